Background: an optimization exercise with open tools, aiming at small area. Do not read the settings as production practice. Function was checked by simulation only, so behaviour that the tests miss may differ from the original. The runs stand in the order in which they began. Some may have run side by side, so a run need not build on the results above it, and the first need not be the original design. Some runs may be left out. An edit can pass the tests and still lose a function that they never use. No driver is modelled on the clock port, so clocking that relies on it looks cheaper here than on a real chip. No activity file was given, so power comes from the tool's default toggle rates.

$ cat design/flow/run.sh
#!/bin/bash
# synth_recipe.tcl (not shown) runs the flow's synth.tcl, then flattens the netlist and writes it again
# the make line also repeats each setting of config.mk as NAME=value (left out here)
make -C /OpenROAD-flow-scripts/flow DESIGN_CONFIG=/design/flow/config.mk WORK_HOME=/design/flow/orfs CLKGATE_MAP_FILE= SYNTH_SCRIPT=/design/flow/synth_recipe.tcl finish
$ cat design/flow/config.mk
export PLATFORM = sky130hd
export DESIGN_NAME = N64_Driver
export DESIGN_NICKNAME = N64_Driver
export VERILOG_FILES = /design/flow/design.v
export SDC_FILE = /design/flow/constraint.sdc
export NUM_CORES = 4
export LEC_CHECK = 0
export CAP_MARGIN = 20
export CORE_MARGIN = 2
export CORE_UTILIZATION = 40
export SLEW_MARGIN = 20
$ cat design/flow/constraint.sdc
create_clock -name core_clock -period 10.0 [get_ports {PCLK}]
set_input_delay 2.0000 -clock core_clock [delete_from_list [all_inputs] [get_ports {PCLK}]]
set_output_delay 2.0000 -clock core_clock [all_outputs]
set_load 0.01 [all_outputs]
$ cat design/flow/design.v
module N64_Driver(
input PCLK,  
input PRESERN,  
input PSEL,  
input PENABLE,  
output wire PREADY,  
output wire PSLVERR,  
input PWRITE,  
input [31:0] PADDR,  
input wire [31:0] PWDATA,  
output reg [31:0] PRDATA,  
input wire N64_data,  
output wire N64_drive_low,  
output reg FABINT
);
assign PREADY = 1'b1;
assign PSLVERR = 1'b0;
reg [31:0] dataReg;
reg [8:0] commandReg;
reg N64_enable;
reg N64_reg;
reg [31:0] N64_reg_out;
reg [31:0] bits_recieved;
reg [31:0] bits_sent;
reg sending_data;
reg recieving_data;
reg recieve_counter_reset;
reg [31:0] recieve_counter;
wire WRITE_EN;
assign WRITE_EN = (PENABLE && PWRITE && PSEL);
reg [31:0] interupt_period;
reg [31:0] interupt_timer;
reg interupt_timer_reset;
always@(posedge PCLK) begin
if (~PRESERN)
	N64_enable <= 0;
else if (WRITE_EN && (PADDR[3:2] == 2'b01))
	N64_enable <= PWDATA[0];
end
reg FABINT_reg;
always@(posedge PCLK) begin
if (~PRESERN) begin
	FABINT <= 1'b0;
	interupt_timer_reset <= 1'b0;
	interupt_timer <= 1'b0;
	interupt_period <= 10000000;
end
else if (interupt_timer_reset) begin
	interupt_timer <= 0;
	interupt_timer_reset <= 0;
end
else if (N64_enable) begin
	if (interupt_timer == interupt_period) begin 
		interupt_timer_reset <= 1;
		FABINT <= 1'b1;
	end
	else begin
		FABINT <= 1'b0;
		interupt_timer <= interupt_timer + 1;
	end
end
end
always@(posedge PCLK) begin
if(~PRESERN)
	recieve_counter <= 0;
else if(recieve_counter_reset)
	recieve_counter <= 0;
else if (recieving_data)
	recieve_counter <= recieve_counter + 1;
end
reg send_counter_reset;
reg [31:0] send_counter;
always@(posedge PCLK) begin
if(~PRESERN)
	send_counter <= 0;
else if(send_counter_reset)
	send_counter <= 0;
else if (sending_data)
	send_counter <= send_counter + 1;
end
reg [2:0] syncer;
always@(posedge PCLK) begin
if(~PRESERN)
    syncer <= 3'b111;
else if(N64_data) begin
    syncer[0] <= 1'b1;
    syncer[1] <= 1'b1;
    syncer[2] <= 1'b1;
end
else begin
    syncer[0] <= 1'b0;
    syncer[1] <= syncer[0];
    syncer[2] <= syncer[1];
end
end
always@(posedge PCLK) begin
if (~PRESERN) begin
	recieving_data <= 0;
	bits_recieved <= 0;
end
else begin
	if (syncer[1] == 1'b0 && syncer[2] == 1'b1 && ~sending_data) begin
		recieve_counter_reset <= 1;
		if (~recieving_data) begin
			recieving_data <= 1;
			bits_recieved <= 0;
		end
	end
	else
		recieve_counter_reset <= 0;
	if (bits_recieved >= 32 && recieving_data) begin
		PRDATA <= N64_reg_out;
		recieving_data <= 0;
		bits_recieved <= 0;
	end
end
if (recieving_data) begin
	if (recieve_counter == 200)
		N64_reg_out <= (N64_reg_out << 1);
	else if (recieve_counter == 201) begin
		if (bits_recieved != 33)
			N64_reg_out[0] <= N64_data;
		bits_recieved <= bits_recieved + 1;
	end
end
if (~PRESERN)
	sending_data <= 0;
else begin
	if (WRITE_EN && PADDR[3:2] == 2'b00)
		commandReg <= PWDATA[8:0];
	if (WRITE_EN && ~sending_data) begin
		sending_data <= 1;
		recieving_data <= 0;
		bits_recieved <= 0;
		send_counter_reset <= 1;
		bits_sent <= 0;
		PRDATA <= N64_reg_out;
	end
	if (sending_data) begin
		if (send_counter < 100)
			N64_reg <= 0;
		else if (send_counter >= 100 && send_counter < 300) begin
			if (commandReg[8-bits_sent])
				N64_reg <= 1;
			else
				N64_reg <= 0;
		end
		else 
			N64_reg <= 1;
		if (send_counter == 300) begin
			if (bits_sent == 8) begin
				sending_data <= 0;
				recieving_data <= 1;
			end
			bits_sent <= bits_sent + 1;
		end
		if (send_counter == 400)
			send_counter_reset <= 1;
		else
			send_counter_reset <= 0;
	end
end
if (~PRESERN) begin
	commandReg <= 0;
	N64_reg <= 0;
	N64_reg_out <= 0;
	bits_recieved <= 0;
	bits_sent <= 0;
	sending_data <= 0;
	recieving_data <= 0;
	recieve_counter_reset <= 0;
	send_counter_reset <= 0;
	PRDATA <= 0;
end
end
assign N64_drive_low = ~N64_reg;
endmodule
==> notes.md, run 1 <==
status=complete, no violations; RSZ-0062 raised after global routing=no; DRC Markers=0; number of setup buffers added after CTS=0; GRT Total Usage=0.168; CTS resizes=0; fin crit share=0.370; CP most frequent cell=buf_4; Yosys warnings=1; Initial Util=0.405; simple-gate area share of the yosys netlist=0.301; dpl cells=roughly 1.8k; R2R Path End=bits_sent[21]$_SDFF_PN0_; number of global-route vias before repair=approximately 9.1k; Vias=about 9.9k; worst slew pin tran=roughly 1 ns; compound-cell area share of the yosys netlist=0.0890; Seq cells post-synth=244; Reg clk slew, reported paths=0.06 ns; Worst Hold End=syncer[1]$_SDFF_PP1_; asr flop ratio synth=0; Post-DP HPWL=around 18000 um; slowest stage delay, CP=between 0.7 and 0.8 ns; reg2reg setup slack=between 7 and 8 ns; Finished Core Util=0.461; root buffer cell=clkbuf_16; # setup viols final=0; Worst path slowest cell=buf_4; clock period minus final worst setup slack=between 3 and 4 ns; die width=177 um; Required @ worst endpoint=10.46 ns; Die Footprint=between 0.03 and 0.04 mm^2; P&R area growth vs syn=13.8%; Rows=63; CP Class=input port to flip-flop; 1st-pass router iterations=5; CTS Hold Bufs=0; Port Buf Inserts=50; clk sinks=244; commonest non-fill, non-tap cell in the layout=dfxtp_1; maximum vdd drop=approximately 0.11 mV; Power Density=about 150 mW/mm^2; crit-path cells=buf_4 > buf_4 > o21ai_4 > buf_4 > nor3_1 > nand3_1 > o21ai_0; Seq/Total Area, Yosys=0.407; reg2reg start=sending_data$_SDFF_PN0_; core area=0.0296 mm^2; HP Class=flip-flop to flip-flop; Final Non-Filler Cells=between 1.5k and 2k; later-pin clock latency in the skew report=~0.54 ns; crit-path max FO=a little over 100; vias per cell=approximately 5.5; Die Span Y=177 um; num ports=between 100 and 150; leakage power=between 4 and 5 nW; post-synthesis mux area share=0.0829; Netlist cell types=60; Antenna Cells=0; Total Wirelength=approximately 27000 um; EDFF count, synth=0; DRT iter0 DRCs=600; ANT nets after route=0; Register Area=just under 0.005 mm^2; multi-input logic area=roughly 0.0066 mm^2; Max Slew Vio Count=0; XOR/XNOR share of the synthesized area=0.0605; HP Start=syncer[0]$_SDFF_PN1_; most frequent cells in the layout=dfxtp_1 (244), nand2_1 (146), nor2_1 (105); average size of a mapped cell=around 8.5 um^2; CTS tree=yes; fill count=roughly 2.9k; synthesized cell area=approximately 0.012 mm^2; initial antenna violation count=0; slew margin rel.=0.325; Reg2Reg Depth=5; clk_skew=between 0.006 and 0.007 ns; Synth Area in Adders=0.0125; Overflow after GRT=0; max cap viols=0; crit end category=flip-flop; routability congestion estimate=between 0.7 and 0.8; hold path cells=1; largest net degree at the start of global routing=between 100 and 150; syn nets=1491; Fin. Hold Viols=0; critical path arrival=4.15 ns; Achievable Freq=~0.27 GHz; critical path launch point type=input port; prevailing post-synth register cell=dfxtp_1; first-pass GRT wire length=about 45000 um; Max clock buf depth=3; largest family of logic cells by synthesized area=simple AND/OR/NAND/NOR gates; share of cells above drive strength 1=0.0531; setup tns final=0 ns; H-tree levels=1; CTS Buf Count=29; Post-Synthesis Cells=1409; final layout net count=1493; WL/cell=between 10 and 15 um
-- per-layer routing --
metal,vias to the layer above,track usage,share of wire
li1,5063,-,-
met1,4696,0.242,0.50
met2,154,0.268,0.45
met3,35,0.0212,0.033
met4,0,0.0393,0.018
met5,-,0,0
-- synthesized netlist by cell type (20+ instances only) --
master,number,area share
nand2_1,146,0.046
nand4_1,50,0.026
nand3_1,65,0.027
clkbuf_1,56,0.017
nor4_1,66,0.034
and3_1,20,0.010
a21oi_1,57,0.024
o21ai_0,48,0.020
nor3_1,43,0.018
dfxtp_1,244,0.41
mux2i_1,95,0.079
and4_1,24,0.017
nor2b_1,44,0.023
nor2_1,105,0.033
xnor2_1,65,0.047
inv_1,40,0.012
or3_1,33,0.017
-- worst max path at each step --
stage            start                           end  slack, ns  cells past startpoint
6_report       PRESERN  bits_recieved[14]$_SDFF_PP0_       6.30                      7
5_1_grt        PRESERN  bits_recieved[14]$_SDFF_PP0_       6.07                      7
2_1_floorplan  PRESERN  bits_recieved[10]$_SDFF_PP0_       6.91                      5
3_5_place_dp      PSEL  bits_recieved[14]$_SDFF_PP0_       5.79                      7
3_3_place_gp      PSEL  bits_recieved[14]$_SDFF_PP0_       5.77                      7
4_1_cts           PSEL  bits_recieved[14]$_SDFF_PP0_       6.33                      7
-- area by class of cell --
type,instances,area share
Clock inverter,8,0.00915
Sequential cell,244,0.357
Clock buffer,42,0.0618
Inverter,40,0.0110
Timing Repair Buffer,61,0.0424
Multi-Input combinational cell,1035,0.483
Tap cell,390,0.0357
-- critical path: cells and delay by family --
kind,cells,cell delay [ns]
compound gates,2,0.40
simple gates,2,0.31
buf+inv,3,1.34
-- cells by family (layout without fill, tap and decap cells) --
family                   Yosys count  count (layout)
buffers and inverters            130             151
XOR/XNOR                          83              83
adder cells (fa/ha/maj)           12              12
AO/OA/AOI/OAI                    173             173
AND/OR/NAND/NOR                  668             668
multiplexers                      97              97
flip-flops                       244             244
other                              2               2
-- stage by stage --
stage          power, mW  hold WS (ns)  setup WS (ns)  area (um^2)
6_report            2.10         0.413           6.30        13700
5_1_grt             2.17         0.419           6.07        13700
4_1_cts             2.13         0.418           6.33        13700
3_5_place_dp        1.05         0.409           5.79        12700
3_3_place_gp        1.05         0.399           5.77        12700
2_1_floorplan       1.04         0.393           6.91        12000
-- power by group --
part	internal (mW)	switching (mW)	leakage, nW
Clock	0.658	0.405	0.473
Combinational	0.0198	0.0344	1.93
Sequential	0.975	0.00342	1.97
==> inputs of run 2 (changes only) <==
==> design/flow/design.v (replaced) <==
module N64_Driver(
input PCLK,
input PRESERN,
input PSEL,
input PENABLE,
output wire PREADY,
output wire PSLVERR,
input PWRITE,
input [31:0] PADDR,
input wire [31:0] PWDATA,
output reg [31:0] PRDATA,
input wire N64_data,
output wire N64_drive_low,
output reg FABINT
);
assign PREADY = 1'b1;
assign PSLVERR = 1'b0;
wire we    = PSEL & PENABLE & PWRITE;
wire wr0   = we & ~PADDR[3] & ~PADDR[2];
wire wr1   = we & ~PADDR[3] &  PADDR[2];
reg        en;
reg  [8:0] cmd;
reg        sending, receiving;
reg  [8:0] scnt;       
reg  [5:0] bcnt;       
reg        nreg;
reg  [1:0] lows;       
reg        rcr;
reg  [7:0] rcnt;       
reg [31:0] sr;
wire start = we & ~sending;
wire fe    = (lows == 2'd2);
wire s301  = (scnt == 9'd301);
wire endsend = sending & s301 & bcnt[3];
wire rdone = receiving & bcnt[5];
wire ev200 = receiving & (rcnt == 8'd200);
wire ev201 = receiving & (rcnt == 8'd201);
wire rsat  = (rcnt == 8'd202);
reg [23:0] lf;
reg        itr;
wire       lterm = (lf == 24'hc9adf3);
wire       lfb   = ~(lf[23] ^ lf[22] ^ lf[21] ^ lf[16]);
wire l_go = PRESERN & ~itr & en & ~lterm;
wire l_hd = PRESERN & ~itr & ~(en & ~lterm);
always @(posedge PCLK) lf <= ({24{l_go}} & {lf[22:0], lfb}) | ({24{l_hd}} & lf);
always @(posedge PCLK) begin
	if (~PRESERN) begin
		itr <= 1'b0;
		FABINT <= 1'b0;
	end else if (itr)
		itr <= 1'b0;
	else if (en) begin
		itr <= lterm;
		FABINT <= lterm;
	end
end
wire c_ld = PRESERN & wr0;
wire c_hd = PRESERN & ~wr0;
wire e_ld = PRESERN & wr1;
wire e_hd = PRESERN & ~wr1;
always @(posedge PCLK) begin
	cmd <= ({9{c_ld}} & PWDATA[8:0]) | ({9{c_hd}} & cmd);
	en <= (e_ld & PWDATA[0]) | (e_hd & en);
end
always @(posedge PCLK) begin
	if (~sending | (scnt == 9'd401))
		scnt <= 9'd0;
	else
		scnt <= scnt + 9'd1;
end
always @(posedge PCLK) begin
	if (~PRESERN)
		lows <= 2'd0;
	else if (N64_data)
		lows <= 2'd0;
	else if (lows != 2'd3)
		lows <= lows + 2'd1;
end
always @(posedge PCLK) rcr <= fe & ~sending;
always @(posedge PCLK) begin
	if (~PRESERN | rcr)
		rcnt <= 8'd0;
	else if (receiving & ~rsat)
		rcnt <= rcnt + 8'd1;
end
wire [8:0] cmdr = {cmd[0], cmd[1], cmd[2], cmd[3], cmd[4], cmd[5], cmd[6], cmd[7], cmd[8]};
always @(posedge PCLK) begin
	if (~PRESERN) begin
		sending <= 1'b0;
		receiving <= 1'b0;
		bcnt <= 6'd0;
		nreg <= 1'b0;
	end else begin
		if (start) begin
			sending <= 1'b1;
			receiving <= 1'b0;
		end else if (endsend) begin
			sending <= 1'b0;
			receiving <= 1'b1;
		end else if (fe & ~sending & ~receiving)
			receiving <= 1'b1;
		else if (rdone)
			receiving <= 1'b0;
		if (start | endsend | (rdone & ~ev201))
			bcnt <= 6'd0;
		else if ((sending & s301) | ev201)
			bcnt <= bcnt + 6'd1;
		if (sending & (scnt != 9'd0)) begin
			if (scnt <= 9'd100)
				nreg <= 1'b0;
			else if (scnt <= 9'd300)
				nreg <= cmdr[bcnt[3:0]];
			else
				nreg <= 1'b1;
		end
	end
end
wire pload = start | rdone;
wire p_ld  = PRESERN & pload;
wire p_hd  = PRESERN & ~pload;
always @(posedge PCLK) PRDATA <= ({32{p_ld}} & sr) | ({32{p_hd}} & PRDATA);
wire s_sh  = PRESERN & ev200;
wire s_hd  = PRESERN & ~ev200;
wire s_h0  = PRESERN & ~ev200 & ~ev201;
wire s_in  = PRESERN & ev201;
always @(posedge PCLK) begin
	sr[31:1] <= ({31{s_sh}} & sr[30:0]) | ({31{s_hd}} & sr[31:1]);
	sr[0] <= (s_in & N64_data) | (s_h0 & sr[0]);
end
assign N64_drive_low = ~nreg;
endmodule
==> run 2 against run 1 <==
  * Die area decreased by 57%
  * Synthesized cell count decreased by 62%
  * Hold slack improved by 0.041 ns
  * Worst setup slack improved by 0.16 ns
  * Non-clock buffer count decreased by 8
  * Clock skew increased by 0.0031 ns
  * Largest cell class is now registers
  * Highest routed layer unchanged
==> notes.md, run 2 <==
Seq/Total Area, Yosys=0.513 (+0.106); final layout net count=658 (-56%); worst slew pin tran=1.05 ns (+0.0475 ns); number of global-route vias before repair=3633 (-60%); clk sinks=129 (-47%); asr flop ratio synth=0 (unchanged); P&R area growth vs syn=22.8%; Post-DP HPWL=6260 um (-65%); fin crit share=0.354 (-0.0158); Internal=0.874 mW (-47%); 1st-pass router iterations=4 (-1); post-route cell area=0.00618 mm^2 (-55%); switching power=0.238 mW (-46%); crit-path max FO=45 (-56%); Worst Hold End=sr[31]$_DFF_P_; HP Start=sr[31]$_DFF_P_; Gate power share=0.023 (-0.003); reg2reg setup slack=7.39 ns (+0.26 ns); post-synth top area share=0.513 (+0.106); slew margin rel.=0.297 (-0.0280); Max clock buf depth=2 (-1); max cap viols=0 (unchanged); DRT iter0 DRCs=161 (-73%); EDFF count, synth=0 (unchanged); GRT Total Usage=0.152 (-0.0159); RSZ-0062 raised after global routing=no; average size of a mapped cell=9.34 um^2 (+9.6%); maximum vdd drop=0.115 mV (+2.0%); CTS Buf Count=17 (-41%); number of setup buffers added after CTS=0 (unchanged); Hold Slack=0.454 ns (+0.0410 ns); Max Slew Vio Count=0 (unchanged); post-synth top area cell=dfxtp_1; Antenna Cells=0 (unchanged); H-tree levels=4 (+3); initial antenna violation count=0 (unchanged); Die Footprint=0.0135 mm^2 (-57%); top post-synthesis cells by count=dfxtp_1 (129), nand2_1 (80), nor2_1 (67), a21oi_1 (42), mux2i_1 (35); critical path launch point type=input port; ANT nets after route=0 (unchanged); first-pass GRT wire length=16200 um (-64%); Overflow after GRT=0 (unchanged); Port Buf Inserts=50 (unchanged); num ports=106 (unchanged); Yosys warnings=1 (unchanged); largest net degree at the start of global routing=46 (-55%); Register Area=0.00258 mm^2 (-47%); commonest non-fill, non-tap cell in the layout=dfxtp_1; sw frac=0.214 (+0.00252); Placed Instance Area=0.00563 mm^2 (-56%); clk_skew=0.00951 ns (+0.00314 ns); reg2reg start=lf[17]$_DFF_P_; fill count=1148 (-61%); CP Class=input port to flip-flop; Initial Util=0.414 (+0.00874); WL/cell=12.6 um (-15%); later-pin clock latency in the skew report=0.41 ns (-0.13 ns); leakage power=2.30 nW (-47%); setup tns final=0 ns (unchanged); clock period minus final worst setup slack=3.54 ns (-0.158 ns); cell types occupying the most area after synthesis=dfxtp_1 (51%), mux2i_1 (7.0%), nand2_1 (6.0%), a22o_1 (5.6%), nor2_1 (5.0%); Clk pwr share=0.510 (+0.003); Reg power frac=0.466 (about the same); HP Class=flip-flop to flip-flop; Seq cells post-synth=129 (-47%); die width=116 um (-34%); CTS tree=yes; most frequent cells in the layout=dfxtp_1 (129), nand2_1 (80), nor2_1 (66); Reg clk slew, reported paths=0.06 ns (about the same); top flop regs=PRDATA: 32 flops, sr: 32 flops, lf: 24 flops; Total Power Consumption=1.11 mW (-47%); Rows=40 (-37%); prevailing post-synth register cell=dfxtp_1; syn nets=620 (-58%); Die Span Y=116 um (-34%); Post-Synthesis Cells=539 (-62%); count leader, synth=dfxtp_1; DRC Markers=0 (unchanged); Vias=3782 (-62%); Fin. Hold Viols=0 (unchanged); Required @ worst endpoint=10.29 ns (-0.17 ns); Reg2Reg Depth=5 (unchanged); Power Density=180 mW/mm^2 (+17%); Netlist cell types=49 (-18%); root buffer cell=clkbuf_16; critical path arrival=3.83 ns (-0.32 ns); hold path cells=2 (+1); synthesized cell area=0.00504 mm^2 (-58%); vias per cell=5.00 (-8.6%); R2R Path End=lf[0]$_DFF_P_; CTS Hold Bufs=0 (unchanged); routability congestion estimate=0.796 (+1.7%); share of cells above drive strength 1=0.0747 (+0.0216); CTS resizes=0 (unchanged); multi-input logic area=0.00227 mm^2 (-66%); core area=0.0122 mm^2 (-59%); status=complete, no violations; Achievable Freq=0.282 GHz (+4.5%); # setup viols final=0 (unchanged); Total Wirelength=9530 um (-65%); crit end category=flip-flop
## run 2: changes by cell type in the layout (fill, tap and decap cells not counted), moves of 32 or more
cell | previous run | this run
nor3_1 | 42 | 4
o21ai_0 | 47 | 11
nand4_1 | 50 | 6
nand3_1 | 65 | 8
xnor2_1 | 65 | 5
nor2_1 | 105 | 66
dfxtp_1 | 244 | 129
mux2i_1 | 95 | 35
nand2_1 | 146 | 80
nor2b_1 | 44 | 3
a22o_1 | 0 | 32
nor4_1 | 66 | 3
## run 2: kinds of logic (layout without fill, tap and decap cells)
kind of cell               Yosys count  count (layout)  share of synthesized area
xor gates and xnor gates            17              17                     0.0296
adders and majority gates           11              11                     0.0273
other                                2               2                    0.00149
AOI/OAI and AO/OA                  101             101                      0.137
and+or+nand+nor                    198             198                      0.181
muxes                               37              37                     0.0740
buffers and inverters               44              94                     0.0373
DFF                                129             129                      0.513
## run 2: how the worst max path moves through the flow
| stage | slack (ns) | startpoint | to |
|---|---|---|---|
| 6_report | 6.46 | PRESERN | PRDATA[25]$_DFF_P_ |
| 5_1_grt | 6.35 | PRESERN | PRDATA[27]$_DFF_P_ |
| 4_1_cts | 6.45 | PRESERN | PRDATA[25]$_DFF_P_ |
| 3_5_place_dp | 6.02 | PRESERN | PRDATA[25]$_DFF_P_ |
| 3_3_place_gp | 6.04 | PRESERN | PRDATA[27]$_DFF_P_ |
| 2_1_floorplan | 6.83 | PWRITE | PRDATA[10]$_DFF_P_ |
## run 2: area by class of cell
class | count | share of cell area
multi-input combinational | 366 | 0.367
inverter | 10 | 0.00607
sequential | 129 | 0.418
clock buffer | 20 | 0.0722
timing repair buffer | 53 | 0.0846
tap | 168 | 0.0340
clock inverter | 11 | 0.0180
## run 2: power groups by stage
| stage | clock network [mW] | registers (mW) | logic (mW) |
|---|---|---|---|
| 2_1_floorplan | 0 | 0.529 | 0.0165 |
| 3_3_place_gp | 0 | 0.529 | 0.0258 |
| 6_report | 0.568 | 0.518 | 0.0261 |
| 3_5_place_dp | 0 | 0.529 | 0.0264 |
| 4_1_cts | 0.585 | 0.518 | 0.0266 |
| 5_1_grt | 0.607 | 0.518 | 0.0291 |
## run 2: layer usage
layer | wire [um] | up-vias | global-route usage
met5 | 0 | - | 0
met3 | 273 | 8 | 0.0379
met2 | 4620 | 73 | 0.254
met1 | 4550 | 1766 | 0.180
li1 | - | 1935 | -
met4 | 82 | 0 | 0.0841
## run 2: per-stage QoR
stage,instances,worst slack (ns),utilization
floorplan,539,6.83,-
global placement,726,6.04,0.463
detailed placement,726,6.02,0.463
CTS,757,6.45,0.508
global route,757,6.35,0.508
finish,757,6.46,0.508
## run 2: worst max-delay path: stages
cell and delay [ns]:
clkdlybuf4s50_1 0.58, inv_2 0.67, nor2_2 0.07, buf_4 0.26, a22o_1 0.23
==> inputs of run 3 (changes only) <==
--- a/design/flow/design.v
+++ b/design/flow/design.v
@@ -37,22 +37,17 @@
 wire ev201 = receiving & (rcnt == 8'd201);
 wire rsat  = (rcnt == 8'd202);
 reg [23:0] lf;
-reg        itr;
 wire       lterm = (lf == 24'hc9adf3);
+wire       itr   = FABINT & lterm;
 wire       lfb   = ~(lf[23] ^ lf[22] ^ lf[21] ^ lf[16]);
 wire l_go = PRESERN & ~itr & en & ~lterm;
 wire l_hd = PRESERN & ~itr & ~(en & ~lterm);
 always @(posedge PCLK) lf <= ({24{l_go}} & {lf[22:0], lfb}) | ({24{l_hd}} & lf);
 always @(posedge PCLK) begin
-	if (~PRESERN) begin
-		itr <= 1'b0;
+	if (~PRESERN)
 		FABINT <= 1'b0;
-	end else if (itr)
-		itr <= 1'b0;
-	else if (en) begin
-		itr <= lterm;
+	else if (en & ~itr)
 		FABINT <= lterm;
-	end
 end
 wire c_ld = PRESERN & wr0;
 wire c_hd = PRESERN & ~wr0;
==> design/flow/flow/run.sh (new file) <==
#!/bin/bash
# Standard ORFS layout, with one netlist rewrite between synthesis and floorplan:
# flop next-state logic of the form D = (L1 & a) | (L2 & Q) is re-mapped onto one
# a22o per flop with shared select gates (see surgery2.py). Registers are untouched.
set -euo pipefail
HERE=$(pwd)
R=$HERE/orfs/results/${FLOW_PLATFORM}/N64_Driver/base
LIB=$FLOW_HOME/platforms/${FLOW_PLATFORM}/lib/sky130_fd_sc_hd__tt_025C_1v80.lib
bash standard.sh synth > $HERE/log_synth.txt 2>&1
cp $R/1_2_yosys.v $HERE/netlist_std.v
python3 $HERE/flow/surgery2.py $LIB $HERE/netlist_std.v $HERE/netlist_rw.v > $HERE/log_surgery.txt 2>&1
cp $HERE/netlist_rw.v $R/1_2_yosys.v
rm -f $R/1_synth.odb
bash standard.sh synth > $HERE/log_synth_odb.txt 2>&1
bash standard.sh > $HERE/log_layout.txt 2>&1
==> design/flow/flow/libparse.py (new file) <==
import re
def parse_liberty(path):
    """cell -> dict(area, inputs[list], outputs{pin:func}, ff(bool))"""
    txt = open(path).read()
    cells = {}
    i = 0
    for m in re.finditer(r'\n\s*cell\s*\(\s*"?([\w]+)"?\s*\)\s*\{', txt):
        pass
    # simple brace walker
    pos = 0
    n = len(txt)
    cell_re = re.compile(r'cell\s*\(\s*"?(\w+)"?\s*\)\s*\{')
    for m in cell_re.finditer(txt):
        name = m.group(1)
        start = m.end()
        depth = 1; j = start
        while depth and j < n:
            c = txt[j]
            if c == '{': depth += 1
            elif c == '}': depth -= 1
            j += 1
        body = txt[start:j]
        am = re.search(r'\barea\s*:\s*([\d.]+)', body)
        info = {'area': float(am.group(1)) if am else 0.0, 'inputs': [], 'outputs': {}, 'ff': ('ff (' in body or 'ff(' in body or 'latch' in body)}
        for pm in re.finditer(r'\bpin\s*\(\s*"?(\w+)"?\s*\)\s*\{', body):
            pn = pm.group(1); s = pm.end(); d = 1; k = s
            while d and k < len(body):
                if body[k] == '{': d += 1
                elif body[k] == '}': d -= 1
                k += 1
            pb = body[s:k]
            dm = re.search(r'direction\s*:\s*"?(\w+)"?', pb)
            if not dm: continue
            if dm.group(1) == 'input': info['inputs'].append(pn)
            elif dm.group(1) == 'output':
                fm = re.search(r'\bfunction\s*:\s*"([^"]*)"', pb)
                info['outputs'][pn] = fm.group(1) if fm else None
        cells[name] = info
    return cells

class Expr:
    def __init__(self, s):
        self.toks = re.findall(r'\w+|[!&|^()\']', s); self.i = 0
    def peek(self): return self.toks[self.i] if self.i < len(self.toks) else None
    def take(self): t = self.toks[self.i]; self.i += 1; return t
    def parse(self):
        e = self.p_or(); return e
    def p_or(self):
        l = self.p_xor()
        while self.peek() in ('|', '+'):
            self.take(); r = self.p_xor(); l = ('|', l, r)
        return l
    def p_xor(self):
        l = self.p_and()
        while self.peek() == '^':
            self.take(); r = self.p_and(); l = ('^', l, r)
        return l
    def p_and(self):
        l = self.p_un()
        while True:
            p = self.peek()
            if p in ('&', '*'):
                self.take(); r = self.p_un(); l = ('&', l, r)
            elif p is not None and (p == '(' or p == '!' or re.match(r'\w', p)):
                r = self.p_un(); l = ('&', l, r)
            else: break
        return l
    def p_un(self):
        t = self.take()
        if t == '!': e = ('!', self.p_un())
        elif t == '(':
            e = self.p_or(); assert self.take() == ')'
        else: e = ('v', t)
        while self.peek() == "'":
            self.take(); e = ('!', e)
        return e

def ev(e, env, mask):
    op = e[0]
    if op == 'v':
        if e[1] in ('1',): return mask
        if e[1] in ('0',): return 0
        return env[e[1]]
    if op == '!': return mask & ~ev(e[1], env, mask)
    a = ev(e[1], env, mask); b = ev(e[2], env, mask)
    if op == '&': return a & b
    if op == '|': return a | b
    if op == '^': return a ^ b
    raise Exception(op)
==> design/flow/flow/surgery2.py (new file) <==
#!/usr/bin/env python3
"""Netlist rewrite for area: for every flop whose next state is, as a function of
nearby nets, D = (L1 & a) | (L2 & Q) with L1, L2 independent of a and Q, drive D
with one a22o (A1=L1, A2=a, B1=L2, B2=Q) and build L1, L2 once for all flops that
share them.  Cells that only fed the old D logic are removed.  Every kept net
keeps its function, flops are untouched.
usage: surgery2.py LIB IN.v OUT.v [-v]"""
import re, sys, itertools
from libparse import parse_liberty, Expr, ev

LIB, INV, OUTV = sys.argv[1:4]
VERB = '-v' in sys.argv
lib = parse_liberty(LIB)
text = open(INV).read()

inst_re = re.compile(r'^(\s*)(sky130_fd_sc_hd__\w+)\s+(\S+)\s*\((.*?)\);\n', re.S | re.M)
pin_re = re.compile(r'\.(\w+)\(([^()]*)\)')
insts = []
for m in inst_re.finditer(text):
    pins = {p: v.strip() for p, v in pin_re.findall(m.group(4))}
    insts.append(dict(type=m.group(2), name=m.group(3), pins=pins, span=(m.start(), m.end())))
if re.search(r'^\s*assign\s', text, re.M):
    print('netlist has assign statements; left as is'); open(OUTV, 'w').write(text); sys.exit(0)

hdr = re.search(r'module\s+\w+\s*\((.*?)\);', text, re.S)
ports = set(p.strip() for p in hdr.group(1).split(','))
def is_port(net): return net.split('[')[0].strip() in ports

driver = {}; fanout = {}
for i, c in enumerate(insts):
    info = lib[c['type']]
    for p, n in c['pins'].items():
        if p in info['outputs']: driver[n] = (i, p)
        else: fanout.setdefault(n, []).append((i, p))

exprs = {}
def func(t, p):
    k = (t, p)
    if k not in exprs: exprs[k] = Expr(lib[t]['outputs'][p]).parse()
    return exprs[k]
def is_comb(i):
    info = lib[insts[i]['type']]
    return (not info['ff']) and len(info['outputs']) == 1 and len(info['inputs']) > 0
def out_net(i):
    c = insts[i]; return [n for p, n in c['pins'].items() if p in lib[c['type']]['outputs']][0]
def is_buf(i): return re.match(r'sky130_fd_sc_hd__(clk)?buf_\d+$', insts[i]['type']) is not None
def root(net):
    while net in driver and is_buf(driver[net][0]): net = insts[driver[net][0]]['pins']['A']
    return net

MAXLEAVES = 11
def eval_cone(d, stops, depth_lim):
    """expand from d through comb cells (shared or not) breadth-first; returns leaves, cells"""
    cells = []; leaves = []
    frontier = [(d, 0)]; seen = set()
    while frontier:
        net, dep = frontier.pop(0)
        if net in seen: continue
        seen.add(net)
        if net not in stops and net in driver and is_comb(driver[net][0]) and dep < depth_lim:
            i = driver[net][0]; cells.append(i)
            for p in lib[insts[i]['type']]['inputs']: frontier.append((insts[i]['pins'][p], dep + 1))
        else:
            leaves.append(net)
    return leaves, cells

def removable(d, keep_nets):
    """fanout-free cone of d (cells only feeding d), not crossing keep_nets"""
    cells = set()
    def rec(net, top):
        if net in keep_nets and not top: return
        if net in driver and is_comb(driver[net][0]) and (top or (len(fanout.get(net, [])) == 1 and not is_port(net))):
            i = driver[net][0]
            if i in cells: return
            cells.add(i)
            for p in lib[insts[i]['type']]['inputs']: rec(insts[i]['pins'][p], False)
    rec(d, True)
    return cells

def tables(leaves, cells, nets):
    k = len(leaves); rows = 1 << k; mask = (1 << rows) - 1
    val = {}
    for j, l in enumerate(leaves):
        v = 0
        blk = 1 << j
        # bit r set iff (r>>j)&1
        pat = ((1 << blk) - 1) << blk
        per = pat
        span = blk * 2
        while span < rows:
            per |= per << span; span *= 2
        val[l] = per & mask
    def get(net):
        if net in val: return val[net]
        i, p = driver[net]; c = insts[i]
        env = {q: get(c['pins'][q]) for q in lib[c['type']]['inputs']}
        v = ev(func(c['type'], p), env, mask); val[net] = v; return v
    for n in nets: get(n)
    return val, mask, rows

def cof(f, rows, ja, av, jq, qv):
    r_ = 0
    for r in range(rows):
        rr = (r & ~(1 << ja) & ~(1 << jq)) | (av << ja) | (qv << jq)
        if (f >> rr) & 1: r_ |= 1 << r
    return r_

def reduce_fn(tt, leaves, rows):
    """drop leaves tt doesn't depend on; merge leaves with the same root; return (tuple roots, tt over them)"""
    k = len(leaves)
    dep = []
    for j in range(k):
        f0 = cof1(tt, rows, j, 0); f1 = cof1(tt, rows, j, 1)
        if f0 != f1: dep.append(j)
    roots = sorted(set(root(leaves[j]) for j in dep))
    n = len(roots); nrows = 1 << n; ntt = 0
    for r in range(nrows):
        # build a full row consistent with these root values (others 0)
        full = 0
        for j in dep:
            if (r >> roots.index(root(leaves[j]))) & 1: full |= 1 << j
        if (tt >> full) & 1: ntt |= 1 << r
    # verify consistency for leaves sharing a root: skip if inconsistent
    return tuple(roots), ntt

def cof1(tt, rows, j, v):
    r_ = 0
    for r in range(rows):
        rr = (r & ~(1 << j)) | (v << j)
        if (tt >> rr) & 1: r_ |= 1 << r
    return r_

# ---------- two-level synthesis of small select functions
def primes(tt, n):
    terms = set()
    for r in range(1 << n):
        if (tt >> r) & 1: terms.add((r, 0))   # (value, dontcare mask)
    allp = set()
    cur = terms
    while cur:
        nxt = set(); used = set()
        lst = list(cur)
        for a in lst:
            for b in lst:
                if a[1] == b[1]:
                    diff = a[0] ^ b[0]
                    if diff and (diff & (diff - 1)) == 0 and a[0] < b[0]:
                        nxt.add((a[0] & ~diff, a[1] | diff)); used.add(a); used.add(b)
        allp |= (cur - used)
        cur = nxt
    return list(allp)
def cover(tt, n):
    ps = primes(tt, n)
    def covers(p, r): return (r & ~p[1]) == p[0]
    left = set(r for r in range(1 << n) if (tt >> r) & 1)
    chosen = []
    while left:
        best = max(ps, key=lambda p: (sum(1 for r in left if covers(p, r)), -bin(~p[1] & ((1 << n) - 1)).count('1')))
        chosen.append(best); left -= set(r for r in left if covers(best, r))
    return chosen

A22O = lib['sky130_fd_sc_hd__a22o_1']['area']
new_cells = []; new_wires = []
uid = [0]
def nm(prefix):
    uid[0] += 1; return f'_surg_{prefix}{uid[0]}_'
def conj_cell(lits, out):
    pos = [n for n, p in lits if p]; neg = [n for n, p in lits if not p]; k = len(lits)
    if k == 1:
        return ('sky130_fd_sc_hd__inv_1', {'A': neg[0], 'Y': out}) if neg else ('sky130_fd_sc_hd__buf_1', {'A': pos[0], 'X': out})
    if k == 2:
        if len(pos) == 2: return ('sky130_fd_sc_hd__and2_1', {'A': pos[0], 'B': pos[1], 'X': out})
        if len(pos) == 1: return ('sky130_fd_sc_hd__nor2b_1', {'A': neg[0], 'B_N': pos[0], 'Y': out})
        return ('sky130_fd_sc_hd__nor2_1', {'A': neg[0], 'B': neg[1], 'Y': out})
    if k == 3:
        if len(pos) == 3: return ('sky130_fd_sc_hd__and3_1', {'A': pos[0], 'B': pos[1], 'C': pos[2], 'X': out})
        if len(pos) == 2: return ('sky130_fd_sc_hd__and3b_1', {'A_N': neg[0], 'B': pos[0], 'C': pos[1], 'X': out})
        if len(pos) == 1: return ('sky130_fd_sc_hd__nor3b_1', {'A': neg[0], 'B': neg[1], 'C_N': pos[0], 'Y': out})
        return ('sky130_fd_sc_hd__nor3_1', {'A': neg[0], 'B': neg[1], 'C': neg[2], 'Y': out})
    if k == 4:
        if len(pos) == 4: return ('sky130_fd_sc_hd__and4_1', {'A': pos[0], 'B': pos[1], 'C': pos[2], 'D': pos[3], 'X': out})
        if len(pos) == 3: return ('sky130_fd_sc_hd__and4b_1', {'A_N': neg[0], 'B': pos[0], 'C': pos[1], 'D': pos[2], 'X': out})
        if len(pos) == 2: return ('sky130_fd_sc_hd__and4bb_1', {'A_N': neg[0], 'B_N': neg[1], 'C': pos[0], 'D': pos[1], 'X': out})
        if len(pos) == 1: return ('sky130_fd_sc_hd__nor4b_1', {'A': neg[0], 'B': neg[1], 'C': neg[2], 'D_N': pos[0], 'Y': out})
        return ('sky130_fd_sc_hd__nor4_1', {'A': neg[0], 'B': neg[1], 'C': neg[2], 'D': neg[3], 'Y': out})
    return None
def synth_fn(roots, tt):
    """cells computing tt over roots; returns (cells, out) or None"""
    n = len(roots); full = (1 << (1 << n)) - 1
    if tt == 0 or tt == full or n > 6: return None
    cov = cover(tt, n)
    if len(cov) > 4: return None
    cells = []; terms = []
    for (v, dc) in cov:
        lits = tuple((roots[j], (v >> j) & 1) for j in range(n) if not (dc >> j) & 1)
        if len(lits) > 4: return None
        if len(lits) == 1 and lits[0][1] == 1 and len(cov) > 1:
            terms.append(lits[0][0]); continue
        o = nm('t'); c = conj_cell(lits, o)
        if c is None: return None
        cells.append((c[0], nm('c'), c[1])); terms.append(o)
    if len(terms) == 1:
        if not cells: return None
        return cells, terms[0]
    o = nm('o')
    orc = {2: 'sky130_fd_sc_hd__or2_1', 3: 'sky130_fd_sc_hd__or3_1', 4: 'sky130_fd_sc_hd__or4_1'}[len(terms)]
    cells.append((orc, nm('c'), dict(zip('ABCD', terms), X=o)))
    return cells, o

sel_cache = {}
def sel_net(roots, tt, leaves_val=None):
    key = (roots, tt)
    if key in sel_cache: return sel_cache[key]
    n = len(roots)
    # identity: a single root, positive
    if n == 1 and tt == 0b10:
        sel_cache[key] = (roots[0], 0.0, []); return sel_cache[key]
    r = synth_fn(roots, tt)
    if r is None: sel_cache[key] = None; return None
    cells, o = r
    cost = sum(lib[t]['area'] for t, _, _ in cells)
    sel_cache[key] = (o, cost, cells); return sel_cache[key]

flops = [i for i, c in enumerate(insts) if c['type'].startswith('sky130_fd_sc_hd__dfxtp')]
plans = []
for i in flops:
    c = insts[i]; d = c['pins']['D']; q = c['pins']['Q']
    if d not in driver or not is_comb(driver[d][0]): continue
    best = None
    for depth in (2, 3, 4, 5):
        base_leaves, _ = eval_cone(d, set(), depth)
        if len(base_leaves) > MAXLEAVES: break
        # candidate data nets: leaves and internal nets of the cone
        _, cells = eval_cone(d, set(), depth)
        cand_stops = [None] + [out_net(j) for j in cells if out_net(j) != d]
        for st in cand_stops:
            stops = set() if st is None else {st}
            leaves, cells2 = eval_cone(d, stops, depth)
            if q not in leaves or len(leaves) > MAXLEAVES: continue
            val, mask, rows = tables(leaves, cells2, [d])
            f = val[d]; jq = leaves.index(q)
            for ja, a in enumerate(leaves):
                if a == q: continue
                if st is not None and a != st: continue
                f00 = cof(f, rows, ja, 0, jq, 0)
                if f00: continue
                f10 = cof(f, rows, ja, 1, jq, 0); f01 = cof(f, rows, ja, 0, jq, 1); f11 = cof(f, rows, ja, 1, jq, 1)
                if f11 != (f10 | f01): continue
                k1 = reduce_fn(f10, leaves, rows); k2 = reduce_fn(f01, leaves, rows)
                if q in k1[0] or q in k2[0] or root(a) in k1[0] or root(a) in k2[0]: continue
                s1 = sel_net(*k1); s2 = sel_net(*k2)
                if s1 is None or s2 is None: continue
                keep = {a, s1[0], s2[0]} | set(k1[0]) | set(k2[0])
                rem = removable(d, keep)
                gain = sum(lib[insts[j]['type']]['area'] for j in rem) - A22O
                if best is None or gain > best[0]:
                    best = (gain, k1, k2, a, rem)
    if best: plans.append((i,) + best)

groups = {}
for p in plans:
    if p[1] > 0.01: groups.setdefault((p[2], p[3]), []).append(p)
accepted = []
total_rem = set(); claimed_d = set()
for key, ps in sorted(groups.items(), key=lambda kv: -sum(p[1] for p in kv[1])):
    s1 = sel_net(*key[0]); s2 = sel_net(*key[1])
    cost = (s1[1] if s1[0] not in claimed_d else 0) + (s2[1] if s2[0] not in claimed_d else 0)
    ps = [p for p in ps if not (p[5] & total_rem) and insts[p[0]]['pins']['D'] not in claimed_d]
    # removal sets must not include cells that compute nets we keep for other rewrites
    g = sum(p[1] for p in ps) - cost
    if g <= 1.0:
        if VERB: print('group not worth it', key, round(g, 1), len(ps))
        continue
    for p in ps:
        accepted.append(p); total_rem |= p[5]; claimed_d.add(insts[p[0]]['pins']['D'])
    claimed_d.add(s1[0]); claimed_d.add(s2[0])

# make sure no removed cell drives a net that we use as a, select leaf, or that survives elsewhere
used = set()
for p in accepted:
    used.add(p[4]); used |= set(p[2][0]) | set(p[3][0])
bad = [j for j in total_rem if out_net(j) in used]
if bad:
    print('conflict: removed cells drive used nets; dropping affected rewrites')
    bset = set(bad)
    accepted = [p for p in accepted if not (p[5] & bset)]
    total_rem = set().union(*[p[5] for p in accepted]) if accepted else set()
# every fanout of every removed cell must be a removed cell or the rewritten D pin's flop
for j in total_rem:
    o = out_net(j)
    for (k, pin) in fanout.get(o, []):
        if k not in total_rem and not (insts[k]['type'].startswith('sky130_fd_sc_hd__dfxtp') and pin == 'D'):
            raise SystemExit(f'internal error: removed {insts[j]["name"]} feeds {insts[k]["name"]}')

emitted_sel = set()
for p in accepted:
    i, gain, k1, k2, a, rem = p
    nets = []
    for k in (k1, k2):
        s = sel_net(*k)
        if s[0] not in emitted_sel and s[2]:
            emitted_sel.add(s[0])
            for t, n, pins in s[2]:
                new_cells.append((t, n, pins))
                for pn, v in pins.items():
                    if v.startswith('_surg_') and v not in new_wires: new_wires.append(v)
        nets.append(s[0])
    fl = insts[i]
    new_cells.append(('sky130_fd_sc_hd__a22o_1', nm('m'), {'A1': nets[0], 'A2': a, 'B1': nets[1], 'B2': fl['pins']['Q'], 'X': fl['pins']['D']}))
    if VERB: print('rewrite', fl['name'], round(gain, 1))

removed_area = sum(lib[insts[j]['type']]['area'] for j in total_rem)
added = sum(lib[t]['area'] for t, _, _ in new_cells)
print(f'{len(accepted)} flops rewritten; removed {len(total_rem)} cells {removed_area:.1f} um2, added {len(new_cells)} cells {added:.1f} um2, net {removed_area - added:.1f} um2')

out = []; last = 0
for j in sorted(total_rem, key=lambda j: insts[j]['span'][0]):
    s0, e0 = insts[j]['span']; out.append(text[last:s0]); last = e0
out.append(text[last:])
res = ''.join(out)
body = ''.join(f'  {t} {n} (\n' + ',\n'.join(f'    .{p}({v}' + (' ' if v.startswith('\\') else '') + ')' for p, v in pins.items()) + '\n  );\n' for t, n, pins in new_cells)
k = res.rindex('endmodule'); res = res[:k] + body + res[k:]
m = re.search(r'module\s+\w+\s*\(.*?\);\n', res, re.S)
res = res[:m.end()] + ''.join(f'  wire {w};\n' for w in new_wires) + res[m.end():]
open(OUTV, 'w').write(res)
==> design/flow/standard.sh (new file) <==
#!/bin/bash
# synth_recipe.tcl (not shown) runs the flow's synth.tcl, then flattens the netlist and writes it again
# the make line also repeats each setting of config.mk as NAME=value (left out here)
make -C /OpenROAD-flow-scripts/flow DESIGN_CONFIG=/design/flow/config.mk WORK_HOME=/design/flow/orfs CLKGATE_MAP_FILE= SYNTH_SCRIPT=/design/flow/synth_recipe.tcl "${@:-finish}"
removed: design/flow/run.sh
==> run 3 against run 2 <==
  * Global-route usage rose by 0.088 points
  * Final cell count fell by 13%
  * Worst setup slack got worse by 0.22 ns
  * First-iteration DRC count fell by 1.2%
  * Power rose by 7.1%
  * Non-clock buffer count did not move
  * Core utilization rose by 0.13 points
  * Highest routed layer unchanged
==> notes.md, run 3 <==
status=complete, no violations; core area=0.0119 mm^2 (-2.1%); synthesized cell area=0.00483 mm^2 (-4.1%); number of global-route vias before repair=3313 (-8.8%); Power Density=196 mW/mm^2 (+9.1%); RSZ-0062 raised after global routing=no; Achievable Freq=0.266 GHz (-5.9%); crit end category=flip-flop; most frequent cells in the layout=dfxtp_1 (128), a22o_1 (90), clkdlybuf4s50_1 (50); Reg clk slew, reported paths=0.06 ns (about the same); Finished Core Util=0.510 (+0.00133); slew margin rel.=0.497 (+0.200); WL/cell=14.2 um (+13%); later-pin clock latency in the skew report=0.41 ns (about the same); critical path arrival=4.11 ns (+0.28 ns); Vias=3482 (-7.9%); Max clock buf depth=2 (unchanged); CTS Hold Bufs=0 (unchanged); Worst path slowest cell=clkdlybuf4s50_1; Critical path buffers and inverters=2 (-1); die width=114 um (-2.0%); Die Span Y=114 um (-2.0%); Port Buf Inserts=50 (unchanged); Overflow after GRT=0 (unchanged); average size of a mapped cell=10.7 um^2 (+14%); Required @ worst endpoint=10.35 ns (+0.06 ns); vias per cell=5.28 (+5.8%); clk sinks=128 (-0.78%); Total Power Consumption=1.19 mW (+7.1%); crit-path cells=clkdlybuf4s50_1 > o21ai_0 > a21oi_2 > buf_4 > a22o_1; Post-Synthesis Cells=452 (-16%); first-pass GRT wire length=15800 um (-2.5%); max cap viols=0 (unchanged); Fin. Hold Viols=0 (unchanged); HP Class=flip-flop to flip-flop; fill count=1062 (-7.5%); crit-path max FO=32 (-29%); Initial Util=0.405 (-0.00863); Antenna Cells=0 (unchanged); setup tns final=0 ns (unchanged); leakage power=2.26 nW (-2.0%); largest net degree at the start of global routing=33 (-28%); Yosys warnings=1 (unchanged); CTS tree=yes; number of setup buffers added after CTS=0 (unchanged); clk_skew=0.00542 ns (-0.00409 ns); ANT nets after route=0 (unchanged); num ports=106 (unchanged); Rows=40 (unchanged); DRT iter0 DRCs=159 (-1.2%); share of cells above drive strength 1=0.0879 (+0.0132); Final Non-Filler Cells=659 (-13%); P&R area growth vs syn=25.7%; critical path's top delay family=buffers and inverters; routability congestion estimate=0.754 (-5.3%); worst slew pin tran=0.746 ns (-0.309 ns); CTS Buf Count=17 (unchanged); Register Area=0.00256 mm^2 (-0.78%); syn nets=533 (-14%); Max Slew Vio Count=0 (unchanged); Post-DP HPWL=5930 um (-5.2%); root buffer cell=clkbuf_16; slowest stage delay, CP=0.94 ns (+0.27 ns); Total Wirelength=9350 um (-1.9%); Die Footprint=0.0130 mm^2 (-4.0%); DRC Markers=0 (unchanged); 1st-pass router iterations=4 (unchanged); final layout net count=580 (-12%); H-tree levels=4 (unchanged); initial antenna violation count=0 (unchanged); critical path launch point type=input port; # setup viols final=0 (unchanged); commonest non-fill, non-tap cell in the layout=dfxtp_1; top flop regs=PRDATA: 32 flops, sr: 32 flops, lf: 24 flops; CP Class=input port to flip-flop; maximum vdd drop=0.142 mV (+24%); fin crit share=0.376 (+0.0222); dpl cells=626 (-14%); GRT Total Usage=0.153 (+0.000882); reg2reg setup slack=7.20 ns (-0.19 ns); multi-input logic area=0.00212 mm^2 (-6.5%); clock period minus final worst setup slack=3.76 ns (+0.222 ns); CTS resizes=0 (unchanged)
[run 3: cell type report]
type	count	area share
Sequential cell	128	0.422
Multi-Input combinational cell	288	0.350
Timing Repair Buffer	53	0.0874
Clock buffer	20	0.0736
Tap cell	147	0.0303
Clock inverter	12	0.0301
Inverter	11	0.00680
[run 3: worst paths after layout]
check / start / end / cells past startpoint
setup / recovery: PRESERN / PRDATA[5]$_DFF_P_ / 5
setup reg to reg: lf[17]$_DFF_P_ / lf[16]$_DFF_P_ / 6
hold reg to reg: sr[31]$_DFF_P_ / PRDATA[31]$_DFF_P_ / 1
hold / removal: sr[31]$_DFF_P_ / PRDATA[31]$_DFF_P_ / 1
[run 3: where the power goes]
| part | internal, mW | total [mW] | switching [mW] |
|---|---|---|---|
| clock | 0.425 | 0.651 | 0.225 |
| combinational | 0.0109 | 0.0266 | 0.0158 |
| sequential | 0.512 | 0.514 | 0.00247 |
[run 3: worst reg2reg max path: stages (launching register included)]
cell,delay [ns]
dfxtp_1,0.32
or4b_1,0.53
nor4_1,0.35
nand3_1,0.50
o21ai_2,0.51
nor2_1,0.22
a22o_1,0.25
[run 3: metal layers]
metal,vias up,track usage,share of wire
li1,1779,-,-
met1,1649,0.195,0.50
met2,44,0.240,0.46
met3,10,0.0494,0.028
met4,0,0.0642,0.010
met5,-,0,0
[run 3: through the flow]
step	setup WS, ns	instance area [um^2]	hold slack [ns]
CTS	6.16	6060	0.469
detailed placement	5.74	5430	0.457
finish	6.24	6070	0.466
global route	6.09	6070	0.487
floorplan	6.87	4830	0.437
global placement	5.76	5430	0.457
==> inputs of run 4 (changes only) <==
==> design/flow/flow/run.sh (replaced) <==
#!/bin/bash
# Standard ORFS layout with three changes:
#  1. between synthesis and floorplan, flop next-state logic of the form
#     D = (L1 & a) | (L2 & Q) is re-mapped onto one a22o per flop with shared
#     select gates, and dead or half-used cells are trimmed (flow/surgery2.py);
#     registers are untouched;
#  2. every input and output port still gets its own buffer, but a buf_1;
#  3. CTS builds the tree from small clock buffers and inserts no dummy loads.
set -euo pipefail
HERE=$(pwd)
R=$HERE/orfs/results/${FLOW_PLATFORM}/N64_Driver/base
LIB=$FLOW_HOME/platforms/${FLOW_PLATFORM}/lib/sky130_fd_sc_hd__tt_025C_1v80.lib
CTSBUF="sky130_fd_sc_hd__clkbuf_2 sky130_fd_sc_hd__clkbuf_4"
bash standard.sh synth > $HERE/log_synth.txt 2>&1
cp $R/1_2_yosys.v $HERE/netlist_std.v
python3 $HERE/flow/surgery2.py $LIB $HERE/netlist_std.v $HERE/netlist_rw.v > $HERE/log_surgery.txt 2>&1
cp $HERE/netlist_rw.v $R/1_2_yosys.v
rm -f $R/1_synth.odb
bash standard.sh synth > $HERE/log_synth_odb.txt 2>&1
bash standard.sh BUFFER_PORTS_ARGS="-buffer_cell sky130_fd_sc_hd__buf_1" \
  CTS_ARGS="-sink_clustering_enable -repair_clock_nets -dont_use_dummy_load -buf_list $CTSBUF" \
  finish > $HERE/log_layout.txt 2>&1
--- a/design/flow/flow/surgery2.py
+++ b/design/flow/flow/surgery2.py
@@ -292,6 +292,27 @@
         if k not in total_rem and not (insts[k]['type'].startswith('sky130_fd_sc_hd__dfxtp') and pin == 'D'):
             raise SystemExit(f'internal error: removed {insts[j]["name"]} feeds {insts[k]["name"]}')
 
+# cells left without any load once the rewritten logic is gone
+def loads_left(net, gone):
+    return [k for (k, pin) in fanout.get(net, []) if k not in gone and not (k in rewritten_flops and pin == 'D')]
+rewritten_flops = set(p[0] for p in accepted)
+new_inputs = set()
+for p in accepted:
+    new_inputs.add(p[4]); new_inputs |= set(p[2][0]) | set(p[3][0])
+changed = True
+dead = set()
+while changed:
+    changed = False
+    for j, c in enumerate(insts):
+        if j in total_rem or j in dead or not is_comb(j): continue
+        o = out_net(j)
+        if is_port(o) or o in new_inputs: continue
+        if not loads_left(o, total_rem | dead):
+            dead.add(j); changed = True
+# a flop D net that is rewritten is driven by the new a22o; its old driver is in total_rem
+total_rem |= dead
+print(f'{len(dead)} cells left without loads removed')
+
 emitted_sel = set()
 for p in accepted:
     i, gain, k1, k2, a, rem = p
@@ -309,6 +330,19 @@
     new_cells.append(('sky130_fd_sc_hd__a22o_1', nm('m'), {'A1': nets[0], 'A2': a, 'B1': nets[1], 'B2': fl['pins']['Q'], 'X': fl['pins']['D']}))
     if VERB: print('rewrite', fl['name'], round(gain, 1))
 
+# half adders with one output unused: keep only the gate that is needed
+for j, c in enumerate(insts):
+    if j in total_rem or not re.match(r'sky130_fd_sc_hd__ha_\d+$', c['type']): continue
+    s_, co = c['pins'].get('SUM'), c['pins'].get('COUT')
+    s_used = s_ is not None and (is_port(s_) or loads_left(s_, total_rem))
+    c_used = co is not None and (is_port(co) or loads_left(co, total_rem))
+    if s_used and c_used: continue
+    total_rem.add(j)
+    if s_used:
+        new_cells.append(('sky130_fd_sc_hd__xor2_1', nm('h'), {'A': c['pins']['A'], 'B': c['pins']['B'], 'X': s_}))
+    elif c_used:
+        new_cells.append(('sky130_fd_sc_hd__and2_1', nm('h'), {'A': c['pins']['A'], 'B': c['pins']['B'], 'X': co}))
+
 removed_area = sum(lib[insts[j]['type']]['area'] for j in total_rem)
 added = sum(lib[t]['area'] for t, _, _ in new_cells)
 print(f'{len(accepted)} flops rewritten; removed {len(total_rem)} cells {removed_area:.1f} um2, added {len(new_cells)} cells {added:.1f} um2, net {removed_area - added:.1f} um2')
==> run 4 against run 3 <==
  * The flow now stops in 4_1_cts
  * Synthesized area fell by 0.78%
  * Synthesized cell count stayed put
==> notes.md, run 4 <==
num ports=106 (unchanged); Rows=39 (-2.5%); syn nets=527 (-1.1%); stage reached=4_1_cts; status=did not finish; Die Span Y=113 um (-0.37%); Port Buf Inserts=50 (unchanged); synthesized cell area=0.00479 mm^2 (-0.78%); Yosys warnings=1 (unchanged); dpl cells=623 (-0.48%); routability congestion estimate=0.858 (+14%); average size of a mapped cell=10.6 um^2 (-0.78%); Post-DP HPWL=6090 um (+2.6%); Post-Synthesis Cells=452 (unchanged); die width=113 um (-0.37%); Initial Util=0.414 (+0.00891); Err=[ERROR STA-0564] clock_tree_synthesis positional arguments not supported.
-- run 4: how the worst min path moves through the flow --
stage | depth (start not counted) | endpoint
3_5_place_dp | 1 | cmd[7]$_DFF_P_
3_3_place_gp | 1 | cmd[7]$_DFF_P_
2_1_floorplan | 1 | cmd[1]$_DFF_P_
-- run 4: stage by stage --
stage          setup WS, ns  power [mW]  area [um^2]  hold slack, ns  utilization
3_3_place_gp           6.22       0.548         5070           0.459        0.438
3_5_place_dp           6.39       0.549         5090           0.460        0.440
2_1_floorplan          6.87       0.541         4790           0.437            -
-- run 4: power by group through the flow --
stage	sequential (mW)	clock [mW]	combinational, mW
after detailed placement	0.525	0	0.0233
after global placement	0.525	0	0.0222
after floorplan	0.524	0	0.0165
==> inputs of run 5 (changes only) <==
--- a/design/flow/flow/run.sh
+++ b/design/flow/flow/run.sh
@@ -10,7 +10,7 @@
 HERE=$(pwd)
 R=$HERE/orfs/results/${FLOW_PLATFORM}/N64_Driver/base
 LIB=$FLOW_HOME/platforms/${FLOW_PLATFORM}/lib/sky130_fd_sc_hd__tt_025C_1v80.lib
-CTSBUF="sky130_fd_sc_hd__clkbuf_2 sky130_fd_sc_hd__clkbuf_4"
+CTSBUF="{sky130_fd_sc_hd__clkbuf_8}"
 bash standard.sh synth > $HERE/log_synth.txt 2>&1
 cp $R/1_2_yosys.v $HERE/netlist_std.v
 python3 $HERE/flow/surgery2.py $LIB $HERE/netlist_std.v $HERE/netlist_rw.v > $HERE/log_surgery.txt 2>&1
--- a/design/flow/flow/surgery2.py
+++ b/design/flow/flow/surgery2.py
@@ -50,18 +50,22 @@
 
 MAXLEAVES = 11
 def eval_cone(d, stops, depth_lim):
-    """expand from d through comb cells (shared or not) breadth-first; returns leaves, cells"""
-    cells = []; leaves = []
-    frontier = [(d, 0)]; seen = set()
-    while frontier:
-        net, dep = frontier.pop(0)
-        if net in seen: continue
-        seen.add(net)
-        if net not in stops and net in driver and is_comb(driver[net][0]) and dep < depth_lim:
-            i = driver[net][0]; cells.append(i)
-            for p in lib[insts[i]['type']]['inputs']: frontier.append((insts[i]['pins'][p], dep + 1))
-        else:
-            leaves.append(net)
+    """cut of d: expand leaves through comb cells (shared or not), breadth first,
+    as long as the number of leaves stays within MAXLEAVES"""
+    cells = []; leaves = [d]; depth = {d: 0}
+    changed = True
+    while changed:
+        changed = False
+        for net in sorted(leaves, key=lambda n: depth[n]):
+            if net in stops or net not in driver or not is_comb(driver[net][0]) or depth[net] >= depth_lim: continue
+            i = driver[net][0]
+            ins = [insts[i]['pins'][p] for p in lib[insts[i]['type']]['inputs']]
+            newl = [x for x in leaves if x != net]
+            for x in ins:
+                if x not in newl: newl.append(x); depth.setdefault(x, depth[net] + 1)
+            if len(newl) > MAXLEAVES and net != d: continue
+            leaves = newl; cells.append(i); changed = True
+            break
     return leaves, cells
 
 def removable(d, keep_nets):
@@ -256,6 +260,7 @@
                 if best is None or gain > best[0]:
                     best = (gain, k1, k2, a, rem)
     if best: plans.append((i,) + best)
+    if VERB: print('plan', c['name'], best and (round(best[0],1), best[1], best[2], best[3]))
 
 groups = {}
 for p in plans:
==> run 5 against run 4 <==
  * Synthesized cell count is the same
  * Now clean on timing, DRC and antenna
  * Synthesized area is the same
==> notes.md, run 5 <==
vias per cell=around 5.4; Worst path slowest cell=o21ai_0; H-tree levels=4; Post-DP HPWL=6090 um (unchanged); slew margin rel.=0.529; root buffer cell=clkbuf_8; commonest non-fill, non-tap cell in the layout=dfxtp_1; Reg clk slew, reported paths=~0.060 ns; Overflow after GRT=0; syn nets=527 (unchanged); Critical path buffers and inverters=2; clk sinks=128; Port Buf Inserts=50 (unchanged); 1st-pass router iterations=4; switching power=between 0.15 and 0.2 mW; largest net degree at the start of global routing=33; Power Density=~160 mW/mm^2; sw frac=0.211; Gate power share=0.027; CTS Buf Count=17; critical path arrival=3.40 ns; Required @ worst endpoint=a little over 10 ns; num ports=106 (unchanged); clock period minus final worst setup slack=roughly 3.1 ns; Final Non-Filler Cells=between 600 and 700; CTS resizes=0; top flop regs=PRDATA: 32 flops, sr: 32 flops, lf: 24 flops; Die Span Y=113 um (unchanged); Max Slew Vio Count=0; average size of a mapped cell=10.6 um^2 (unchanged); fill count=around 1.1k; crit end category=flip-flop; HP Class=flip-flop to flip-flop; Initial Util=0.414 (unchanged); final layout net count=574; Antenna Cells=0; Die Footprint=0.0129 mm^2; leakage power=slightly below 2 nW; Vias=roughly 3.5k; die width=113 um (unchanged); slowest stage delay, CP=between 0.5 and 0.6 ns; dpl cells=623 (unchanged); status=complete, no violations; setup tns final=0 ns; RSZ-0062 raised after global routing=no; Achievable Freq=between 0.3 and 0.4 GHz; Yosys warnings=1 (unchanged); share of cells above drive strength 1=0.0664; synthesized cell area=0.00479 mm^2 (unchanged); critical path launch point type=input port; Rows=39 (unchanged); initial antenna violation count=0; Reg power frac=0.607; Hold Slack=around 0.48 ns; reg2reg setup slack=7.32 ns; most frequent cells in the layout=dfxtp_1 (128), a22o_1 (90), buf_1 (50); CTS Hold Bufs=0; first-pass GRT wire length=about 16000 um; Fin. Hold Viols=0; later-pin clock latency in the skew report=between 0.4 and 0.5 ns; worst slew pin tran=between 0.6 and 0.7 ns; fin crit share=0.310; CP Class=input port to flip-flop; DRC Markers=0; critical path's top delay family=compound AO/OA/AOI/OAI gates; P&R area growth vs syn=11.1%; ANT nets after route=0; DRT iter0 DRCs=approximately 130; # setup viols final=0; clk_skew=between 0.03 and 0.04 ns; Post-Synthesis Cells=452 (unchanged); Total Wirelength=roughly 9200 um; core area=roughly 0.012 mm^2; Max clock buf depth=2; dpl ws=6.39 ns (unchanged); crit-path cells=buf_1 > nand3_1 > o21ai_0 > a21oi_2 > buf_4 > a22o_1; CTS tree=yes; number of setup buffers added after CTS=0; routability congestion estimate=0.858 (unchanged); Clk pwr share=0.366; fin worst setup slack=6.90 ns; Internal=0.668 mW; max cap viols=0; number of global-route vias before repair=around 3.3k; maximum vdd drop=approximately 0.055 mV; GRT Total Usage=0.150; WL/cell=14.3 um; crit-path max FO=32
==> run 5: area by class of cell <==
| cell class | count | area, um^2 | share of cell area |
|---|---|---|---|
| Clock buffer | 17 | 234 | 0.0440 |
| Inverter | 11 | 41.3 | 0.00776 |
| Multi-Input combinational cell | 288 | 2090 | 0.392 |
| Sequential cell | 128 | 2560 | 0.481 |
| Tap cell | 143 | 179 | 0.0336 |
| Timing Repair Buffer | 53 | 218 | 0.0409 |
==> run 5: worst register-to-register path, stage by stage, from the launching register on <==
cell and delay [ns]:
dfxtp_1 0.31, or4b_1 0.53, nor4_1 0.31, nand3_1 0.45, o21ai_2 0.48, nor2_1 0.23, a22o_1 0.26
==> run 5: per-stage QoR <==
| stage | power [mW] | instance area (um^2) | util |
|---|---|---|---|
| 2_1_floorplan | 0.541 | 4790 | - |
| 4_1_cts | 0.858 | 5320 | 0.460 |
| 3_5_place_dp | 0.549 | 5090 | 0.440 |
| 5_1_grt | 0.884 | 5320 | 0.460 |
| 6_report | 0.847 | 5320 | 0.460 |
| 3_3_place_gp | 0.548 | 5070 | 0.438 |
==> run 5: path summary, 6_finish.rpt <==
check	startpoint	end	cells after the start
min	PRDATA[13]$_DFF_P_	PRDATA[13]$_DFF_P_	1
min reg2reg	PRDATA[13]$_DFF_P_	PRDATA[13]$_DFF_P_	1
max reg2reg	lf[17]$_DFF_P_	lf[16]$_DFF_P_	6
max	PWRITE	PRDATA[28]$_DFF_P_	6
==> run 5: power groups by stage <==
| stage | clock (mW) | combinational, mW | sequential (mW) |
|---|---|---|---|
| finish | 0.310 | 0.0230 | 0.514 |
| global route | 0.344 | 0.0256 | 0.514 |
| CTS | 0.321 | 0.0233 | 0.514 |
| detailed placement | 0 | 0.0233 | 0.525 |
| global placement | 0 | 0.0222 | 0.525 |
| floorplan | 0 | 0.0165 | 0.524 |
==> run 5: layer usage <==
| layer | part of all wire | track usage | wire, um |
|---|---|---|---|
| met1 | 0.49 | 0.200 | 4490 |
| met5 | 0 | 0 | 0 |
| met4 | 0.0092 | 0.0480 | 84 |
| met2 | 0.45 | 0.228 | 4140 |
| met3 | 0.049 | 0.0531 | 450 |
==> inputs of run 6 (changes only) <==
--- a/design/flow/design.v
+++ b/design/flow/design.v
@@ -21,32 +21,36 @@
 reg        en;
 reg  [8:0] cmd;
 reg        sending, receiving;
-reg  [8:0] scnt;       
+reg  [1:0] sph;        
+reg  [6:0] scnt;       
 reg  [5:0] bcnt;       
 reg        nreg;
-reg  [1:0] lows;       
+reg        lowa, lowb;  
 reg        rcr;
 reg  [7:0] rcnt;       
 reg [31:0] sr;
 wire start = we & ~sending;
-wire fe    = (lows == 2'd2);
-wire s301  = (scnt == 9'd301);
+wire fe    = lowa & lowb;    
+wire s99   = scnt[6] & scnt[5] & scnt[1] & scnt[0];
+wire s101  = scnt[6] & scnt[5] & scnt[2] & scnt[0];
+wire swrap = (sph == 2'd3) ? s101 : s99;
+wire s301  = (sph == 2'd3) & (scnt == 7'd0);
 wire endsend = sending & s301 & bcnt[3];
 wire rdone = receiving & bcnt[5];
-wire ev200 = receiving & (rcnt == 8'd200);
-wire ev201 = receiving & (rcnt == 8'd201);
-wire rsat  = (rcnt == 8'd202);
+wire ev200 = receiving & (rcnt[6:0] == 7'b1000001);
+wire ev201 = receiving & (rcnt[7:1] == 7'b1000001);
+wire rsat  = (rcnt[7:2] == 6'b000001) & ~rcnt[0];
 reg [23:0] lf;
 wire       lterm = (lf == 24'hc9adf3);
 wire       itr   = FABINT & lterm;
 wire       lfb   = ~(lf[23] ^ lf[22] ^ lf[21] ^ lf[16]);
-wire l_go = PRESERN & ~itr & en & ~lterm;
+wire l_go = PRESERN & en & ~lterm;
 wire l_hd = PRESERN & ~itr & ~(en & ~lterm);
 always @(posedge PCLK) lf <= ({24{l_go}} & {lf[22:0], lfb}) | ({24{l_hd}} & lf);
 always @(posedge PCLK) begin
 	if (~PRESERN)
 		FABINT <= 1'b0;
-	else if (en & ~itr)
+	else if (en)
 		FABINT <= lterm;
 end
 wire c_ld = PRESERN & wr0;
@@ -58,26 +62,23 @@
 	en <= (e_ld & PWDATA[0]) | (e_hd & en);
 end
 always @(posedge PCLK) begin
-	if (~sending | (scnt == 9'd401))
-		scnt <= 9'd0;
-	else
-		scnt <= scnt + 9'd1;
+	if (~sending) begin
+		sph <= 2'd3;
+		scnt <= 7'd101;
+	end else if (swrap) begin
+		sph <= sph + 2'd1;
+		scnt <= 7'd0;
+	end else
+		scnt <= scnt + 7'd1;
 end
 always @(posedge PCLK) begin
-	if (~PRESERN)
-		lows <= 2'd0;
-	else if (N64_data)
-		lows <= 2'd0;
-	else if (lows != 2'd3)
-		lows <= lows + 2'd1;
+	lowa <= PRESERN & ~N64_data & (lowa | lowb);
+	lowb <= PRESERN & ~N64_data & ~lowa;
 end
 always @(posedge PCLK) rcr <= fe & ~sending;
-always @(posedge PCLK) begin
-	if (~PRESERN | rcr)
-		rcnt <= 8'd0;
-	else if (receiving & ~rsat)
-		rcnt <= rcnt + 8'd1;
-end
+wire r_go = PRESERN & ~rcr & receiving & ~rsat;
+wire r_hd = PRESERN & ~rcr & ~(receiving & ~rsat);
+always @(posedge PCLK) rcnt <= ({8{r_go}} & {rcnt[6:0], ~(rcnt[7] ^ rcnt[2])}) | ({8{r_hd}} & rcnt);
 wire [8:0] cmdr = {cmd[0], cmd[1], cmd[2], cmd[3], cmd[4], cmd[5], cmd[6], cmd[7], cmd[8]};
 always @(posedge PCLK) begin
 	if (~PRESERN) begin
@@ -100,12 +101,12 @@
 			bcnt <= 6'd0;
 		else if ((sending & s301) | ev201)
 			bcnt <= bcnt + 6'd1;
-		if (sending & (scnt != 9'd0)) begin
-			if (scnt <= 9'd100)
+		if (sending) begin
+			if (sph == 2'd0)
 				nreg <= 1'b0;
-			else if (scnt <= 9'd300)
+			else if (sph != 2'd3)
 				nreg <= cmdr[bcnt[3:0]];
-			else
+			else if (~swrap)
 				nreg <= 1'b1;
 		end
 	end
==> design/flow/flow/run.sh (replaced) <==
#!/bin/bash
# Standard ORFS layout with four changes:
#  1. between synthesis and floorplan, flop next-state logic of the form
#     D = (L1 & a) | (L2 & Q) is re-mapped onto one a22o per flop with shared
#     select gates, and dead or half-used cells are trimmed (flow/surgery2.py);
#     registers are untouched;
#  2. every input and output port still gets its own buffer, but a buf_1;
#  3. CTS builds the tree from clkbuf_4 and inserts no dummy loads;
#  4. after CTS, clock buffers with a large fanout are upsized (flow/clkfix.tcl).
set -euo pipefail
HERE=$(pwd)
R=$HERE/orfs/results/${FLOW_PLATFORM}/N64_Driver/base
LIB=$FLOW_HOME/platforms/${FLOW_PLATFORM}/lib/sky130_fd_sc_hd__tt_025C_1v80.lib
ARGS=(BUFFER_PORTS_ARGS="-buffer_cell sky130_fd_sc_hd__buf_1"
      CTS_ARGS="-sink_clustering_enable -repair_clock_nets -dont_use_dummy_load -buf_list {sky130_fd_sc_hd__clkbuf_4}")
bash standard.sh synth > $HERE/log_synth.txt 2>&1
cp $R/1_2_yosys.v $HERE/netlist_std.v
python3 $HERE/flow/surgery2.py $LIB $HERE/netlist_std.v $HERE/netlist_rw.v > $HERE/log_surgery.txt 2>&1
cp $HERE/netlist_rw.v $R/1_2_yosys.v
rm -f $R/1_synth.odb
bash standard.sh synth > $HERE/log_synth_odb.txt 2>&1
bash standard.sh "${ARGS[@]}" cts > $HERE/log_to_cts.txt 2>&1
CTS_ODB=$R/4_cts.odb LIB_FILE=$LIB CLK_MAX_FANOUT=11 CLK_BIG_BUF=sky130_fd_sc_hd__clkbuf_8 \
  openroad -no_init -exit $HERE/flow/clkfix.tcl > $HERE/log_clkfix.txt 2>&1
bash standard.sh "${ARGS[@]}" finish > $HERE/log_layout.txt 2>&1
==> design/flow/flow/clkfix.tcl (new file) <==
set odb $::env(CTS_ODB)
read_liberty $::env(LIB_FILE)
read_db $odb
set block [ord::get_db_block]
set maxfo $::env(CLK_MAX_FANOUT)
set big $::env(CLK_BIG_BUF)
set n 0
foreach inst [$block getInsts] {
  set m [[$inst getMaster] getName]
  if {![string match "sky130_fd_sc_hd__clkbuf_*" $m]} { continue }
  foreach it [$inst getITerms] {
    if {[$it isOutputSignal]} {
      set net [$it getNet]
      if {$net == "NULL"} { continue }
      set fo [expr {[llength [$net getITerms]] - 1}]
      if {$fo >= $maxfo && $m != $big} {
        set bm [[ord::get_db] findMaster $big]
        $inst swapMaster $bm
        incr n
        puts "clkfix: [$inst getName] $m -> $big (fanout $fo)"
      }
    }
  }
}
puts "clkfix: $n buffers upsized"
detailed_placement
check_placement
write_db $odb
==> run 6 against run 5 <==
  * Worst setup slack got worse by 0.43 ns
  * Combinational power up 29%
  * Die area fell by 5.1%
  * Flip-flop and latch count unchanged
  * Non-clock buffer count is 1 higher
  * Still clean
  * Sequential share of layout area grew 3.3 points
  * Largest power group unchanged
  * Core utilization decreased by 0.47 points
  * Critical path type unchanged
  * Power fell by 6.5%
  * Global-route usage down 0.50 points
==> notes.md, run 6 <==
status=complete, no violations; Fin. Hold Viols=0 (unchanged); clock period minus final worst setup slack=3.53 ns (+0.428 ns); Post-DP HPWL=5600 um (-8.1%); Overflow after GRT=0 (unchanged); synthesized cell area=0.00454 mm^2 (-5.3%); later-pin clock latency in the skew report=0.41 ns (-0.02 ns); Antenna Cells=0 (unchanged); clk sinks=128 (unchanged); crit-path max FO=20 (-38%); Die Footprint=0.0122 mm^2 (-5.1%); DRC Markers=0 (unchanged); vias per cell=5.27 (-2.9%); number of global-route vias before repair=3066 (-6.2%); share of cells above drive strength 1=0.0742 (+0.00784); Vias=3153 (-9.3%); setup tns final=0 ns (unchanged); GRT Total Usage=0.145 (-0.00498); CP Class=input port to flip-flop; HP Class=flip-flop to flip-flop; Reg clk slew, reported paths=0.07 ns (about the same); grt met2 use=0.214 (-0.0132); crit end category=flip-flop; Required @ worst endpoint=10.33 ns (+0.03 ns); 1st-pass router iterations=4 (unchanged); clk_skew=0.0348 ns (+0.00383 ns); gr busiest metal=met2; RSZ-0062 raised after global routing=no; Final Non-Filler Cells=598 (-6.6%); critical path arrival=3.85 ns (+0.45 ns); top flop regs=PRDATA: 32 flops, sr: 32 flops, lf: 24 flops; CTS Buf Count=17 (unchanged); P&R area growth vs syn=9.73%; WL/cell=14.1 um (-1.8%); DRT iter0 DRCs=196 (+48%); routability congestion estimate=0.778 (-9.4%); critical path launch point type=input port; CTS resizes=0 (unchanged); Total Wirelength=8410 um (-8.2%); leakage power=1.87 nW (-2.9%); initial antenna violation count=0 (unchanged); commonest non-fill, non-tap cell in the layout=dfxtp_1; maximum vdd drop=0.0847 mV (+53%); Power Density=159 mW/mm^2 (-0.14%); Global Route met1 Usage=0.194 (-0.00600); Die Span Y=111 um (-2.6%); largest net degree at the start of global routing=33 (unchanged); core area=0.0109 mm^2 (-5.4%); Initial Util=0.415 (+0.000735); ANT nets after route=0 (unchanged); # setup viols final=0 (unchanged); most frequent cells in the layout=dfxtp_1 (128), a22o_1 (94), buf_1 (50); dpl cells=581 (-6.7%); root buffer cell=clkbuf_4; average size of a mapped cell=11.0 um^2 (+4.2%); H-tree levels=4 (unchanged); Max Slew Vio Count=0 (unchanged); Total Power Consumption=0.792 mW (-6.5%); num ports=106 (unchanged); first-pass GRT wire length=14700 um (-6.1%); syn nets=485 (-8.0%); Achievable Freq=0.284 GHz (-12%); Rows=38 (-2.6%); Post-Synthesis Cells=411 (-9.1%); fill count=1048 (-4.8%); Port Buf Inserts=50 (unchanged); slew margin rel.=0.571 (+0.0421); max cap viols=0 (unchanged); CTS Hold Bufs=0 (unchanged); CTS tree=yes; worst slew pin tran=0.643 ns (-0.0564 ns); Register Area=0.00256 mm^2 (unchanged); number of setup buffers added after CTS=0 (unchanged); M3 GR Usage=0.0510 (-0.00209); multi-input logic area=0.00185 mm^2 (-11%); fin crit share=0.353 (+0.0428); die width=111 um (-2.6%); final layout net count=534 (-7.0%); Yosys warnings=1 (unchanged); Max clock buf depth=2 (unchanged)
-- run 6: layout make-up --
class	count	area share
clock buffer	17	0.0294
timing repair buffer	54	0.0437
sequential	128	0.514
inverter	8	0.00603
multi-input combinational	251	0.371
tap	140	0.0352
-- run 6: per-layer routing --
metal  vias up  wire length (um)
met5         -                 0
met4         0                56
met3         5               333
met2        51              3730
met1      1489              4290
li1       1608                 -
-- run 6: worst paths after layout --
| check | from | slack (ns) | depth (start not counted) | end |
|---|---|---|---|---|
| worst max-delay path | PRESERN | 6.47 | 5 | sr[1]$_DFF_P_ |
| worst min-delay path | lowb$_DFF_P_ | 0.45 | 2 | rcr$_DFF_P_ |
| worst max register to register | lf[17]$_DFF_P_ | 7.63 | 6 | lf[7]$_DFF_P_ |
| worst min register to register | lowb$_DFF_P_ | 0.45 | 2 | rcr$_DFF_P_ |
-- run 6: metrics by stage --
stage / util / setup slack [ns] / hold WS (ns) / area [um^2]
floorplan: - / 6.82 / 0.397 / 4540
global placement: 0.442 / 6.03 / 0.422 / 4830
detailed placement: 0.442 / 6.01 / 0.427 / 4830
CTS: 0.454 / 6.55 / 0.448 / 4960
global route: 0.455 / 6.20 / 0.465 / 4980
finish: 0.455 / 6.47 / 0.445 / 4980
-- run 6: critical path, cell delays in order --
cell	delay, ns
buf_1	0.36
inv_1	0.36
a31oi_2	0.60
buf_4	0.35
a22o_1	0.17
-- run 6: where the power goes --
part / total (mW) / leakage, nW / switching, mW / internal, mW
Sequential: 0.516 / 1.03 / 0.00355 / 0.513
Clock: 0.246 / 0.0860 / 0.154 / 0.0918
Combinational: 0.0296 / 0.753 / 0.0200 / 0.00967
Total: 0.792 / 1.87 / 0.178 / 0.614
==> inputs of run 7 (changes only) <==
==> design/flow/flow/run.sh (replaced) <==
#!/bin/bash
# Standard ORFS layout with these changes, each tool logging to its own file here:
#  1. after the standard synthesis, its combinational logic is mapped again by
#     ABC for area (flow/remap.abc); the flip-flops are kept as they are;
#  2. flop next-state logic of the form D = (L1 & a) | (L2 & Q) is re-mapped onto
#     one a22o per flop with shared select gates, and dead or half-used cells
#     are trimmed (flow/surgery2.py); flip-flops are untouched;
#  3. a Yosys equivalence check compares the result with the standard netlist;
#     if it fails, the standard netlist is used as it is;
#  4. every input and output port still gets its own buffer, but a buf_1;
#  5. CTS builds the tree from clkbuf_4 and inserts no dummy loads; afterwards
#     clock buffers with a large fanout are upsized (flow/clkfix.tcl).
set -euo pipefail
HERE=$(pwd)
F=$HERE/flow
R=$HERE/orfs/results/${FLOW_PLATFORM}/N64_Driver/base
LIB=$FLOW_HOME/platforms/${FLOW_PLATFORM}/lib/sky130_fd_sc_hd__tt_025C_1v80.lib
YOSYS=$(command -v yosys || echo $FLOW_HOME/../tools/install/yosys/bin/yosys)
OPENROAD=$(command -v openroad || echo $FLOW_HOME/../tools/install/OpenROAD/bin/openroad)
DU=$(sed -n '/DONT_USE_CELLS/,/^$/p' $FLOW_HOME/platforms/${FLOW_PLATFORM}/config.mk | grep -o "sky130_fd_sc_hd__[a-z0-9_]*" | sed 's/^/-dont_use /' | tr '\n' ' ')
ARGS=(BUFFER_PORTS_ARGS="-buffer_cell sky130_fd_sc_hd__buf_1"
      CTS_ARGS="-sink_clustering_enable -repair_clock_nets -dont_use_dummy_load -buf_list {sky130_fd_sc_hd__clkbuf_4}")

bash standard.sh synth > $HERE/log_synth.txt 2>&1
cp $R/1_2_yosys.v $HERE/netlist_std.v
python3 $F/genmodels.py $LIB $HERE/cell_models.v > $HERE/log_models.txt 2>&1

cat > $HERE/remap.ys <<EOY
read_liberty -lib $LIB
read_verilog $HERE/netlist_std.v
hierarchy -top $FLOW_TOP
techmap -map $HERE/cell_models.v
opt -fast
techmap
opt -fast
opt_clean -purge
abc -liberty $LIB $DU -script $F/remap.abc
opt_clean -purge
write_verilog -noattr -noexpr -nohex -nodec $HERE/netlist_remap.v
EOY
$YOSYS -s $HERE/remap.ys > $HERE/log_remap.txt 2>&1
python3 $F/surgery2.py $LIB $HERE/netlist_remap.v $HERE/netlist_rw.v > $HERE/log_surgery.txt 2>&1

cat > $HERE/equiv.ys <<EOY
read_liberty -ignore_miss_func $LIB
read_verilog $HERE/netlist_std.v
rename $FLOW_TOP gold
read_verilog $HERE/netlist_rw.v
rename $FLOW_TOP gate
flatten
opt_clean
equiv_make gold gate eq
hierarchy -top eq
equiv_simple -seq 2
equiv_induct
equiv_status -assert
EOY
if $YOSYS -s $HERE/equiv.ys > $HERE/log_equiv.txt 2>&1 && \
   [ "$(grep -c 'sky130_fd_sc_hd__df' $HERE/netlist_rw.v)" = "$(grep -c 'sky130_fd_sc_hd__df' $HERE/netlist_std.v)" ]; then
  cp $HERE/netlist_rw.v $R/1_2_yosys.v
  echo "using the rewritten netlist" > $HERE/log_choice.txt
else
  echo "equivalence check failed: using the standard netlist" > $HERE/log_choice.txt
fi
rm -f $R/1_synth.odb
bash standard.sh synth > $HERE/log_synth_odb.txt 2>&1
bash standard.sh "${ARGS[@]}" cts > $HERE/log_to_cts.txt 2>&1
CTS_ODB=$R/4_cts.odb LIB_FILE=$LIB CLK_MAX_FANOUT=11 CLK_BIG_BUF=sky130_fd_sc_hd__clkbuf_8 \
  $OPENROAD -no_init -exit $F/clkfix.tcl > $HERE/log_clkfix.txt 2>&1
bash standard.sh "${ARGS[@]}" finish > $HERE/log_layout.txt 2>&1
==> design/flow/flow/genmodels.py (new file) <==
# write behavioural Verilog models of the library's combinational cells (single output or ha/fa)
import sys, re
from libparse import parse_liberty, Expr
lib = parse_liberty(sys.argv[1])
def vexpr(e):
    op = e[0]
    if op == 'v': return {'1': "1'b1", '0': "1'b0"}.get(e[1], e[1])
    if op == '!': return '(~' + vexpr(e[1]) + ')'
    return '(' + vexpr(e[1]) + {'&': ' & ', '|': ' | ', '^': ' ^ '}[op] + vexpr(e[2]) + ')'
out = []
for name, c in lib.items():
    if not name.startswith('sky130_fd_sc_hd__') or c['ff'] or not c['outputs']: continue
    if any(f is None for f in c['outputs'].values()): continue
    if not c['inputs']: continue
    pins = c['inputs'] + list(c['outputs'])
    s = f'module {name}(' + ', '.join(pins) + ');\n'
    for p in c['inputs']: s += f'  input {p};\n'
    for p, f in c['outputs'].items():
        s += f'  output {p};\n  assign {p} = {vexpr(Expr(f).parse())};\n'
    out.append(s + 'endmodule\n')
open(sys.argv[2], 'w').write('\n'.join(out))
print(len(out), 'models')
==> design/flow/flow/remap.abc (new file) <==
strash; &get -n; &st; &dch -f; &nf -R 1000 -p -F 8 -A 4 -C 32; &put
==> run 7 against run 6 <==
  * Synthesized cell count shrank 1.7%
  * Sequential power about the same
  * Non-clock buffer count is 1 higher
  * Critical path depth is 1 higher
  * Clock-buffer cell count stayed put
  * Die area shrank 4.3%
  * Maximum frequency is 11% higher
  * Critical endpoint is now PRDATA[18]$_DFF_P_
  * Largest power group unchanged
==> notes.md, run 7 <==
status=complete, no violations; ANT nets after route=0 (unchanged); slowest stage delay, CP=0.70 ns (+0.10 ns); clock period minus final worst setup slack=3.18 ns (-0.350 ns); crit-path cells=buf_1 > nand3_1 > nand2b_1 > nand2_1 > a21oi_4 > a22o_1; Power Density=161 mW/mm^2 (+1.4%); slew margin rel.=0.310 (-0.261); later-pin clock latency in the skew report=0.39 ns (-0.02 ns); post-route cell area=0.00489 mm^2 (-1.7%); first-pass GRT wire length=13800 um (-5.7%); number of global-route vias before repair=2976 (-2.9%); synthesized cell area=0.00434 mm^2 (-4.5%); initial antenna violation count=0 (unchanged); top flop regs=PRDATA: 32 flops, sr: 32 flops, lf: 24 flops; critical path arrival=3.49 ns (-0.36 ns); RSZ-0062 raised after global routing=no; CTS resizes=0 (unchanged); Rows=38 (unchanged); final layout net count=548 (+2.6%); P&R area growth vs syn=12.9%; Max clock buf depth=2 (unchanged); worst slew pin tran=1.03 ns (+0.391 ns); reg2reg start=lf[17]$_DFF_P_; Fin. Hold Viols=0 (unchanged); critical path launch point type=input port; Post-DP HPWL=5450 um (-2.6%); DRT iter0 DRCs=134 (-32%); maximum vdd drop=0.0772 mV (-8.8%); Vias=3295 (+4.5%); R2R Path End=lf[4]$_DFF_P_; clk sinks=128 (unchanged); Post-Synthesis Cells=404 (-1.7%); Worst path slowest cell=a21oi_4; fill count=1053 (+0.48%); Max Slew Vio Count=0 (unchanged); hold path cells=1 (-1); critical path's top delay family=compound AO/OA/AOI/OAI gates; Initial Util=0.405 (-0.00972); commonest non-fill, non-tap cell in the layout=dfxtp_1; Hold Slack=0.445 ns (-0.000770 ns); routability congestion estimate=0.787 (+1.2%); CTS Hold Bufs=0 (unchanged); CTS tree=yes; setup tns final=0 ns (unchanged); Required @ worst endpoint=10.31 ns (-0.02 ns); Achievable Freq=0.315 GHz (+11%); max cap viols=0 (unchanged); Worst Hold End=scnt[0]$_SDFF_PN1_; multi-input logic area=0.00177 mm^2 (-4.1%); leakage power=1.78 nW (-4.6%); GRT Total Usage=0.149 (+0.00471); share of cells above drive strength 1=0.0567 (-0.0175); Total Power Consumption=0.789 mW (-0.33%); crit end category=flip-flop; Reg2Reg Depth=7 (+1); Reg clk slew, reported paths=0.07 ns (about the same); fin crit share=0.318 (-0.0350); core area=0.0107 mm^2 (-2.2%); crit-path max FO=32 (+60%); HP Start=scnt[0]$_SDFF_PN1_; Port Buf Inserts=50 (unchanged); number of setup buffers added after CTS=0 (unchanged); Placed Instance Area=0.00475 mm^2 (-1.7%); 1st-pass router iterations=4 (unchanged); root buffer cell=clkbuf_4; CTS Buf Count=17 (unchanged); vias per cell=5.35 (+1.4%); # setup viols final=0 (unchanged); largest net degree at the start of global routing=33 (unchanged); WL/cell=13.6 um (-3.4%); Critical path buffers and inverters=1 (-2); CP Class=input port to flip-flop; Die Span Y=108 um (-2.2%); Register Area=0.00256 mm^2 (unchanged); clk_skew=0.0363 ns (+0.00152 ns); H-tree levels=4 (unchanged); DRC Markers=0 (unchanged); HP Class=flip-flop to flip-flop; Overflow after GRT=0 (unchanged); Total Wirelength=8370 um (-0.51%); syn nets=474 (-2.3%); num ports=106 (unchanged); reg2reg setup slack=7.74 ns (+0.11 ns); die width=108 um (-2.2%); average size of a mapped cell=10.7 um^2 (-2.8%); Antenna Cells=0 (unchanged); Yosys warnings=1 (unchanged); most frequent cells in the layout=dfxtp_1 (128), a22o_1 (73), buf_1 (50); Die Footprint=0.0117 mm^2 (-4.3%)
[run 7: cell count changes in the layout (fill, tap and decap cells not counted), moves of 5 or more]
cell / before / now
a22o_1: 94 / 73
xnor2_1: 11 / 3
inv_1: 8 / 0
nand3_1: 12 / 7
nor2b_1: 5 / 0
o21ai_0: 6 / 29
nor2_1: 25 / 48
clkinv_1: 0 / 5
mux2i_1: 11 / 16
nor3_1: 3 / 13
[run 7: worst max path at each step]
stage	startpoint	endpoint	slack, ns	cells after the start
6_report	PWRITE	PRDATA[18]$_DFF_P_	6.82	6
5_1_grt	PWRITE	PRDATA[18]$_DFF_P_	6.71	6
4_1_cts	PRDATA[13]$_DFF_P_	PRDATA[13]	6.90	1
3_5_place_dp	PWRITE	PRDATA[18]$_DFF_P_	6.42	6
3_3_place_gp	PWRITE	PRDATA[18]$_DFF_P_	6.47	6
2_1_floorplan	PENABLE	PRDATA[0]$_DFF_P_	5.53	4
[run 7: cell type report]
| type | count | area share |
|---|---|---|
| Timing Repair Buffer | 55 | 0.0460 |
| Sequential cell | 128 | 0.524 |
| Tap cell | 140 | 0.0358 |
| Multi-Input combinational cell | 271 | 0.362 |
| Inverter | 5 | 0.00383 |
| Clock buffer | 17 | 0.0286 |
[run 7: through the flow]
stage,setup slack [ns],cells,util
final,6.82,616,0.458
after global routing,6.71,616,0.458
after CTS,6.90,616,0.456
after detailed placement,6.42,599,0.444
after global placement,6.47,599,0.444
after floorplan,5.53,404,-
[run 7: per-layer routing]
metal | up-vias | global-route usage | share of wire
met5 | - | 0 | 0
met1 | 1564 | 0.193 | 0.50
met4 | 0 | 0.0568 | 0.012
met3 | 8 | 0.0518 | 0.051
li1 | 1648 | - | -
met2 | 75 | 0.230 | 0.44
[run 7: power breakdown]
group / leakage (nW) / switching (mW) / internal [mW]
logic: 0.668 / 0.0210 / 0.0114
clock network: 0.0834 / 0.151 / 0.0877
registers: 1.03 / 0.00468 / 0.514
[run 7: worst register-to-register path, stage by stage, from the launching register on]
cell,delay (ns)
dfxtp_1,0.33
nor3_1,0.21
nand4_1,0.12
nor3_1,0.17
nand3_1,0.25
o21ai_0,0.72
buf_4,0.28
o21ai_0,0.09
==> inputs of run 8 (changes only) <==
--- a/design/flow/flow/run.sh
+++ b/design/flow/flow/run.sh
@@ -19,7 +19,7 @@
 OPENROAD=$(command -v openroad || echo $FLOW_HOME/../tools/install/OpenROAD/bin/openroad)
 DU=$(sed -n '/DONT_USE_CELLS/,/^$/p' $FLOW_HOME/platforms/${FLOW_PLATFORM}/config.mk | grep -o "sky130_fd_sc_hd__[a-z0-9_]*" | sed 's/^/-dont_use /' | tr '\n' ' ')
 ARGS=(BUFFER_PORTS_ARGS="-buffer_cell sky130_fd_sc_hd__buf_1"
-      CTS_ARGS="-sink_clustering_enable -repair_clock_nets -dont_use_dummy_load -buf_list {sky130_fd_sc_hd__clkbuf_4}")
+      CTS_ARGS="-sink_clustering_enable -repair_clock_nets -dont_use_dummy_load -buf_list {sky130_fd_sc_hd__clkbuf_8} -sink_buffer_max_cap_derate 1.0")
 
 bash standard.sh synth > $HERE/log_synth.txt 2>&1
 cp $R/1_2_yosys.v $HERE/netlist_std.v
==> run 8 against run 7 <==
  * Sequential share of layout area decreased by 0.98 points
  * Non-clock buffer count unchanged
  * Sequential power hardly changed
  * Largest power group unchanged
==> notes.md, run 8 <==
multi-input logic area=0.00177 mm^2 (unchanged); Port Buf Inserts=50 (unchanged); dpl ws=6.42 ns (unchanged); maximum vdd drop=0.0834 mV (+8.0%); Die Span Y=108 um (unchanged); P&R area growth vs syn=15.0%; Reg power frac=0.603 (-0.054); critical path arrival=3.51 ns (+0.02 ns); Antenna Cells=0 (unchanged); fin worst setup slack=6.82 ns (-0.00175 ns); Internal=0.675 mW (+10%); switching power=0.186 mW (+5.6%); sw frac=0.216 (-0.00725); Rows=38 (unchanged); Clk pwr share=0.360 (+0.058); status=complete, no violations; die width=108 um (unchanged); Global Route met1 Usage=0.191 (-0.00278); Critical path buffers and inverters=1 (unchanged); Hold Slack=0.439 ns (-0.00547 ns); # setup viols final=0 (unchanged); Power Density=173 mW/mm^2 (+7.1%); Vias=3304 (+0.27%); Reg clk slew, reported paths=0.05 ns (-0.02 ns); clk sinks=128 (unchanged); DRC Markers=0 (unchanged); top flop regs=PRDATA: 32 flops, sr: 32 flops, lf: 24 flops; Worst path slowest cell=a21oi_4; worst slew pin tran=1.03 ns (-0.00678 ns); number of setup buffers added after CTS=0 (unchanged); grt met2 use=0.238 (+0.00764); Register Area=0.00256 mm^2 (unchanged); Total Wirelength=8440 um (+0.82%); Required @ worst endpoint=10.33 ns (+0.02 ns); post-route cell area=0.00499 mm^2 (+1.9%); DRT iter0 DRCs=123 (-8.2%); CTS Buf Count=17 (unchanged); M3 GR Usage=0.0482 (-0.00362); RSZ-0062 raised after global routing=no; CTS resizes=0 (unchanged); vias per cell=5.36 (+0.27%); HP Class=flip-flop to flip-flop; later-pin clock latency in the skew report=0.43 ns (+0.04 ns); syn nets=474 (unchanged); leakage power=1.82 nW (+2.2%); setup tns final=0 ns (unchanged); Max clock buf depth=2 (unchanged); critical path launch point type=input port; Post-DP HPWL=5450 um (unchanged); 1st-pass router iterations=5 (+1); critical path's top delay family=compound AO/OA/AOI/OAI gates; CTS Hold Bufs=0 (unchanged); commonest non-fill, non-tap cell in the layout=dfxtp_1; Max Slew Vio Count=0 (unchanged); number of global-route vias before repair=3024 (+1.6%); Placed Instance Area=0.00475 mm^2 (unchanged); clock period minus final worst setup slack=3.18 ns (+0.00175 ns); num ports=106 (unchanged); CP Class=input port to flip-flop; Fin. Hold Viols=0 (unchanged); fill count=1045 (-0.76%); WL/cell=13.7 um (+0.82%); CTS tree=yes; clk_skew=0.0455 ns (+0.00922 ns); slew margin rel.=0.314 (+0.00452); Yosys warnings=1 (unchanged); share of cells above drive strength 1=0.0567 (unchanged); largest net degree at the start of global routing=33 (unchanged); fin crit share=0.318 (about the same); GRT Total Usage=0.149 (-0.000675); crit-path max FO=32 (unchanged); Gate power share=0.038 (-0.003); ANT nets after route=0 (unchanged); crit end category=flip-flop; core area=0.0107 mm^2 (unchanged); Final Non-Filler Cells=616 (unchanged); final layout net count=548 (unchanged); most frequent cells in the layout=dfxtp_1 (128), a22o_1 (73), buf_1 (50); Initial Util=0.405 (unchanged); root buffer cell=clkbuf_8; routability congestion estimate=0.787 (unchanged); Achievable Freq=0.315 GHz (about the same); Overflow after GRT=0 (unchanged); gr busiest metal=met2; H-tree levels=4 (unchanged); slowest stage delay, CP=0.72 ns (+0.02 ns); initial antenna violation count=0 (unchanged); dpl cells=599 (unchanged); Total Power Consumption=0.861 mW (+9.2%); max cap viols=0 (unchanged); average size of a mapped cell=10.7 um^2 (unchanged); Post-Synthesis Cells=404 (unchanged); first-pass GRT wire length=13900 um (+0.45%); crit-path cells=buf_1 > nand3_1 > nand2b_1 > nand2_1 > a21oi_4 > a22o_1; Finished Core Util=0.466 (+0.00877); Die Footprint=0.0117 mm^2 (unchanged); synthesized cell area=0.00434 mm^2 (unchanged)
==> run 8: final timing paths <==
check | from | to | slack (ns) | cells after the start
worst min-delay path | lowa$_DFF_P_ | lowb$_DFF_P_ | 0.44 | 1
worst max-delay path | PWRITE | PRDATA[18]$_DFF_P_ | 6.82 | 6
worst min register to register | lowa$_DFF_P_ | lowb$_DFF_P_ | 0.44 | 1
worst max register to register | lf[17]$_DFF_P_ | lf[4]$_DFF_P_ | 7.76 | 7
==> run 8: final cells by class <==
cell class / instances / area share
well taps: 140 / 0.0351
multi-input cells: 271 / 0.355
flip-flops and latches: 128 / 0.514
repair buffers: 55 / 0.0451
inverters: 5 / 0.00376
clock buffers: 17 / 0.0469
==> run 8: layer usage <==
metal,share of wire,routed length [um]
met1,0.50,4190
met2,0.45,3790
met3,0.046,392
met4,0.0081,68
met5,0,0
==> run 8: power by group through the flow <==
stage / clock, mW / combinational (mW) / sequential, mW
floorplan: 0 / 0.0213 / 0.529
global placement: 0 / 0.0317 / 0.530
detailed placement: 0 / 0.0325 / 0.530
CTS: 0.321 / 0.0327 / 0.519
global route: 0.342 / 0.0365 / 0.519
finish: 0.310 / 0.0324 / 0.519
==> run 8: worst reg2reg max path, delay by kind of cell, from the launching register on <==
family | cells | cell delay (ns)
AOI/OAI and AO/OA | 2 | 0.78
and+or+nand+nor | 4 | 0.75
DFF | 1 | 0.32
buffers and inverters | 1 | 0.28
==> inputs of run 9 (changes only) <==
--- a/design/flow/flow/run.sh
+++ b/design/flow/flow/run.sh
@@ -19,7 +19,7 @@
 OPENROAD=$(command -v openroad || echo $FLOW_HOME/../tools/install/OpenROAD/bin/openroad)
 DU=$(sed -n '/DONT_USE_CELLS/,/^$/p' $FLOW_HOME/platforms/${FLOW_PLATFORM}/config.mk | grep -o "sky130_fd_sc_hd__[a-z0-9_]*" | sed 's/^/-dont_use /' | tr '\n' ' ')
 ARGS=(BUFFER_PORTS_ARGS="-buffer_cell sky130_fd_sc_hd__buf_1"
-      CTS_ARGS="-sink_clustering_enable -repair_clock_nets -dont_use_dummy_load -buf_list {sky130_fd_sc_hd__clkbuf_8} -sink_buffer_max_cap_derate 1.0")
+      CTS_ARGS="-sink_clustering_enable -repair_clock_nets -dont_use_dummy_load -buf_list {sky130_fd_sc_hd__clkbuf_8} -sink_clustering_size 30 -sink_clustering_max_diameter 100 -sink_clustering_levels 1")
 
 bash standard.sh synth > $HERE/log_synth.txt 2>&1
 cp $R/1_2_yosys.v $HERE/netlist_std.v
==> run 9 against run 8 <==
  * Core utilization did not move
  * Die area did not move
  * Critical endpoint unchanged
  * Non-clock buffer count did not move
  * Combinational power barely moved
  * Hold slack did not move
  * Final cell count did not move
  * Sequential share of layout area did not move
  * Sequential power barely moved
  * Flip-flop and latch count did not move
  * Worst setup slack did not move
  * Global-route usage did not move
  * Clock skew did not move
==> notes.md, run 9 <==
synthesized cell area=0.00434 mm^2 (unchanged); hold path cells=1 (unchanged); HP Class=flip-flop to flip-flop; fill count=1045 (unchanged); Max clock buf depth=2 (unchanged); Power Density=173 mW/mm^2 (unchanged); vias per cell=5.36 (unchanged); P&R area growth vs syn=15.0% (unchanged); root buffer cell=clkbuf_8; WL/cell=13.7 um (unchanged); Post-DP HPWL=5450 um (unchanged); CTS Hold Bufs=0 (unchanged); Initial Util=0.405 (unchanged); routability congestion estimate=0.787 (unchanged); Internal=0.675 mW (unchanged); switching power=0.186 mW (unchanged); average size of a mapped cell=10.7 um^2 (unchanged); Achievable Freq=0.315 GHz (unchanged); syn nets=474 (unchanged); Critical path buffers and inverters=1 (unchanged); critical path's top delay family=compound AO/OA/AOI/OAI gates; Clk pwr share=0.360 (about the same); Total Wirelength=8440 um (unchanged); number of setup buffers added after CTS=0 (unchanged); Max Slew Vio Count=0 (unchanged); final layout net count=548 (unchanged); Reg2Reg Depth=7 (unchanged); crit-path cells=buf_1 > nand3_1 > nand2b_1 > nand2_1 > a21oi_4 > a22o_1; top flop regs=PRDATA: 32 flops, sr: 32 flops, lf: 24 flops; number of global-route vias before repair=3024 (unchanged); Die Footprint=0.0117 mm^2 (unchanged); leakage power=1.82 nW (unchanged); die width=108 um (unchanged); DRC Markers=0 (unchanged); crit end category=flip-flop; share of cells above drive strength 1=0.0567 (unchanged); CTS Buf Count=17 (unchanged); Die Span Y=108 um (unchanged); Overflow after GRT=0 (unchanged); slowest stage delay, CP=0.72 ns (about the same); setup tns final=0 ns (unchanged); most frequent cells in the layout=dfxtp_1 (128), a22o_1 (73), buf_1 (50); Fin. Hold Viols=0 (unchanged); num ports=106 (unchanged); CTS resizes=0 (unchanged); critical path launch point type=input port; sw frac=0.216 (unchanged); Rows=38 (unchanged); first-pass GRT wire length=13900 um (unchanged); CP Class=input port to flip-flop; maximum vdd drop=0.0834 mV (unchanged); CP Depth=6 (unchanged); Gate power share=0.038 (about the same); DRT iter0 DRCs=123 (unchanged); 1st-pass router iterations=5 (unchanged); largest net degree at the start of global routing=33 (unchanged); clk_skew=0.0455 ns (unchanged); RSZ-0062 raised after global routing=no; CTS tree=yes; Port Buf Inserts=50 (unchanged); commonest non-fill, non-tap cell in the layout=dfxtp_1; Worst path slowest cell=a21oi_4; Reg power frac=0.603 (about the same); Reg clk slew, reported paths=0.05 ns (about the same); critical path arrival=3.51 ns (about the same); fin crit share=0.318 (unchanged); Antenna Cells=0 (unchanged); GRT Total Usage=0.149 (unchanged); max cap viols=0 (unchanged); Yosys warnings=1 (unchanged); crit-path max FO=32 (unchanged); clock period minus final worst setup slack=3.18 ns (unchanged); core area=0.0107 mm^2 (unchanged); Required @ worst endpoint=10.33 ns (about the same); # setup viols final=0 (unchanged); Vias=3304 (unchanged); ANT nets after route=0 (unchanged); initial antenna violation count=0 (unchanged); clk sinks=128 (unchanged); worst slew pin tran=1.03 ns (unchanged); status=complete, no violations; Post-Synthesis Cells=404 (unchanged); slew margin rel.=0.314 (unchanged); later-pin clock latency in the skew report=0.43 ns (about the same); H-tree levels=4 (unchanged); Total Power Consumption=0.861 mW (unchanged)
-- run 9: path summary, 6_finish.rpt --
| check | startpoint | end | slack [ns] |
|---|---|---|---|
| setup / recovery | PWRITE | PRDATA[18]$_DFF_P_ | 6.82 |
| hold reg to reg | lowa$_DFF_P_ | lowb$_DFF_P_ | 0.44 |
| hold / removal | lowa$_DFF_P_ | lowb$_DFF_P_ | 0.44 |
| setup reg to reg | lf[17]$_DFF_P_ | lf[4]$_DFF_P_ | 7.76 |
-- run 9: cell type report --
type,count,area [um^2],area share
flip-flops and latches,128,2560,0.514
multi-input cells,271,1770,0.355
clock buffers,17,234,0.0469
repair buffers,55,225,0.0451
well taps,140,175,0.0351
inverters,5,18.8,0.00376
-- run 9: metal layers --
layer  global-route usage  wire length [um]  vias to the layer above
li1                     -                 -                     1647
met1                0.191              4190                     1574
met2                0.238              3790                       77
met3               0.0482               392                        6
met4               0.0485                68                        0
met5                    0                 0                        -
-- run 9: power by group through the flow --
| stage | clock, mW | sequential, mW | combinational, mW |
|---|---|---|---|
| after global routing | 0.342 | 0.519 | 0.0365 |
| after detailed placement | 0 | 0.530 | 0.0325 |
| after CTS | 0.321 | 0.519 | 0.0327 |
| final | 0.310 | 0.519 | 0.0324 |
| after floorplan | 0 | 0.529 | 0.0213 |
| after global placement | 0 | 0.530 | 0.0317 |
-- run 9: per-stage QoR --
step                      hold WS [ns]  setup slack (ns)  std cells  utilization  instance area (um^2)
final                            0.439              6.82        616        0.466                  4990
after global routing             0.475              6.71        616        0.466                  4990
after CTS                        0.443              6.84        616        0.466                  4990
after detailed placement         0.429              6.42        599        0.444                  4750
after global placement           0.421              6.47        599        0.444                  4750
after floorplan                  0.406              5.53        404            -                  4340

## port drivers added, routing unchanged
The results above use ideal ports. As a check the final layouts listed here were re-extracted and re-timed, cells and wires unchanged. Step 1 assumes that a clkbuf_16 drives the clock port and a buf_2 every other input. Step 2 times the ports against the registers' clock, not the clock port: input delays grow and output delays shrink by t, the midpoint of the rising clock arrivals with the driver on. Three values: ideal ports, drivers, drivers and shift; two values: the first two.
run	t (ns)	setup WS [ns]	worst setup path after step 2
run 1	0.581	6.302 / 6.311 / 5.729	input to register
run 2	0.444	6.460 / 6.475 / 6.031	input to register
run 3	0.444	6.238 / 6.251 / 5.807	input to register
run 5	0.448	6.902 / 6.912 / 6.464	input to register
run 6	0.423	6.474 / 6.483 / 6.060	input to register
run 7	0.409	6.824 / 6.839 / 6.430	input to register
run 8	0.439	6.822 / 6.834 / 6.395	input to register
run 9	0.439	6.822 / 6.834 / 6.395	input to register
After both steps every run listed still meets setup and hold. The setup slack of run 1, which loses most, moves by +0.009 ns with the drivers and by -0.573 ns with both steps.
